From an optimization exercise on the open Yosys and OpenROAD flow, aimed at small area; shortcuts taken in it are not production practice.
RTL that was checked went through simulation tests only; none was proved equivalent to the original.
Order is by start time. A run may have started before the one above it ended, and the first run may already hold edits.
Some runs may be left out. An edit can pass the tests and still lose a function that they never use.
Only the layout flow was run in run 1; the RTL was not checked for function there.
Power and IR drop assume default switching activity.

## flow/run.sh

```bash
#!/bin/bash
# synth_recipe.tcl (not shown) runs the flow's synth.tcl, then flattens the netlist and writes it again
# the make line also repeats each setting of config.mk as NAME=value (left out here)
make -C /OpenROAD-flow-scripts/flow DESIGN_CONFIG=/design/flow/config.mk WORK_HOME=/design/flow/orfs CLKGATE_MAP_FILE= SYNTH_SCRIPT=/design/flow/synth_recipe.tcl finish
```

## flow/config.mk

```make
export PLATFORM = sky130hd
export DESIGN_NAME = tlb
export DESIGN_NICKNAME = tlb
export VERILOG_FILES = /design/flow/design.v
export SDC_FILE = /design/flow/constraint.sdc
export NUM_CORES = 4
export LEC_CHECK = 0
export CAP_MARGIN = 20
export CORE_MARGIN = 2
export CORE_UTILIZATION = 40
export PLACE_DENSITY = 0.6
export SLEW_MARGIN = 20
export SYNTH_MEMORY_MAX_BITS = 16384
```

## flow/constraint.sdc

```tcl
create_clock -name core_clock -period 8.0 [get_ports {clk}]
set_input_delay 1.6000 -clock core_clock [delete_from_list [all_inputs] [get_ports {clk}]]
set_output_delay 1.6000 -clock core_clock [all_outputs]
set_load 0.01 [all_outputs]
```

## flow/design.v

```verilog
module tlb (
    input wire clk, reset,
    input wire [31:0] vaddr,
    output reg [31:0] paddr,
    output reg hit,
    input wire mmu_update_request,
    input wire [31:0] mmu_paddr
);
    localparam SETS = 32;                
    localparam ASSOCIATIVITY = 4;        
    localparam LINES = SETS * ASSOCIATIVITY;
    localparam TAG_WIDTH = 15;           
    localparam PPAGE_WIDTH = 20;         
    localparam VALID_BIT = 1;
    localparam WIDTH = TAG_WIDTH + PPAGE_WIDTH + VALID_BIT;  
    reg [WIDTH-1:0] tlb_mem [0:LINES-1];  
    wire [14:0] tag         = vaddr[31:17];      
    wire [4:0]  idx         = vaddr[16:12];      
    wire [6:0]  base_index  = {idx, 2'b00};
    wire [19:0] ppage_mmu   = mmu_paddr[31:12];
    reg [6:0] target_idx;
    reg found;
    always @(posedge clk) begin
        hit = 0;
        paddr = 32'h0;
        if (reset)
            for (int i = 0; i < LINES; i = i + 1)
                tlb_mem[i] <= 0;
        else if (mmu_update_request) begin
            target_idx = base_index;
            found = 0;
            for (int W = 0; W < ASSOCIATIVITY; W = W + 1) begin
                if (!found) begin
                    if (tlb_mem[base_index + W][0] && (tlb_mem[base_index + W][35:21] == tag)) begin
                        target_idx = base_index + W;
                        found = 1;
                    end
                    else if (!tlb_mem[base_index + W][0])
                        target_idx = base_index + W;
                end
            end
            tlb_mem[target_idx] <= {tag, ppage_mmu, 1'b1};
        end
        else
            for (int W = 0; W < ASSOCIATIVITY; W = W + 1)
                if (!hit && tlb_mem[base_index + W][0] && (tlb_mem[base_index + W][35:21] == tag)) begin
                    hit = 1;
                    paddr = {tlb_mem[base_index + W][20:1], vaddr[11:0]};  
                end
    end
endmodule
```

==> flow_summary.yaml, run 1 <==
critical_path:
  crit_fanout: 33
  cp.required_ns: 8.76
  worstSetupStartpointType: "input pin"
  end_kind: "flip-flop"
  arrival_ns: 7.33
  crit_type: "in -> reg"
cts:
  postCtsSetupBuffers: 0
  root_buffer: "clkbuf_16"
  cts_resized: 0
  cts_tree: "yes"
  clkTransAtPathRegs_ns: 0.06
  clock_path_buffers: 4
  cts_hold_buffers: 0
  cts_buffers: 483
  clkSinkCount: 4641
  clkLatencyLatePin_ns: 1.09
  htree_levels: 5
timing:
  fin_setup_tns_ns: 0
  fin_crit_sh: 0.821
  rsz0062_at_grt: "no"
  finalSetupViolations: 0
  period_minus_slack_ns: 6.57
  final.setup_skew_ns: 0.142
  slew_viol_final: 0
  worstMarginPinSlew_ns: 1.20
  whs_ns: 0.450
  hold_viol_final: 0
  clock.fmax_ghz: 0.152
  slew_headroom: 0.203
drt:
  via_per_inst: 5.95
  first_pass_iters: 8
  ant_nets: 0
  drc: 0
  post_drt_wl_per_cell_um: 32.5
  drt-total-wl_um: 689000
  first_iter_violations: 17000
  vias: 126000
place:
  gp_congestion: 0.893
  hpwl_um: 400000
  dpl_cell_area_um2: 223000
  numPortBuffers: 87
floorplan:
  coreArea_um2: 529000
  fp.dieH_um: 733
  start_util: 0.402
  rows: 267
  dieArea_um2: 537000
  ios: 100
  die_w_um: 733
synth:
  synth_fa_ha_area_frac: 0
  synth-main-ff-cell: "edfxtp_1"
  synth-seq-area-share: 0.648
  synth_fp_nets: 14200
  ys_seq_elements: 4641
  synth_cells: 14200
  synth_compound_area_frac: 0.0262
  synth.avg_cell_area_um2: 15.0
  yosys.area_share.simple: 0.148
  synth.distinct_cells: 65
  async_flop_share: 0
  yosysWarningCount: 1
  synth_mux_area_frac: 0.140
  synth_edf_count: 4480
  synth_top_family_by_area: "simple AND/OR/NAND/NOR gates"
  syn_area_um2: 212000
  synth_xor_area_frac: 0.00214
power_and_ir_drop:
  cellLeakagePower_uw: 0.0949
  powerDensity_nw_per_um2: 229
  ir_drop_v: 0.000245
worst_hold_path:
  min-delay-path-class: "reg -> reg"
global_routing:
  grt_max_degree: 205
  grt_pass1_wl_um: 963000
  grt_pass1_vias: 123000
  grt_use_met2: 0.385
  grt.met1_usage: 0.345
  antenna_found_initial: 65
  gr-total-overflow: 0
  top_usage_layer: "met2"
  use_met3: 0.0518
  grt_use_total: 0.249
layout:
  layout_common_cells: "4,480 x edfxtp_1, 2,317 x and2_1, 2,275 x and3_1"
  nets: 13800
  drive_gt1_frac: 0.187
  area_delta_synth_final_pct: 12.6
  final_common_cell: "edfxtp_1"
  final_area_um2: 239000
  final_util: 0.453
run:
  max_cap_violations: 0
status:
  status: "finished clean"
-- metrics by stage --
step | total power (uW) | setup WS [ns] | cells
finish | 54800 | 1.43 | 21200
global route | 56100 | 1.36 | 21200
CTS | 54900 | 1.73 | 21200
detailed placement | 32400 | 0.575 | 20300
global placement | 32300 | 0.533 | 20300
floorplan | 30400 | 0.512 | 14200
-- power by group --
group	switching (uW)	total (uW)	leakage, uW	internal, uW
clock	9840	22900	0.00773	13000
sequential	231	27700	0.0466	27500
combinational	2820	4210	0.0406	1390
-- sequential cells by signal, summed over array words and instances (netlist names) --
name and flops:
hit 1, tlb_mem 4608, paddr 32
-- layer usage --
metal	vias up	routed length [um]
li1	52800	-
met1	65900	277000
met2	6308	313000
met3	1073	68000
met4	6	31000
met5	-	38
-- logic make-up after synthesis --
group / after synthesis
compound gates: 841
xor+xnor: 52
buf+inv: 1733
flops: 4641
mux: 1847
simple gates: 5044
-- final timing paths --
kind / start / endpoint / slack, ns / depth (start not counted)
worst max register to register: tlb_mem[121][32] / tlb_mem[79][29] / 2.71 / 12
worst min register to register: tlb_mem[124][0] / tlb_mem[124][0] / 0.45 / 1
worst min-delay path: tlb_mem[124][0] / tlb_mem[124][0] / 0.45 / 1
worst max-delay path: vaddr[14] / tlb_mem[79][29] / 1.43 / 14
-- worst max-delay path, stage by stage --
cell and delay (ns):
buf_8 0.41, nand2b_4 0.69, o22ai_1 0.21, o32ai_1 0.92, o211ai_1 0.20, xnor2_1 0.18, nand2_1 0.09, or4_1 0.57
o31a_1 0.51, nand3_4 0.22, buf_12 0.22, nor3_4 0.79, or2_2 0.32, buf_12 0.19
-- Yosys cell counts (all sizes together), types with 6 or more instances --
library cell	instances	area, um2
a22oi	152	1140
nand3	51	268
nand4	20	125
nor2	88	333
nand2	42	160
a21o	128	961
mux2i	902	9030
nor3	45	405
o21ai	122	611
nor2b	24	150
and2	2321	14500
or2	131	820
or4	18	139
xor2	25	219
mux2	53	597
o22ai	283	1770
mux4	892	20100
o21ba	7	70.1
a211oi	6	45.0
buf	499	2990
a221oi	13	114
edfxtp	4480	135000
o211ai	21	158
dfxtp	161	3220
clkbuf	1229	4620
or3	7	43.8
xnor2	27	236
a21oi	72	360
nor4	14	109
and3	2275	14200
-- area by class of cell --
class / count / area, um2
Clock buffer: 623 / 12900
Timing Repair Buffer: 840 / 9360
Clock inverter: 280 / 2950
Multi-Input combinational cell: 7784 / 67500
Sequential cell: 4641 / 138000
Inverter: 5 / 31.3
Tap cell: 6994 / 8750
Antenna cell: 29 / 72.6
Fill cell: 45600 / 290000
==> run 2: changes to the inputs <==
==> flow/design.v (replaced) <==
module tlb (
    input wire clk, reset,
    input wire [31:0] vaddr,
    output reg [31:0] paddr,
    output reg hit,
    input wire mmu_update_request,
    input wire [31:0] mmu_paddr
);
    localparam SETS = 32;
    localparam WAYS = 4;
    localparam LINES = SETS * WAYS;
    localparam TW = 15;
    localparam PW = 20;
    wire [TW-1:0] tag   = vaddr[31:17];
    wire [4:0]    idx   = vaddr[16:12];
    wire [PW-1:0] ppage = mmu_paddr[31:12];
    reg [TW*LINES-1:0] tags;
    reg [PW*LINES-1:0] ppns;
    reg [3*SETS-1:0]   cnts;
    wire [SETS-1:0] ssel = 32'b1 << idx;
    reg [TW*WAYS-1:0] stag;
    reg [PW*WAYS-1:0] sppn;
    reg [2:0]         scnt;
    integer s;
    always @* begin
        stag = 0;
        sppn = 0;
        scnt = 0;
        for (s = 0; s < SETS; s = s + 1) begin
            stag = stag | ({TW*WAYS{ssel[s]}} & tags[s*TW*WAYS +: TW*WAYS]);
            sppn = sppn | ({PW*WAYS{ssel[s]}} & ppns[s*PW*WAYS +: PW*WAYS]);
            scnt = scnt | ({3{ssel[s]}} & cnts[s*3 +: 3]);
        end
    end
    wire [WAYS-1:0] valid;
    assign valid[3] = scnt != 3'd0;
    assign valid[2] = scnt[2] | scnt[1];
    assign valid[1] = scnt[2] | (scnt[1] & scnt[0]);
    assign valid[0] = scnt[2];
    wire full = scnt[2];
    wire [WAYS-1:0] match;
    genvar w;
    generate
        for (w = 0; w < WAYS; w = w + 1) begin : g_match
            assign match[w] = valid[w] && (stag[w*TW +: TW] == tag);
        end
    endgenerate
    wire any = |match;
    reg [PW-1:0] hit_ppn;
    integer k;
    always @* begin
        hit_ppn = 0;
        for (k = 0; k < WAYS; k = k + 1)
            hit_ppn = hit_ppn | ({PW{match[k]}} & sppn[k*PW +: PW]);
    end
    wire [WAYS-1:0] fillw = {scnt == 3'd0, scnt == 3'd1, scnt == 3'd2, scnt == 3'd3 | full};
    wire [WAYS-1:0] target = any ? match : fillw;
    wire wr = mmu_update_request & ~reset;
    wire inc = wr & ~any & ~full;
    integer e;
    always @(posedge clk) begin
        for (e = 0; e < LINES; e = e + 1)
            if (wr && ssel[e/WAYS] && target[e%WAYS]) begin
                tags[e*TW +: TW] <= tag;
                ppns[e*PW +: PW] <= ppage;
            end
        for (s = 0; s < SETS; s = s + 1)
            if (reset)
                cnts[s*3 +: 3] <= 3'd0;
            else if (inc && ssel[s])
                cnts[s*3 +: 3] <= scnt + 3'd1;
    end
    always @(posedge clk) begin
        if (reset || mmu_update_request) begin
            hit   <= 1'b0;
            paddr <= 32'h0;
        end else begin
            hit   <= any;
            paddr <= any ? {hit_ppn, vaddr[11:0]} : 32'h0;
        end
    end
endmodule
--- a/flow/config.mk
+++ b/flow/config.mk
@@ -8,6 +8,7 @@
 export CAP_MARGIN = 20
 export CORE_MARGIN = 2
-export CORE_UTILIZATION = 40
-export PLACE_DENSITY = 0.6
+export CORE_UTILIZATION = 60
+export CTS_BUF_LIST = sky130_fd_sc_hd__clkbuf_4 sky130_fd_sc_hd__clkbuf_8
+export PLACE_DENSITY = 0.75
 export SLEW_MARGIN = 20
 export SYNTH_MEMORY_MAX_BITS = 16384
==> flow_summary.yaml, run 2 <==
critical_path:
  arrival_ns: 7.73
  worstSetupStartpointType: "input pin"
  end_kind: "flip-flop"
  cp.required_ns: 8.76
  crit_fanout: 34
  crit_type: "in -> reg"
floorplan:
  start_util: 0.602
  rows: 194
  ios: 100
  die_w_um: 533
  coreArea_um2: 279000
  fp.dieH_um: 533
  dieArea_um2: 284000
drt:
  vias: 111000
  ant_nets: 0
  drc: 0
  drt-total-wl_um: 614000
  via_per_inst: 7.62
  first_iter_violations: 26200
  first_pass_iters: 7
  post_drt_wl_per_cell_um: 42.0
layout:
  largest_reg_flops: 2560
  regMostFlops: "ppns"
  final_area_um2: 194000
  layout_common_cells: "4,480 x edfxtp_1, 1,957 x a22oi_1, 698 x clkbuf_8"
  final_common_cell: "edfxtp_1"
  final_util: 0.696
  area_delta_synth_final_pct: 15.5
  nets: 10400
  fill_cells: 16700
  drive_gt1_frac: 0.182
timing:
  rsz0062_at_grt: "no"
  fin_setup_tns_ns: 0
  fin_crit_sh: 0.871
  slew_viol_final: 0
  period_minus_slack_ns: 6.97
  worstMarginPinSlew_ns: 1.32
  slew_headroom: 0.119
  final.setup_skew_ns: 0.0980
  clock.fmax_ghz: 0.143
  finalSetupViolations: 0
  hold_viol_final: 0
cts:
  clkLatencyLatePin_ns: 1.16
  root_buffer: "clkbuf_8"
  clkTransAtPathRegs_ns: 0.06
  clkSinkCount: 4609
  htree_levels: 6
  cts_resized: 0
  cts_hold_buffers: 0
  postCtsSetupBuffers: 0
  cts_buffers: 678
  clock_path_buffers: 4
  cts_tree: "yes"
synth:
  async_flop_share: 0
  synth_fp_nets: 9581
  synth-seq-area-share: 0.816
  syn_area_um2: 168000
  synth-main-ff-cell: "edfxtp_1"
  synth_top_area_frac: 0.800
  synthTopCellsByCount: "4,480 x edfxtp_1, 1,957 x a22oi_1, 499 x nand2_1, 391 x clkbuf_1, 310 x nand4_1"
  yosys.area.top_type: "edfxtp_1"
  synth.most_common_cell: "edfxtp_1"
  yosysWarningCount: 1
  ys_seq_elements: 4609
  synth.avg_cell_area_um2: 17.7
  yosys-top-cells-area: "edfxtp_1 80%, a22oi_1 8.7%, dfxtp_1 1.5%"
  synth.distinct_cells: 83
  synth_cells: 9509
  synth_edf_count: 4480
power_and_ir_drop:
  power_frac_clock: 0.395
  power.share.switching: 0.224
  finalPower_uw: 46800
  cellLeakagePower_uw: 0.0626
  seq_power_share: 0.567
  ir_drop_v: 0.000200
  comb_power_share: 0.038
  powerDensity_nw_per_um2: 241
  internal-power_uw: 36300
  p_sw_uw: 10500
place:
  hpwl_um: 338000
  numPortBuffers: 87
  dpl_cell_area_um2: 181000
  gp_congestion: 0.991
global_routing:
  grt_max_degree: 105
  grt_use_total: 0.423
  antenna_found_initial: 47
  grt_pass1_vias: 105000
  grt_pass1_wl_um: 826000
  gr-total-overflow: 0
run:
  max_cap_violations: 0
status:
  status: "finished clean"
worst_hold_path:
  min-delay-path-class: "reg -> reg"
-- run 2: changes by cell type after synthesis, moves of 458 or more --
cell,change
nand2_1,+458
a22oi_1,+1805
mux2i_1,-828
mux4_2,-891
clkbuf_1,-830
and3_1,-2111
and2_1,-2305
-- run 2: critical path: stages --
cell and delay, ns:
buf_2 0.70, nand2_1 0.73, nor3_2 1.02, buf_12 0.43, buf_4 0.46, a22oi_1 0.16
nand4_1 0.16, nor4_1 0.13, xor2_1 0.16, o2111ai_1 0.24, nor4_4 0.14, buf_12 0.17
nor3_1 0.28, nor2_4 0.06, buf_12 0.19, buf_4 0.17, nor2_4 0.50, buf_12 0.30
-- run 2: metrics by stage --
| stage | setup WS (ns) | instances | hold WS [ns] |
|---|---|---|---|
| floorplan | 0.760 | 9509 | 0.444 |
| global placement | 0.426 | 13400 | 0.454 |
| detailed placement | 0.321 | 13400 | 0.461 |
| CTS | 1.44 | 14600 | 0.470 |
| global route | 1.15 | 14600 | 0.489 |
| finish | 1.03 | 14600 | 0.471 |
-- run 2: per-layer routing --
| layer | global-route usage | share of wire |
|---|---|---|
| met1 | 0.552 | 0.30 |
| met2 | 0.609 | 0.43 |
| met3 | 0.157 | 0.19 |
| met4 | 0.254 | 0.076 |
| met5 | 0 | 0.00074 |
-- run 2: kinds of logic (layout without fill, tap and decap cells) --
kind of cell | after synthesis | in the layout | share of synthesized area
multiplexers | 95 | 95 | 0.00588
XOR/XNOR | 50 | 50 | 0.00260
adder cells (fa/ha/maj) | 5 | 5 | 0.000372
buffers and inverters | 647 | 1994 | 0.0160
other | 0 | 26 | 0
flip-flops | 4609 | 4609 | 0.816
AO/OA/AOI/OAI | 2381 | 2381 | 0.107
AND/OR/NAND/NOR | 1722 | 1722 | 0.0526
-- run 2: path summary, 6_finish.rpt --
path,from,end,slack [ns],cells past startpoint
setup / recovery,vaddr[13],ppns[146],1.03,18
hold / removal,cnts[47],cnts[47],0.47,2
setup reg to reg,tags[213],ppns[2522],2.85,12
hold reg to reg,cnts[47],cnts[47],0.47,2
-- run 2: power groups by stage --
stage | clock [uW] | sequential (uW) | combinational, uW
global route | 19300 | 26500 | 1770
global placement | 0 | 27000 | 1610
CTS | 18300 | 26500 | 1650
floorplan | 0 | 27000 | 583
detailed placement | 0 | 27000 | 1650
finish | 18500 | 26500 | 1780
-- run 2: cell type report --
type / instances / area [um2] / area share
well taps: 3724 / 4660 / 0.0240
diodes: 26 / 65.1 / 0.000335
multi-input cells: 4253 / 29600 / 0.152
repair buffers: 775 / 9760 / 0.0502
flip-flops and latches: 4609 / 137000 / 0.706
clock inverters: 249 / 1530 / 0.00790
clock buffers: 927 / 11300 / 0.0583
inverters: 43 / 161 / 0.000831
==> run 3: changes to the inputs <==
--- a/flow/config.mk
+++ b/flow/config.mk
@@ -8,7 +8,9 @@
 export CAP_MARGIN = 20
 export CORE_MARGIN = 2
-export CORE_UTILIZATION = 60
-export CTS_BUF_LIST = sky130_fd_sc_hd__clkbuf_4 sky130_fd_sc_hd__clkbuf_8
-export PLACE_DENSITY = 0.75
+export CORE_UTILIZATION = 40
+export CTS_BUF_LIST = sky130_fd_sc_hd__clkbuf_16
+export CTS_CLUSTER_DIAMETER = 60
+export CTS_CLUSTER_SIZE = 24
+export PLACE_DENSITY = 0.6
 export SLEW_MARGIN = 20
 export SYNTH_MEMORY_MAX_BITS = 16384
==> flow_summary.yaml, run 3 <==
synth:
  synth_edf_count: 4480
  yosysWarningCount: 1
  ys_seq_elements: 4609
  synth.avg_cell_area_um2: 17.7
  synth_fp_nets: 9581
  syn_area_um2: 168000
  synth.distinct_cells: 83
  synth-seq-area-share: 0.816
  synthTopCellsByCount: "4,480 x edfxtp_1, 1,957 x a22oi_1, 499 x nand2_1, 391 x clkbuf_1, 310 x nand4_1"
  async_flop_share: 0
  synth_cells: 9509
  yosys-top-cells-area: "edfxtp_1 80%, a22oi_1 8.7%, dfxtp_1 1.5%"
  yosys.area.top_type: "edfxtp_1"
  synth.most_common_cell: "edfxtp_1"
  synth-main-ff-cell: "edfxtp_1"
  synth_top_area_frac: 0.800
floorplan:
  rows: 238
  fp.dieH_um: 652
  coreArea_um2: 419000
  dieArea_um2: 426000
  start_util: 0.401
  ios: 100
  die_w_um: 652
global_routing:
  grt_pass1_wl_um: 866000
  antenna_found_initial: 42
  grt_pass1_vias: 100000
  grt_use_total: 0.296
  gr-total-overflow: 0
  grt_max_degree: 100
drt:
  wl_met1_um: 232000
  drt-total-wl_um: 650000
  vias: 107000
  first_pass_iters: 9
  met3_length_um: 99200
  post_drt_wl_per_cell_um: 40.7
  via_per_inst: 6.73
  first_iter_violations: 22400
  highest_layer: "met5"
  drc: 0
  dr_wl_met2_um: 285000
  ant_nets: 0
timing:
  rsz0062_at_grt: "no"
  final.setup_skew_ns: 0.0767
  fin_crit_sh: 0.884
  slew_viol_final: 0
  finalSetupViolations: 0
  hold_viol_final: 0
  clock.fmax_ghz: 0.141
  whs_ns: 0.476
  period_minus_slack_ns: 7.07
  slew_headroom: 0.133
  worstMarginPinSlew_ns: 1.30
place:
  gp_congestion: 0.913
  dp_cells: 15400
  numPortBuffers: 87
  hpwl_um: 384000
cts:
  cts_resized: 0
  root_buffer: "clkbuf_16"
  clkSinkCount: 4609
  clkTransAtPathRegs_ns: 0.09
  cts_buffers: 298
  clkLatencyLatePin_ns: 1.02
  clock_path_buffers: 4
  cts_hold_buffers: 0
  postCtsSetupBuffers: 0
  htree_levels: 5
  cts_tree: "yes"
worst_hold_path:
  min-delay-path-class: "reg -> reg"
  holdPathStages: 2
  hp-start: "cnts[63]"
  hold-path-endpoint: "cnts[63]"
critical_path:
  crit_slowest_cell: "a2111oi_1"
  cp_cell_sequence: "buf_2 > nand3b_1 > buf_4 > nor2_4 > buf_12 > a22oi_1 > and4_1 > and3_1 > xnor2_1 > a2111oi_1 > buf_4 > and4_2 > buf_4 > buf_4 > a22oi_1 > a21oi_1 > buf_4"
  r2r_end: "paddr[15]"
  rr_worst_depth: 13
  reg2reg_slack_ns: 2.70
  crit_fanout: 58
  worstSetupStartpointType: "input pin"
  crit_type: "in -> reg"
  arrival_ns: 7.98
  critical-path-top-delay-family: "buffers and inverters"
  reg2reg_from: "tags[1689]"
  cp.required_ns: 8.92
  critPathLaunch: "vaddr[12]"
  slowest_delay_ns: 0.79
  crit_top_cell: "buf_4"
  end_kind: "flip-flop"
  crit_buf_inv: 7
layout:
  instances_no_fill: 16000
  drive_gt1_frac: 0.160
  regMostFlops: "ppns"
  area_delta_synth_final_pct: 16.9
  largest_reg_flops: 2560
  layout_common_cells: "4,480 x edfxtp_1, 1,957 x a22oi_1, 568 x buf_4"
  nets: 10300
  final_common_cell: "edfxtp_1"
status:
  status: "finished clean"
run:
  max_cap_violations: 0
power_and_ir_drop:
  ir_drop_v: 0.000209
  finalPower_uw: 45300
  cellLeakagePower_uw: 0.0623
  powerDensity_nw_per_um2: 230
## run 3: logic make-up after synthesis
group | synth area share
compound gates | 0.107
buf+inv | 0.0160
mux | 0.00588
flops | 0.816
simple gates | 0.0526
fa+ha+maj | 0.000372
xor+xnor | 0.00260
## run 3: power breakdown
part / leakage (uW) / internal [uW] / switching [uW]
clock: 0.00506 / 7840 / 9090
combinational: 0.0160 / 396 / 1480
sequential: 0.0413 / 26500 / 7.33
total: 0.0623 / 34700 / 10600
## run 3: worst min-delay path, delay by kind of cell (launching register included)
kind	cells	cell delay (ns)
compound gates	2	0.11
flops	1	0.32
## run 3: worst max path at each step
stage / to / slack (ns) / cells past startpoint
after global routing: cnts[79] / 1.09 / 16
after floorplan: ppns[1040] / 0.76 / 22
after CTS: tags[654] / 1.30 / 18
final: paddr[15] / 0.93 / 17
after global placement: ppns[1937] / -0.14 / 18
after detailed placement: ppns[1934] / 0.32 / 18
## run 3: area by class of cell
cell class / instances / area (um2)
diodes: 16 / 40.0
multi-input cells: 4253 / 29600
clock buffers: 306 / 7660
well taps: 5520 / 6910
flip-flops and latches: 4609 / 137000
inverters: 43 / 161
repair buffers: 997 / 12400
clock inverters: 217 / 2620
fillers: 34800 / 223000
## run 3: per-layer routing
metal,GRT usage,up-vias
met1,0.405,55100
met2,0.447,9982
li1,-,40800
met4,0.120,24
met3,0.0819,1558
met5,0,-
## run 3: per-stage QoR
| step | setup WS (ns) | utilization | setup TNS [ns] | area, um2 |
|---|---|---|---|---|
| after floorplan | 0.760 | - | 0 | 168000 |
| after global placement | -0.138 | 0.444 | -33.75 | 186000 |
| after detailed placement | 0.320 | 0.444 | 0 | 186000 |
| after CTS | 1.30 | 0.468 | 0 | 196000 |
| after global routing | 1.09 | 0.469 | 0 | 196000 |
| final | 0.932 | 0.469 | 0 | 196000 |
==> run 4: changes to the inputs <==
==> flow/design.v (replaced) <==
module tlb_hold (
    input  wire q,
    input  wire d,
    input  wire en,
    input  wire en_n,
    output wire y
);
    assign y = (q & en_n) | (d & en);
endmodule
module tlb_rdcol (
    input  wire [31:0] sel_n,
    input  wire [31:0] d,
    output wire        y
);
    assign y = &(sel_n | d);
endmodule
module tlb (
    input wire clk, reset,
    input wire [31:0] vaddr,
    output reg [31:0] paddr,
    output reg hit,
    input wire mmu_update_request,
    input wire [31:0] mmu_paddr
);
    localparam SETS = 32;
    localparam WAYS = 4;
    localparam LINES = SETS * WAYS;
    localparam TW = 15;
    localparam PW = 20;
    localparam EW = TW + PW;             
    localparam RW = EW * WAYS + 3;       
    wire [TW-1:0] tag   = vaddr[31:17];
    wire [4:0]    idx   = vaddr[16:12];
    wire [PW-1:0] ppage = mmu_paddr[31:12];
    reg [EW*LINES-1:0] ents;
    reg [3*SETS-1:0]   cnts;
    wire [SETS-1:0] ssel   = 32'b1 << idx;
    wire [SETS-1:0] ssel_n = ~ssel;
    wire [RW*SETS-1:0] rows;
    wire [RW-1:0]      rd;
    genvar gs, gc;
    generate
        for (gs = 0; gs < SETS; gs = gs + 1) begin : g_row
            assign rows[gs*RW +: RW] = {cnts[gs*3 +: 3], ents[gs*WAYS*EW +: WAYS*EW]};
        end
        for (gc = 0; gc < RW; gc = gc + 1) begin : g_col
            wire [SETS-1:0] col;
            for (gs = 0; gs < SETS; gs = gs + 1) begin : g_bit
                assign col[gs] = rows[gs*RW + gc];
            end
            tlb_rdcol u_rd (.sel_n(ssel_n), .d(col), .y(rd[gc]));
        end
    endgenerate
    wire [2:0] scnt = rd[EW*WAYS +: 3];
    wire [WAYS-1:0] valid;
    assign valid[3] = scnt != 3'd0;
    assign valid[2] = scnt[2] | scnt[1];
    assign valid[1] = scnt[2] | (scnt[1] & scnt[0]);
    assign valid[0] = scnt[2];
    wire full = scnt[2];
    wire [WAYS-1:0] match;
    genvar w;
    generate
        for (w = 0; w < WAYS; w = w + 1) begin : g_match
            assign match[w] = valid[w] && (rd[w*EW +: TW] == tag);
        end
    endgenerate
    wire any = |match;
    reg [PW-1:0] hit_ppn;
    integer k;
    always @* begin
        hit_ppn = 0;
        for (k = 0; k < WAYS; k = k + 1)
            hit_ppn = hit_ppn | ({PW{match[k]}} & rd[k*EW + TW +: PW]);
    end
    wire [WAYS-1:0] fillw = {scnt == 3'd0, scnt == 3'd1, scnt == 3'd2, scnt == 3'd3 | full};
    wire [WAYS-1:0] target = any ? match : fillw;
    wire wr = mmu_update_request & ~reset;
    wire inc = wr & ~any & ~full;
    wire [EW-1:0] wdata = {ppage, tag};
    wire [EW*LINES-1:0] ents_d;
    genvar e, b;
    generate
        for (e = 0; e < LINES; e = e + 1) begin : g_ent
            wire wen   = wr & ssel[e/WAYS] & target[e%WAYS];
            wire wen_n = ~wen;
            for (b = 0; b < EW; b = b + 1) begin : g_b
                tlb_hold u_h (.q(ents[e*EW + b]), .d(wdata[b]), .en(wen), .en_n(wen_n),
                              .y(ents_d[e*EW + b]));
            end
        end
    endgenerate
    always @(posedge clk)
        ents <= ents_d;
    integer i;
    always @(posedge clk)
        for (i = 0; i < SETS; i = i + 1)
            if (reset)
                cnts[i*3 +: 3] <= 3'd0;
            else if (inc && ssel[i])
                cnts[i*3 +: 3] <= scnt + 3'd1;
    always @(posedge clk) begin
        if (reset || mmu_update_request) begin
            hit   <= 1'b0;
            paddr <= 32'h0;
        end else begin
            hit   <= any;
            paddr <= any ? {hit_ppn, vaddr[11:0]} : 32'h0;
        end
    end
endmodule
--- a/flow/config.mk
+++ b/flow/config.mk
@@ -14,3 +14,5 @@
 export PLACE_DENSITY = 0.6
 export SLEW_MARGIN = 20
+export SYNTH_HIERARCHICAL = 1
 export SYNTH_MEMORY_MAX_BITS = 16384
+export SYNTH_MINIMUM_KEEP_SIZE = 0
==> flow_summary.yaml, run 4 <==
synth:
  yosys.area.top_type: "dfxtp_1"
  syn_area_um2: 158000
  synth_top_area_frac: 0.585
  async_flop_share: 0
  synth-seq-area-share: 0.585
  synth-main-ff-cell: "dfxtp_1"
  synth_cells: 13800
  synth_edf_count: 0
  yosys-top-cells-area: "dfxtp_1 59%, a22o_1 25%, o22ai_1 9.1%"
  synth_fa_ha_area_frac: 0.000397
  synth_fp_nets: 13900
  synth_top_family_by_area: "compound AO/OA/AOI/OAI gates"
  synth_compound_area_frac: 0.343
  yosys.area_share.simple: 0.0590
  synth.avg_cell_area_um2: 11.4
  synth.most_common_cell: "dfxtp_1"
  synthTopCellsByCount: "4,609 x dfxtp_1, 4,480 x a22o_1, 2,288 x o22ai_1, 1,481 x nor2_1, 324 x nand4_1"
  synth_xor_area_frac: 0.00333
  ys_seq_elements: 4609
  synth_mux_area_frac: 0.00610
  synth.distinct_cells: 38
  yosysWarningCount: 7
layout:
  drive_gt1_frac: 0.0977
  nets: 14900
  instances_no_fill: 20400
  layout_common_cells: "4,609 x dfxtp_1, 4,480 x a22o_1, 2,288 x o22ai_1"
  regMostFlops: "ents"
  area_delta_synth_final_pct: 18.4
  final_common_cell: "dfxtp_1"
  fill_cells: 36000
  largest_reg_flops: 4480
  final_area_um2: 187000
cts:
  cts_hold_buffers: 0
  root_buffer: "clkbuf_16"
  postCtsSetupBuffers: 0
  htree_levels: 5
  clkTransAtPathRegs_ns: 0.08
  cts_tree: "yes"
  cts_buffers: 353
  clkLatencyLatePin_ns: 1.06
  clkSinkCount: 4609
  cts_resized: 0
  clock_path_buffers: 4
place:
  numPortBuffers: 87
  gp_congestion: 0.965
  hpwl_um: 391000
  dpl_cell_area_um2: 174000
  dp_cells: 19700
drt:
  drc: 0
  post_drt_wl_per_cell_um: 31.1
  first_iter_violations: 15500
  vias: 135000
  drt-total-wl_um: 632000
  via_per_inst: 6.65
  ant_nets: 0
  first_pass_iters: 6
floorplan:
  ios: 100
  die_w_um: 632
  fp.dieH_um: 632
  rows: 230
  dieArea_um2: 399000
  start_util: 0.402
  coreArea_um2: 393000
timing:
  fin_crit_sh: 0.876
  finalSetupViolations: 0
  fin_setup_tns_ns: 0
  worstMarginPinSlew_ns: 1.28
  clock.fmax_ghz: 0.143
  period_minus_slack_ns: 7.01
  slew_viol_final: 0
  final.setup_skew_ns: 0.0744
  rsz0062_at_grt: "no"
  slew_headroom: 0.147
  hold_viol_final: 0
critical_path:
  arrival_ns: 7.97
  end_kind: "flip-flop"
  worstSetupStartpointType: "input pin"
  crit_fanout: 37
  crit_type: "in -> reg"
  cp.required_ns: 8.96
power_and_ir_drop:
  cellLeakagePower_uw: 0.0721
  ir_drop_v: 0.000184
  powerDensity_nw_per_um2: 267
  finalPower_uw: 49900
global_routing:
  grt_pass1_wl_um: 912000
  gr-total-overflow: 0
  antenna_found_initial: 35
  grt_max_degree: 94
  grt_use_total: 0.303
  grt_pass1_vias: 125000
worst_hold_path:
  min-delay-path-class: "reg -> reg"
status:
  status: "finished clean"
run:
  max_cap_violations: 0
run 4: cell count changes in the layout (fill, tap and decap cells not counted), sizes merged, moves of 303 or more:
cell    previous run  this run
buf              951       648
o22ai             35      2288
a22o              77      4480
edfxtp          4480         0
a22oi           1957        40
dfxtp            129      4609
nor2             226      1481
nand2            499       163
run 4: per-module statistics from Yosys (local to each module, per instance):
module,cell area [um2],flops+latches
tlb,97500,4609
tlb_hold,8.76,0
tlb_rdcol,146,0
run 4: final timing paths:
| check | start | end | slack (ns) | depth (start not counted) |
|---|---|---|---|---|
| hold / removal | cnts[47] | cnts[47] | 0.48 | 2 |
| setup reg to reg | ents[1263] | ents[1401] | 3.45 | 13 |
| hold reg to reg | cnts[47] | cnts[47] | 0.48 | 2 |
| setup / recovery | vaddr[15] | ents[3829] | 0.99 | 17 |
run 4: cell families after synthesis:
| family | count (synthesis) |
|---|---|
| compound gates | 6838 |
| xor+xnor | 60 |
| fa+ha+maj | 5 |
| buf+inv | 100 |
| flops | 4609 |
| mux | 96 |
| simple gates | 2141 |
run 4: per-layer routing:
metal  global-route usage  wire [um]  vias to the layer above
met1                0.434     275000                    68700
li1                     -          -                    58900
met2                0.428     260000                     6799
met5                    0         93                        -
met3               0.0679      64200                     1079
met4                0.146      33200                       14
run 4: final cells by class:
type / count / area (um2) / share of cell area
multi-input combinational: 9140 / 66400 / 0.356
inverter: 8 / 30.0 / 0.000161
sequential: 4609 / 92300 / 0.494
clock buffer: 357 / 8930 / 0.0479
timing repair buffer: 700 / 8530 / 0.0457
antenna: 25 / 62.6 / 0.000335
tap: 5220 / 6530 / 0.0350
clock inverter: 301 / 3860 / 0.0207
run 4: metrics by stage:
stage               hold slack, ns  utilization  worst slack (ns)
detailed placement           0.466        0.443             0.178
global route                 0.496        0.475              1.14
finish                       0.483        0.475             0.993
global placement             0.458        0.443             0.164
CTS                          0.482        0.475              1.22
floorplan                    0.449            -             0.339
run 4: critical path, cell delays in order:
cell             delay [ns]
clkdlybuf4s50_1        0.93
nor2b_4                0.72
buf_4                  0.35
nand2_8                0.19
buf_12                 0.24
o22ai_1                0.20
nor2_1                 0.11
nand4_1                0.33
nor2_1                 0.10
xor2_1                 0.15
nor4_1                 0.73
nand4_1                0.18
buf_4                  0.31
o41a_2                 0.29
buf_12                 0.21
nor2_4                 0.84
a22o_1                 0.24
run 4: where the power goes:
part           switching (uW)  total, uW  internal (uW)
sequential                937      25700          24700
clock                   10100      19500           9410
combinational            2620       4680           2050
total                   13700      49900          36200
==> run 5: changes to the inputs <==
==> flow/flow/run.sh (new file) <==
#!/bin/bash
# Own layout flow: the standard synthesis unchanged (standard.sh synth),
# then the standard layout (standard.sh) with two changes passed to ORFS:
#  - the resizer may not use buffers larger than buf_2/clkbuf_2, so the fanout
#    trees it builds for the wide write and select nets use many small buffers
#    instead of a few very large ones;
#  - clock tree synthesis uses clkbuf_8 in clusters of at most 16 sinks within
#    50 um, without dummy loads.
# ORFS keeps each tool's full log under orfs/logs; make's own output goes to
# synth.log and layout.log in this folder.
set -uo pipefail
bash standard.sh synth > synth.log 2>&1 || exit 1
DU="sky130_fd_sc_hd__probe_p_8 sky130_fd_sc_hd__probec_p_8 sky130_fd_sc_hd__lpflow_bleeder_1 sky130_fd_sc_hd__lpflow_clkbufkapwr_1 sky130_fd_sc_hd__lpflow_clkbufkapwr_16 sky130_fd_sc_hd__lpflow_clkbufkapwr_2 sky130_fd_sc_hd__lpflow_clkbufkapwr_4 sky130_fd_sc_hd__lpflow_clkbufkapwr_8 sky130_fd_sc_hd__lpflow_clkinvkapwr_1 sky130_fd_sc_hd__lpflow_clkinvkapwr_16 sky130_fd_sc_hd__lpflow_clkinvkapwr_2 sky130_fd_sc_hd__lpflow_clkinvkapwr_4 sky130_fd_sc_hd__lpflow_clkinvkapwr_8 sky130_fd_sc_hd__lpflow_decapkapwr_12 sky130_fd_sc_hd__lpflow_decapkapwr_3 sky130_fd_sc_hd__lpflow_decapkapwr_4 sky130_fd_sc_hd__lpflow_decapkapwr_6 sky130_fd_sc_hd__lpflow_decapkapwr_8 sky130_fd_sc_hd__lpflow_inputiso0n_1 sky130_fd_sc_hd__lpflow_inputiso0p_1 sky130_fd_sc_hd__lpflow_inputiso1n_1 sky130_fd_sc_hd__lpflow_inputiso1p_1 sky130_fd_sc_hd__lpflow_inputisolatch_1 sky130_fd_sc_hd__lpflow_isobufsrc_1 sky130_fd_sc_hd__lpflow_isobufsrc_16 sky130_fd_sc_hd__lpflow_isobufsrc_2 sky130_fd_sc_hd__lpflow_isobufsrc_4 sky130_fd_sc_hd__lpflow_isobufsrc_8 sky130_fd_sc_hd__lpflow_isobufsrckapwr_16 sky130_fd_sc_hd__lpflow_lsbuf_lh_hl_isowell_tap_1 sky130_fd_sc_hd__lpflow_lsbuf_lh_hl_isowell_tap_2 sky130_fd_sc_hd__lpflow_lsbuf_lh_hl_isowell_tap_4 sky130_fd_sc_hd__lpflow_lsbuf_lh_isowell_4 sky130_fd_sc_hd__lpflow_lsbuf_lh_isowell_tap_1 sky130_fd_sc_hd__lpflow_lsbuf_lh_isowell_tap_2 sky130_fd_sc_hd__lpflow_lsbuf_lh_isowell_tap_4"
DU="$DU sky130_fd_sc_hd__buf_4 sky130_fd_sc_hd__buf_6 sky130_fd_sc_hd__buf_8 sky130_fd_sc_hd__buf_12 sky130_fd_sc_hd__buf_16"
DU="$DU sky130_fd_sc_hd__bufbuf_8 sky130_fd_sc_hd__bufbuf_16 sky130_fd_sc_hd__bufinv_8 sky130_fd_sc_hd__bufinv_16"
DU="$DU sky130_fd_sc_hd__clkbuf_4 sky130_fd_sc_hd__clkbuf_8 sky130_fd_sc_hd__clkbuf_16"
CTS="-sink_clustering_enable -repair_clock_nets -buf_list sky130_fd_sc_hd__clkbuf_8"
CTS="$CTS -sink_clustering_size 16 -sink_clustering_max_diameter 50 -dont_use_dummy_load"
bash standard.sh "DONT_USE_CELLS=$DU" "CTS_ARGS=$CTS" finish > layout.log 2>&1 || exit 1
==> flow/standard.sh (new file) <==
#!/bin/bash
# synth_recipe.tcl (not shown) runs the flow's synth.tcl, then flattens the netlist and writes it again
# the make line also repeats each setting of config.mk as NAME=value (left out here)
make -C /OpenROAD-flow-scripts/flow DESIGN_CONFIG=/design/flow/config.mk WORK_HOME=/design/flow/orfs CLKGATE_MAP_FILE= SYNTH_SCRIPT=/design/flow/synth_recipe.tcl "${@:-finish}"
--- a/flow/config.mk
+++ b/flow/config.mk
@@ -9,7 +9,7 @@
 export CORE_MARGIN = 2
 export CORE_UTILIZATION = 40
-export CTS_BUF_LIST = sky130_fd_sc_hd__clkbuf_16
-export CTS_CLUSTER_DIAMETER = 60
-export CTS_CLUSTER_SIZE = 24
+export CTS_BUF_LIST = sky130_fd_sc_hd__clkbuf_8
+export CTS_CLUSTER_DIAMETER = 50
+export CTS_CLUSTER_SIZE = 16
 export PLACE_DENSITY = 0.6
 export SLEW_MARGIN = 20
removed: flow/run.sh
==> flow_summary.yaml, run 5 <==
global_routing:
  grt_max_degree: 60
  antenna_found_initial: 60
  grt_pass1_vias: 127000
  gr-total-overflow: 0
  grt_pass1_wl_um: 920000
  grt_use_total: 0.307
timing:
  fin_setup_tns_ns: 0
  period_minus_slack_ns: 7.06
  final.setup_skew_ns: 0.197
  rsz0062_at_grt: "no"
  postLayoutSetupSlackWorst_ns: 0.937
  finalSetupViolations: 0
  worstMarginPinSlew_ns: 1.35
  fin_crit_sh: 0.883
  slew_headroom: 0.0952
  slew_viol_final: 0
  hold_viol_final: 0
  clock.fmax_ghz: 0.142
drt:
  drt-total-wl_um: 641000
  vias: 137000
  highest_layer: "met5"
  met3_length_um: 67500
  wl_met1_um: 274000
  ant_nets: 0
  drc: 0
  first_iter_violations: 16600
  via_per_inst: 6.56
  post_drt_wl_per_cell_um: 30.7
  dr_wl_met2_um: 264000
  first_pass_iters: 8
floorplan:
  die_w_um: 632
  rows: 230
  ios: 100
  dieArea_um2: 399000
  coreArea_um2: 393000
  fp.dieH_um: 632
  start_util: 0.402
synth:
  synth_top_family_by_area: "compound AO/OA/AOI/OAI gates"
  synth_fa_ha_area_frac: 0.000397
  synth_mux_area_frac: 0.00610
  synth.avg_cell_area_um2: 11.4
  ys_seq_elements: 4609
  synth-main-ff-cell: "dfxtp_1"
  synth_compound_area_frac: 0.343
  yosys.area_share.simple: 0.0590
  synth_fp_nets: 13900
  yosys-top-cells-area: "dfxtp_1 59%, a22o_1 25%, o22ai_1 9.1%"
  synth_cells: 13800
  async_flop_share: 0
  yosys.area.top_type: "dfxtp_1"
  syn_area_um2: 158000
  synth.most_common_cell: "dfxtp_1"
  synth-seq-area-share: 0.585
  synth_xor_area_frac: 0.00333
  synth.distinct_cells: 38
  yosysWarningCount: 7
  synth_top_area_frac: 0.585
  synthTopCellsByCount: "4,609 x dfxtp_1, 4,480 x a22o_1, 2,288 x o22ai_1, 1,481 x nor2_1, 324 x nand4_1"
  synth_edf_count: 0
critical_path:
  cp_cell_sequence: "buf_1 > and2_2 > nand2_8 > o22ai_1 > nor2_1 > nand4_1 > nor2_1 > inv_1 > ha_1 > nor4_1 > nand4_1 > buf_2 > a41o_1 > buf_2 > nand2_1 > buf_2 > a22o_1"
  critPathLaunch: "vaddr[15]"
  slowest_delay_ns: 0.87
  reg2reg_from: "cnts[41]"
  crit_fanout: 46
  end_kind: "flip-flop"
  arrival_ns: 8.02
  critical-path-top-delay-family: "simple AND/OR/NAND/NOR gates"
  crit_top_cell: "buf_2"
  crit_slowest_cell: "and2_2"
  crit_type: "in -> reg"
  worstSetupStartpointType: "input pin"
  cp.required_ns: 8.96
  crit_buf_inv: 5
  reg2reg_slack_ns: 2.93
layout:
  area_delta_synth_final_pct: 12.9
  fill_cells: 37000
  regMostFlops: "ents"
  seq_area_um2: 92300
  multi_input_area_um2: 66400
  final_common_cell: "dfxtp_1"
  largest_reg_flops: 4480
  nets: 15700
  layout_common_cells: "4,609 x dfxtp_1, 4,480 x a22o_1, 2,288 x o22ai_1"
  drive_gt1_frac: 0.100
run:
  max_cap_violations: 0
cts:
  cts_tree: "yes"
  root_buffer: "clkbuf_8"
  cts_hold_buffers: 0
  postCtsSetupBuffers: 0
  htree_levels: 5
  cts_resized: 0
  clkSinkCount: 4609
  clkTransAtPathRegs_ns: 0.06
  cts_buffers: 445
  clkLatencyLatePin_ns: 1.26
  clock_path_buffers: 4
status:
  status: "finished clean"
place:
  place_ws_ns: 0.141
  gp_congestion: 0.975
  hpwl_um: 444000
  numPortBuffers: 87
power_and_ir_drop:
  ir_drop_v: 0.000142
  finalPower_uw: 43100
  powerDensity_nw_per_um2: 242
  cellLeakagePower_uw: 0.0685
worst_hold_path:
  min-delay-path-class: "reg -> reg"
  hp-start: "cnts[20]"
## run 5: kinds of logic (layout without fill, tap and decap cells)
| kind of cell | count (synthesis) | in the layout |
|---|---|---|
| buffers and inverters | 100 | 1874 |
| and+or+nand+nor | 2141 | 2141 |
| muxes | 96 | 96 |
| other | 0 | 58 |
| xor gates and xnor gates | 60 | 60 |
| DFF | 4609 | 4609 |
| adders and majority gates | 5 | 5 |
| AOI/OAI and AO/OA | 6838 | 6838 |
## run 5: worst reg2reg max path, cell delays in order (launching register included)
cell     delay [ns]
dfxtp_1        0.33
o22ai_1        0.19
nor2_1         0.12
nand4_1        0.13
nor2_1         0.06
inv_1          0.24
ha_1           0.75
nor4_1         0.19
nand4_1        0.17
buf_2          0.58
a41o_1         0.72
buf_2          0.52
nand2_1        0.25
buf_2          0.35
a22o_1         0.27
## run 5: worst paths after layout
check	end	cells after the start
hold reg to reg	cnts[20]	2
setup reg to reg	ents[2248]	14
setup / recovery	ents[2248]	17
hold / removal	cnts[20]	2
## run 5: where the power goes
group | total (uW) | switching (uW) | internal, uW
Clock | 12700 | 7780 | 4920
Combinational | 4690 | 2700 | 2000
Sequential | 25700 | 946 | 24700
Total | 43100 | 11400 | 31700
## run 5: cell type report
| type | count | share of cell area |
|---|---|---|
| sequential | 4609 | 0.518 |
| timing repair buffer | 1421 | 0.0365 |
| multi-input combinational | 9140 | 0.373 |
| tap | 5220 | 0.0367 |
| inverter | 8 | 0.000169 |
| antenna | 58 | 0.000815 |
| clock buffer | 445 | 0.0344 |
## run 5: modules after synthesis (local to each module, per instance)
module	flip-flops and latches	cell area (um2)	cells inside	times used
tlb	4609	97500	5508	1
tlb_hold	0	8.76	1	4480
tlb_rdcol	0	146	27	143
## run 5: metal layers
layer  vias to the layer above  global-route usage
li1                      60200                   -
met1                     68800               0.431
met2                      6982               0.439
met3                      1204              0.0734
met4                        18               0.148
met5                         -                   0
## run 5: metrics by stage
step | cell area, um2 | cells | utilization | hold slack [ns]
floorplan | 158000 | 13800 | - | 0.449
global placement | 172000 | 20400 | 0.438 | 0.461
detailed placement | 172000 | 20400 | 0.438 | 0.466
finish | 178000 | 20900 | 0.454 | 0.479
CTS | 178000 | 20800 | 0.453 | 0.478
global route | 178000 | 20900 | 0.453 | 0.492
==> run 6: changes to the inputs <==
--- a/flow/design.v
+++ b/flow/design.v
@@ -8,4 +8,17 @@
     assign y = (q & en_n) | (d & en);
 endmodule
+module tlb_rd2 (
+    input  wire [1:0] sel_n,
+    input  wire [1:0] d,
+    output wire       y_n
+);
+    assign y_n = ~((sel_n[0] | d[0]) & (sel_n[1] | d[1]));
+endmodule
+module tlb_rd8 (
+    input  wire [3:0] p_n,
+    output wire       y_n
+);
+    assign y_n = |p_n;
+endmodule
 module tlb_rdcol (
     input  wire [31:0] sel_n,
@@ -13,5 +26,16 @@
     output wire        y
 );
-    assign y = &(sel_n | d);
+    wire [15:0] p_n;
+    wire [3:0]  q_n;
+    genvar i;
+    generate
+        for (i = 0; i < 16; i = i + 1) begin : g_p
+            tlb_rd2 u_p (.sel_n(sel_n[i*2 +: 2]), .d(d[i*2 +: 2]), .y_n(p_n[i]));
+        end
+        for (i = 0; i < 4; i = i + 1) begin : g_q
+            tlb_rd8 u_q (.p_n(p_n[i*4 +: 4]), .y_n(q_n[i]));
+        end
+    endgenerate
+    assign y = ~|q_n;
 endmodule
 module tlb (
--- a/flow/config.mk
+++ b/flow/config.mk
@@ -12,5 +12,5 @@
 export CTS_CLUSTER_DIAMETER = 50
 export CTS_CLUSTER_SIZE = 16
-export PLACE_DENSITY = 0.6
+export PLACE_DENSITY = 0.75
 export SLEW_MARGIN = 20
 export SYNTH_HIERARCHICAL = 1
==> flow_summary.yaml, run 6 <==
status:
  status: "finished clean"
critical_path:
  critPathLaunch: "vaddr[14]"
  reg2reg_slack_ns: 2.01
  reg2reg_from: "cnts[26]"
  end_kind: "flip-flop"
  crit_type: "in -> reg"
  crit_fanout: 56
  cp_cell_sequence: "buf_1 > and3b_1 > buf_2 > nand2_8 > o22ai_1 > or4_1 > nor4_2 > inv_1 > ha_1 > nor4_1 > nand4_1 > buf_2 > o41a_2 > buf_2 > nor2_4 > buf_2 > a22o_1"
  worstSetupStartpointType: "input pin"
  rr_worst_depth: 13
  cp-endpoint: "ents[3130]"
  arrival_ns: 8.61
  slowest_delay_ns: 0.68
  crit_top_cell: "buf_2"
  crit_slowest_cell: "buf_2"
  cp.required_ns: 9.09
  r2r_end: "ents[3130]"
timing:
  fin_setup_tns_ns: 0
  worstMarginPinSlew_ns: 1.47
  whs_ns: 0.479
  slew_headroom: 0.0205
  slew_viol_final: 0
  rsz0062_at_grt: "no"
  clock.fmax_ghz: 0.133
  fin_crit_sh: 0.940
  final.setup_skew_ns: 0.178
  finalSetupViolations: 0
  postLayoutSetupSlackWorst_ns: 0.480
  hold_viol_final: 0
  period_minus_slack_ns: 7.52
layout:
  area_delta_synth_final_pct: 13.1
  instances_no_fill: 20100
  final_common_cell: "dfxtp_1"
  seq_area_um2: 92300
  multi_input_area_um2: 66300
  regMostFlops: "ents"
  fill_cells: 35600
  largest_reg_flops: 4480
  layout_common_cells: "4,609 x dfxtp_1, 4,480 x a22o_1, 2,288 x o22ai_1"
  drive_gt1_frac: 0.118
  nets: 14900
place:
  gp_congestion: 0.982
  place_ws_ns: -0.220
  hpwl_um: 427000
  dp_cells: 19600
  numPortBuffers: 87
power_and_ir_drop:
  ir_drop_v: 0.000170
  finalPower_uw: 42200
  cellLeakagePower_uw: 0.0693
  powerDensity_nw_per_um2: 238
synth:
  yosys-top-cells-area: "dfxtp_1 59%, a22o_1 25%, o22ai_1 9.1%"
  yosys.area.top_type: "dfxtp_1"
  synth.avg_cell_area_um2: 12.1
  synth_top_area_frac: 0.587
  yosysWarningCount: 7
  synth_edf_count: 0
  synth-main-ff-cell: "dfxtp_1"
  async_flop_share: 0
  synth-seq-area-share: 0.587
  synth_cells: 13000
  synth_fp_nets: 13100
  syn_area_um2: 157000
  synth.most_common_cell: "dfxtp_1"
  ys_seq_elements: 4609
  synthTopCellsByCount: "4,609 x dfxtp_1, 4,480 x a22o_1, 2,288 x o22ai_1, 572 x or4_1, 194 x nor2_1"
  synth.distinct_cells: 40
drt:
  first_iter_violations: 20500
  first_pass_iters: 7
  ant_nets: 0
  drt-total-wl_um: 636000
  post_drt_wl_per_cell_um: 31.6
  vias: 140000
  drc: 0
  via_per_inst: 6.99
cts:
  clkTransAtPathRegs_ns: 0.09
  cts_tree: "yes"
  cts_resized: 0
  clkSinkCount: 4609
  clkLatencyLatePin_ns: 1.23
  clock_path_buffers: 4
  cts_hold_buffers: 0
  postCtsSetupBuffers: 0
  cts_buffers: 399
  root_buffer: "clkbuf_8"
  htree_levels: 5
global_routing:
  grt_pass1_vias: 130000
  grt_use_total: 0.303
  antenna_found_initial: 48
  grt_pass1_wl_um: 910000
  gr-total-overflow: 0
  grt_max_degree: 64
floorplan:
  fp.dieH_um: 631
  die_w_um: 631
  coreArea_um2: 392000
  dieArea_um2: 398000
  ios: 100
  start_util: 0.401
  rows: 230
worst_hold_path:
  holdPathStages: 2
  hp-start: "cnts[2]"
  min-delay-path-class: "reg -> reg"
run:
  max_cap_violations: 0
==> run 6: cell count changes in the layout (fill, tap and decap cells not counted), sizes merged <==
cell	previous run	this run
clkbuf	447	404
nor2	1481	194
buf	1419	1512
diode	58	64
nor4	11	154
nand4	324	38
or4	0	572
==> run 6: area by class of cell <==
cell class,instances,share of cell area
clock buffer,399,0.0309
multi-input combinational,8282,0.373
sequential,4609,0.519
timing repair buffer,1517,0.0386
antenna,64,0.000902
tap,5220,0.0368
inverter,8,0.000169
==> run 6: logic make-up (layout without fill, tap and decap cells) <==
family                     after synthesis  after routing  synth area share
AOI/OAI and AO/OA                     6838           6838             0.344
xor gates and xnor gates                60             60           0.00335
adders and majority gates                5              5          0.000398
buffers and inverters                  100           1924           0.00264
DFF                                   4609           4609             0.587
muxes                                   96             96           0.00612
other                                    0             64                 0
and+or+nand+nor                       1283           1283            0.0557
==> run 6: critical path, delay by kind of cell <==
| family | cells | cell delay [ns] |
|---|---|---|
| buffers and inverters | 6 | 2.18 |
| AND/OR/NAND/NOR | 7 | 3.45 |
| adder cells (fa/ha/maj) | 1 | 0.51 |
| AO/OA/AOI/OAI | 3 | 0.76 |
==> run 6: metrics by stage <==
stage / utilization / instance area, um2
final: 0.454 / 178000
after CTS: 0.453 / 177000
after floorplan: - / 157000
after detailed placement: 0.439 / 172000
after global routing: 0.453 / 177000
after global placement: 0.439 / 172000
==> run 6: routing by layer <==
metal / part of all wire / global-route usage
met5: 0.0011 / 0.00568
met4: 0.096 / 0.244
met3: 0.14 / 0.0996
met2: 0.39 / 0.415
met1: 0.37 / 0.388
==> run 6: how the worst min path moves through the flow <==
stage | endpoint | slack (ns)
floorplan | cnts[0] | 0.45
global placement | cnts[18] | 0.46
detailed placement | cnts[2] | 0.47
CTS | cnts[58] | 0.48
global route | ents[4401] | 0.49
finish | cnts[2] | 0.48
==> run 6: where the power goes <==
group          total [uW]  leakage, uW  internal, uW  switching [uW]
Sequential          25700       0.0374         24700             967
Clock               11900      0.00287          4430            7500
Combinational        4560       0.0290          2080            2480
==> run 6: Yosys stat by module (local to each module, per instance) <==
module | flip-flops and latches | copies in the design
tlb_rdcol | 0 | 143
tlb_hold | 0 | 4480
tlb | 4609 | 1
tlb_rd2 | 0 | 2288
tlb_rd8 | 0 | 572
==> run 7: changes to the inputs <==
--- a/flow/flow/run.sh
+++ b/flow/flow/run.sh
@@ -1,12 +1,15 @@
 #!/bin/bash
 # Own layout flow: the standard synthesis unchanged (standard.sh synth),
-# then the standard layout (standard.sh) with two changes passed to ORFS:
+# then the standard layout (standard.sh) with these changes passed to ORFS:
 #  - the resizer may not use buffers larger than buf_2/clkbuf_2, so the fanout
 #    trees it builds for the wide write and select nets use many small buffers
 #    instead of a few very large ones;
-#  - clock tree synthesis uses clkbuf_8 in clusters of at most 16 sinks within
-#    50 um, without dummy loads.
+#  - clock tree synthesis uses clkbuf_4 in clusters of at most 9 sinks within
+#    40 um, without dummy loads;
+#  - up to and including CTS the resizer aims 10% (not 20%) below the slew and
+#    capacitance limits; from global routing on it aims 20% below them again,
+#    so the repair after global routing restores the usual margin.
 # ORFS keeps each tool's full log under orfs/logs; make's own output goes to
-# synth.log and layout.log in this folder.
+# synth.log, place.log and route.log in this folder.
 set -uo pipefail
 bash standard.sh synth > synth.log 2>&1 || exit 1
@@ -15,5 +18,6 @@
 DU="$DU sky130_fd_sc_hd__bufbuf_8 sky130_fd_sc_hd__bufbuf_16 sky130_fd_sc_hd__bufinv_8 sky130_fd_sc_hd__bufinv_16"
 DU="$DU sky130_fd_sc_hd__clkbuf_4 sky130_fd_sc_hd__clkbuf_8 sky130_fd_sc_hd__clkbuf_16"
-CTS="-sink_clustering_enable -repair_clock_nets -buf_list sky130_fd_sc_hd__clkbuf_8"
-CTS="$CTS -sink_clustering_size 16 -sink_clustering_max_diameter 50 -dont_use_dummy_load"
-bash standard.sh "DONT_USE_CELLS=$DU" "CTS_ARGS=$CTS" finish > layout.log 2>&1 || exit 1
+CTS="-sink_clustering_enable -repair_clock_nets -buf_list sky130_fd_sc_hd__clkbuf_4"
+CTS="$CTS -sink_clustering_size 9 -sink_clustering_max_diameter 40 -dont_use_dummy_load"
+bash standard.sh "DONT_USE_CELLS=$DU" "CTS_ARGS=$CTS" SLEW_MARGIN=10 CAP_MARGIN=10 cts > place.log 2>&1 || exit 1
+bash standard.sh "DONT_USE_CELLS=$DU" "CTS_ARGS=$CTS" SLEW_MARGIN=20 CAP_MARGIN=20 finish > route.log 2>&1 || exit 1
--- a/flow/config.mk
+++ b/flow/config.mk
@@ -9,7 +9,7 @@
 export CORE_MARGIN = 2
 export CORE_UTILIZATION = 40
-export CTS_BUF_LIST = sky130_fd_sc_hd__clkbuf_8
-export CTS_CLUSTER_DIAMETER = 50
-export CTS_CLUSTER_SIZE = 16
+export CTS_BUF_LIST = sky130_fd_sc_hd__clkbuf_4
+export CTS_CLUSTER_DIAMETER = 40
+export CTS_CLUSTER_SIZE = 9
 export PLACE_DENSITY = 0.75
 export SLEW_MARGIN = 20
==> flow_summary.yaml, run 7 <==
status:
  status: "finished clean"
critical_path:
  cp.required_ns: 9.47
  end_kind: "flip-flop"
  crit_fanout: 56
  arrival_ns: 8.51
  crit_type: "in -> reg"
  worstSetupStartpointType: "input pin"
cts:
  cts_buffers: 617
  cts_resized: 0
  clkSinkCount: 4609
  root_buffer: "clkbuf_4"
  htree_levels: 6
  clock_path_buffers: 4
  clkTransAtPathRegs_ns: 0.09
  cts_hold_buffers: 0
  postCtsSetupBuffers: 0
  clkLatencyLatePin_ns: 1.78
  cts_tree: "yes"
floorplan:
  dieArea_um2: 398000
  die_w_um: 631
  coreArea_um2: 392000
  ios: 100
  fp.dieH_um: 631
  rows: 230
  start_util: 0.401
drt:
  post_drt_wl_per_cell_um: 31.6
  drc: 0
  first_iter_violations: 20900
  ant_nets: 0
  via_per_inst: 7.03
  drt-total-wl_um: 641000
  vias: 143000
  first_pass_iters: 6
synth:
  synth.avg_cell_area_um2: 12.1
  synth_cells: 13000
  synth_edf_count: 0
  synth.most_common_cell: "dfxtp_1"
  synth_top_area_frac: 0.587
  yosys.area.top_type: "dfxtp_1"
  synth-seq-area-share: 0.587
  ys_seq_elements: 4609
  synth_fp_nets: 13100
  async_flop_share: 0
  yosysWarningCount: 7
  synth-main-ff-cell: "dfxtp_1"
  syn_area_um2: 157000
  synthTopCellsByCount: "4,609 x dfxtp_1, 4,480 x a22o_1, 2,288 x o22ai_1, 572 x or4_1, 194 x nor2_1"
  yosys-top-cells-area: "dfxtp_1 59%, a22o_1 25%, o22ai_1 9.1%"
  synth.distinct_cells: 40
timing:
  finalSetupViolations: 0
  clock.fmax_ghz: 0.142
  period_minus_slack_ns: 7.04
  slew_viol_final: 0
  worstMarginPinSlew_ns: 1.42
  hold_viol_final: 0
  slew_headroom: 0.0523
  postLayoutSetupSlackWorst_ns: 0.959
  fin_crit_sh: 0.880
  final.setup_skew_ns: 0.302
  rsz0062_at_grt: "no"
  fin_setup_tns_ns: 0
global_routing:
  antenna_found_initial: 55
  grt_pass1_wl_um: 918000
  grt_use_total: 0.306
  gr-total-overflow: 0
  grt_pass1_vias: 132000
  grt_max_degree: 64
place:
  numPortBuffers: 87
  gp_congestion: 0.982
  place_ws_ns: -0.202
  hpwl_um: 428000
  dp_cells: 19600
layout:
  nets: 15100
  regMostFlops: "ents"
  instances_no_fill: 20300
  area_delta_synth_final_pct: 12.5
  largest_reg_flops: 4480
  layout_common_cells: "4,609 x dfxtp_1, 4,480 x a22o_1, 2,288 x o22ai_1"
  final_common_cell: "dfxtp_1"
  drive_gt1_frac: 0.130
power_and_ir_drop:
  powerDensity_nw_per_um2: 235
  ir_drop_v: 0.000135
  finalPower_uw: 41500
  cellLeakagePower_uw: 0.0693
worst_hold_path:
  min-delay-path-class: "in -> reg"
run:
  max_cap_violations: 0
run 7: cell counts after synthesis:
No cell type changed its count.
run 7: cell type report:
type,instances,area (um2)
Inverter,8,30.0
Timing Repair Buffer,1514,6840
Clock buffer,617,4630
Sequential cell,4609,92300
Antenna cell,81,203
Multi-Input combinational cell,8282,66300
Tap cell,5220,6530
Fill cell,36200,215000
run 7: power breakdown:
group,switching [uW],internal (uW)
combinational,2490,2090
sequential,970,24700
clock,7640,3540
run 7: path summary, 6_finish.rpt:
kind / to / slack [ns] / depth (start not counted) / start
setup / recovery: paddr[22] / 0.96 / 15 / vaddr[14]
hold reg to reg: ents[2158] / 0.48 / 1 / ents[2158]
hold / removal: paddr[0] / 0.18 / 2 / vaddr[0]
setup reg to reg: paddr[22] / 1.94 / 11 / cnts[32]
run 7: logic make-up (layout without fill, tap and decap cells):
family | Yosys count | count (layout) | share of synthesized area
other | 0 | 81 | 0
muxes | 96 | 96 | 0.00612
and+or+nand+nor | 1283 | 1283 | 0.0557
adders and majority gates | 5 | 5 | 0.000398
buffers and inverters | 100 | 2139 | 0.00264
xor gates and xnor gates | 60 | 60 | 0.00335
DFF | 4609 | 4609 | 0.587
AOI/OAI and AO/OA | 6838 | 6838 | 0.344
run 7: per-module statistics from Yosys (local to each module, per instance):
module / flip-flops and latches / area, um2 / cells inside
tlb: 4609 / 97500 / 5508
tlb_hold: 0 / 8.76 / 1
tlb_rd2: 0 / 6.26 / 1
tlb_rd8: 0 / 7.51 / 1
tlb_rdcol: 0 / 12.5 / 1
run 7: metrics by stage:
stage                     cell area (um2)  hold WS [ns]   util
after detailed placement           172000         0.467  0.439
after CTS                          176000        0.0760  0.450
final                              177000         0.177  0.451
after global routing               177000         0.102  0.451
after floorplan                    157000         0.449      -
after global placement             172000         0.462  0.439
run 7: routing by layer:
metal	part of all wire	wire, um	vias to the layer above	global-route usage
met2	0.39	253000	11000	0.418
met1	0.37	236000	70200	0.386
li1	-	-	59200	-
met3	0.14	91800	2434	0.106
met4	0.094	60500	22	0.250
met5	0.00022	138	-	0.000966
run 7: worst max-delay path, cell delays in order:
cell and delay [ns]:
buf_1 0.29, and3b_1 0.45, buf_2 0.27, nand2_8 0.50
o22ai_1 0.14, or4_1 0.61, nor4_2 0.58, inv_1 0.20
ha_1 0.53, nor4_1 0.50, and4_1 0.44, buf_2 0.40
buf_2 0.48, a22oi_1 0.53, a21oi_1 0.93
==> run 8: changes to the inputs <==
--- a/flow/flow/run.sh
+++ b/flow/flow/run.sh
@@ -7,7 +7,11 @@
 #  - clock tree synthesis uses clkbuf_4 in clusters of at most 9 sinks within
 #    40 um, without dummy loads;
-#  - up to and including CTS the resizer aims 10% (not 20%) below the slew and
-#    capacitance limits; from global routing on it aims 20% below them again,
-#    so the repair after global routing restores the usual margin.
+#  - before the resizer's fanout repair after global placement, the buffers
+#    that timing-driven global placement kept are removed and the ports are
+#    buffered again (flow/pre_resize.tcl); the repair then rebuilds the buffer
+#    trees aiming 0% (not 20%) below the slew and capacitance limits, and
+#    repair_timing (SETUP_SLACK_MARGIN 0.5 in config.mk) restores setup slack;
+#  - from global routing on the resizer aims 20% below the limits again, so
+#    the repair after global routing restores the usual margin.
 # ORFS keeps each tool's full log under orfs/logs; make's own output goes to
 # synth.log, place.log and route.log in this folder.
@@ -20,4 +24,4 @@
 CTS="-sink_clustering_enable -repair_clock_nets -buf_list sky130_fd_sc_hd__clkbuf_4"
 CTS="$CTS -sink_clustering_size 9 -sink_clustering_max_diameter 40 -dont_use_dummy_load"
-bash standard.sh "DONT_USE_CELLS=$DU" "CTS_ARGS=$CTS" SLEW_MARGIN=10 CAP_MARGIN=10 cts > place.log 2>&1 || exit 1
+bash standard.sh "DONT_USE_CELLS=$DU" "CTS_ARGS=$CTS" SLEW_MARGIN=0 CAP_MARGIN=0 "PRE_RESIZE_TCL=$PWD/flow/pre_resize.tcl" cts > place.log 2>&1 || exit 1
 bash standard.sh "DONT_USE_CELLS=$DU" "CTS_ARGS=$CTS" SLEW_MARGIN=20 CAP_MARGIN=20 finish > route.log 2>&1 || exit 1
==> flow/flow/pre_resize.tcl (new file) <==
# Undo the fanout repair that timing-driven global placement kept, keeping
# every port buffered, so that repair_design below rebuilds the buffer trees
# with this flow's margins.
remove_buffers
buffer_ports
--- a/flow/config.mk
+++ b/flow/config.mk
@@ -13,4 +13,5 @@
 export CTS_CLUSTER_SIZE = 9
 export PLACE_DENSITY = 0.75
+export SETUP_SLACK_MARGIN = 0.5
 export SLEW_MARGIN = 20
 export SYNTH_HIERARCHICAL = 1
==> flow_summary.yaml, run 8 <==
power_and_ir_drop:
  cellLeakagePower_uw: 0.0674
  powerDensity_nw_per_um2: 240
  finalPower_uw: 41500
  ir_drop_v: 0.000148
floorplan:
  coreArea_um2: 392000
  die_w_um: 631
  ios: 100
  dieArea_um2: 398000
  fp.dieH_um: 631
  start_util: 0.401
  rows: 230
synth:
  synth.most_common_cell: "dfxtp_1"
  synth.avg_cell_area_um2: 12.1
  yosys-top-cells-area: "dfxtp_1 59%, a22o_1 25%, o22ai_1 9.1%"
  synth-main-ff-cell: "dfxtp_1"
  synth_edf_count: 0
  synth_fa_ha_area_frac: 0.000398
  synth_top_family_by_area: "compound AO/OA/AOI/OAI gates"
  synth.distinct_cells: 40
  syn_area_um2: 157000
  ys_seq_elements: 4609
  synthTopCellsByCount: "4,609 x dfxtp_1, 4,480 x a22o_1, 2,288 x o22ai_1, 572 x or4_1, 194 x nor2_1"
  synth_cells: 13000
  yosys.area.top_type: "dfxtp_1"
  synth_fp_nets: 13100
  synth-seq-area-share: 0.587
  yosys.area_share.simple: 0.0557
  synth_top_area_frac: 0.587
  synth_mux_area_frac: 0.00612
  yosysWarningCount: 7
  synth_xor_area_frac: 0.00335
  async_flop_share: 0
  synth_compound_area_frac: 0.344
worst_hold_path:
  holdPathStages: 2
  min-delay-path-class: "in -> reg"
cts:
  cts_buffers: 612
  htree_levels: 6
  cts_tree: "yes"
  clkTransAtPathRegs_ns: 0.09
  clkSinkCount: 4609
  clock_path_buffers: 4
  root_buffer: "clkbuf_4"
  clkLatencyLatePin_ns: 1.77
timing:
  clock.fmax_ghz: 0.131
  fin_setup_tns_ns: 0
  finalSetupViolations: 0
  period_minus_slack_ns: 7.65
  fin_crit_sh: 0.956
  whs_ns: 0.277
  slew_viol_final: 0
  postLayoutSetupSlackWorst_ns: 0.353
  rsz0062_at_grt: "no"
  hold_viol_final: 0
  worstMarginPinSlew_ns: 1.45
  slew_headroom: 0.0314
  final.setup_skew_ns: 0.235
critical_path:
  end_kind: "flip-flop"
  crit_fanout: 73
  crit_type: "in -> reg"
  arrival_ns: 9.11
  worstSetupStartpointType: "input pin"
  cp.required_ns: 9.46
  rr_worst_depth: 11
drt:
  ant_nets: 0
  drc: 0
  drt-total-wl_um: 657000
  vias: 139000
  via_per_inst: 7.26
  post_drt_wl_per_cell_um: 34.3
  first_pass_iters: 11
  first_iter_violations: 20200
layout:
  largest_reg_flops: 4480
  area_delta_synth_final_pct: 10.2
  fill_cells: 35900
  final_common_cell: "dfxtp_1"
  drive_gt1_frac: 0.105
  nets: 14000
  layout_common_cells: "4,609 x dfxtp_1, 4,480 x a22o_1, 2,288 x o22ai_1"
  regMostFlops: "ents"
status:
  status: "finished clean"
global_routing:
  antenna_found_initial: 26
  grt_use_total: 0.310
  grt_max_degree: 146
  grt_pass1_vias: 129000
  gr-total-overflow: 0
  grt_pass1_wl_um: 923000
place:
  gp_congestion: 1.08
  hpwl_um: 353000
  numPortBuffers: 87
  place_ws_ns: -2.96
run:
  max_cap_violations: 0
[run 8: cell counts after synthesis]
Identical to the previous run, type by type.
[run 8: layout make-up]
cell class	instances	area, um2	area share
sequential	4609	92300	0.533
multi-input combinational	8347	67700	0.391
tap	5220	6530	0.0377
clock buffer	612	4590	0.0265
timing repair buffer	354	2000	0.0116
antenna	27	67.6	0.000390
inverter	8	30.0	0.000173
[run 8: routing by layer]
layer	wire (um)	vias to the layer above	global-route usage	part of all wire
li1	-	57000	-	-
met1	237000	68700	0.382	0.36
met2	260000	10900	0.430	0.40
met3	99200	2609	0.123	0.15
met4	58400	43	0.237	0.089
met5	1900	-	0.0215	0.0029
[run 8: report_power, final]
group          internal, uW  switching, uW
clock network          3510           7660
registers             24700            961
logic                  2070           2580
total                 30300          11200
[run 8: logic make-up after synthesis]
family	count (synthesis)
buffers and inverters	100
and+or+nand+nor	1283
xor gates and xnor gates	60
AOI/OAI and AO/OA	6838
adders and majority gates	5
muxes	96
DFF	4609
[run 8: timing repair]
action                      CTS  global route
pin swaps                    46            10
cloned                       61             9
setup endpoints to repair  4560          4551
setup buffers                47            23
hold buffers                  0             0
gates resized for setup      90            15
[run 8: through the flow]
stage	utilization	instances	instance area, um2
2_1_floorplan	-	13000	157000
3_3_place_gp	0.437	19500	171000
3_5_place_dp	0.425	18400	167000
4_1_cts	0.440	19100	172000
5_1_grt	0.442	19200	173000
6_report	0.442	19200	173000
[run 8: critical path: stages]
cell and delay, ns:
clkbuf_2 0.44, nor3_4 0.11, buf_2 0.33, buf_1 0.29
nand2_8 0.64, o22ai_1 0.14, or4_1 0.61, nor4_4 0.52
inv_1 0.40, ha_1 0.56, nor4_1 0.43, and4_1 0.86
o41a_4 0.47, buf_2 0.80, nor2_4 0.40, a22o_1 0.31
[run 8: path summary, 6_finish.rpt]
path,start,endpoint,slack (ns)
worst min-delay path,vaddr[26],ents[1724],0.28
worst max register to register,cnts[32],ents[2350],1.88
worst min register to register,cnts[2],cnts[2],0.48
worst max-delay path,vaddr[14],ents[2350],0.35
[run 8: modules after synthesis, one instance, submodules excluded]
module	cells inside	times used	flip-flops and latches
tlb	5508	1	4609
tlb_rd2	1	2288	0
tlb_hold	1	4480	0
tlb_rdcol	1	143	0
tlb_rd8	1	572	0

## port drivers added, routing unchanged
No port has a modelled driver above. Below, the same layouts with a new extraction and two added sets of constraints.
Step 1 sets driving cells, clkbuf_16 on the clock port and buf_2 on the other inputs (assumed; they add their load-dependent delay and slew).
Step 2 times the ports against the registers' clock, not the clock port: input delays grow and output delays shrink by t, the midpoint of the rising clock arrivals with the driver on.
a / b / c = ideal ports / drivers / drivers and shift; a / b = the first two.
run	t (ns)	setup WS [ns]	hold WS [ns]	worst setup path after step 2	latest minus earliest clock arrival (ns)
run 1	1.139	1.432 / 1.501 / 0.362	0.450 / 0.450 / 0.450	input to register	0.143 / 0.143
run 2	1.223	1.031 / 1.083 / -0.140	0.471 / 0.471 / 0.471	input to register	0.098 / 0.099
run 3	1.092	0.932 / 0.987 / -0.105	0.476 / 0.476 / 0.476	input to register	0.077 / 0.076
run 4	1.118	0.993 / 1.037 / -0.081	0.483 / 0.483 / 0.483	input to register	0.075 / 0.074
run 5	1.270	0.937 / 0.739 / -0.530	0.479 / 0.479 / 0.479	input to register	0.198 / 0.197
run 6	1.251	0.480 / 0.358 / -0.893	0.479 / 0.479 / 0.479	input to register	0.177 / 0.178
run 7	1.734	0.959 / 0.822 / -0.912	0.177 / 0.107 / 0.483	input to register	0.301 / 0.302
run 8	1.736	0.353 / 0.406 / -1.330	0.277 / 0.211 / 0.476	input to register	0.236 / 0.236
Met with ideal ports but missed after step 2: setup timing in 7 of these runs. The setup slack of run 7, which loses most, moves by -0.137 ns with the drivers and by -1.871 ns with both steps.
